Background: an optimization exercise with open tools, aiming at small area. Do not read the settings as production practice. In this exercise RTL edits were held to simulation tests only and were not proved equivalent to the original. Runs are listed by start time; runs that overlapped did not see each other's results, and the first one shown may already differ from the original design. Some runs may be left out. An edit can pass the tests and still lose a function that they never use.

### flow/config.mk
export PLATFORM = sky130hd
export DESIGN_NAME = fir_filter_wo_axis
export DESIGN_NICKNAME = fir_filter_wo_axis
export VERILOG_FILES = /design/flow/design.v
export SDC_FILE = /design/flow/constraint.sdc
export NUM_CORES = 4
export LEC_CHECK = 0
export CAP_MARGIN = 20
export CORE_MARGIN = 2
export CORE_UTILIZATION = 40
export PLACE_DENSITY = 0.6
export SLEW_MARGIN = 20
### flow/constraint.sdc
create_clock -name core_clock -period 10.0 [get_ports {clk}]
set_input_delay 2.0000 -clock core_clock [delete_from_list [all_inputs] [get_ports {clk}]]
set_output_delay 2.0000 -clock core_clock [all_outputs]
set_load 0.01 [all_outputs]
### flow/design.v
`timescale 1ns/ 1ps
module fir_filter_wo_axis #(
  parameter DATA_WIDTH  = 16
  )(
  input                                     clk,
  input                                     reset,
  input      signed [DATA_WIDTH -1 : 0]     fir_data_in,
  input                                     enable_fir,
  output reg signed [DATA_WIDTH * 2- 1 : 0] fir_data_out  
);
  reg  signed [DATA_WIDTH - 1 : 0]   buff0, buff1, buff2, buff3, buff4, buff5, buff6, buff7, buff8, buff9, buff10, buff11, buff12, buff13, buff14;
  reg  signed [2*DATA_WIDTH - 1 : 0] acc0, acc1, acc2, acc3, acc4, acc5, acc6, acc7, acc8, acc9, acc10, acc11, acc12, acc13, acc14;
  wire signed [DATA_WIDTH - 1 : 0]   tap0, tap1, tap2, tap3, tap4, tap5, tap6, tap7, tap8, tap9, tap10, tap11, tap12, tap13, tap14;
  assign tap0  = 16'hfe64;
  assign tap1  = 16'hfc8a; 
  assign tap2  = 16'hfc04; 
  assign tap3  = 16'hff93; 
  assign tap4  = 16'h0883; 
  assign tap5  = 16'h14ef; 
  assign tap6  = 16'h1ff7; 
  assign tap7  = 16'h2463; 
  assign tap8  = 16'h1ff7; 
  assign tap9  = 16'h14ef;
  assign tap10 = 16'h0883; 
  assign tap11 = 16'hff93; 
  assign tap12 = 16'hfc04; 
  assign tap13 = 16'hfc8a; 
  assign tap14 = 16'hfe64;
  always @(posedge clk or posedge reset) begin
    if (reset == 1'b1) begin
      buff0 <= 0; buff1 <= 0; buff2 <= 0; buff3 <= 0; buff4 <= 0;
      buff5 <= 0; buff6 <= 0; buff7 <= 0; buff8 <= 0; buff9 <= 0;
      buff10 <= 0; buff11 <= 0; buff12 <= 0; buff13 <= 0; buff14 <= 0;
      acc0 <= 0; acc1 <= 0; acc2 <= 0; acc3 <= 0; acc4 <= 0;
      acc5 <= 0; acc6 <= 0; acc7 <= 0; acc8 <= 0; acc9 <= 0;
      acc10 <= 0; acc11 <= 0; acc12 <= 0; acc13 <= 0; acc14 <= 0;
    end else if (enable_fir == 1'b1) begin
      buff0         <= fir_data_in;
      acc0          <= tap0 * buff0;
      buff1         <= buff0;
      acc1          <= tap1 * buff1;
      buff2         <= buff1;
      acc2          <= tap2 * buff2;
      buff3         <= buff2;
      acc3          <= tap3 * buff3;
      buff4         <= buff3;
      acc4          <= tap4 * buff4;
      buff5         <= buff4;
      acc5          <= tap5 * buff5;
      buff6         <= buff5;
      acc6          <= tap6 * buff6;
      buff7         <= buff6;
      acc7          <= tap7 * buff7;
      buff8         <= buff7;
      acc8          <= tap8 * buff8;
      buff9         <= buff8;
      acc9          <= tap9 * buff9;
      buff10        <= buff9;
      acc10         <= tap10 * buff10;
      buff11        <= buff10;
      acc11         <= tap11 * buff11;
      buff12        <= buff11;
      acc12         <= tap12 * buff12;
      buff13        <= buff12;
      acc13         <= tap13 * buff13;
      buff14        <= buff13;
      acc14         <= tap14 * buff14;
    end
  end
  always @(posedge clk or posedge reset) begin
    if (reset == 1'b1) begin
      fir_data_out <= 0;
    end else if (enable_fir) begin
       fir_data_out <= acc0 + acc1 + acc2 + acc3 + acc4 + acc5 + acc6 + acc7 + acc8 + acc9 + acc10 + acc11 + acc12 + acc13 + acc14;
    end
  end   
endmodule
### flow/run.sh
#!/bin/bash
# synth_recipe.tcl (not shown) runs the flow's synth.tcl, then flattens the netlist and writes it again
# the make line also repeats each setting of config.mk as NAME=value (left out here)
make -C /OpenROAD-flow-scripts/flow DESIGN_CONFIG=/design/flow/config.mk WORK_HOME=/design/flow/orfs CLKGATE_MAP_FILE= SYNTH_SCRIPT=/design/flow/synth_recipe.tcl finish
==> impl_metrics.sql, run 1 <==
INSERT INTO impl_metrics (metric_group, metric, value, unit) VALUES
('synthesis', 'synth.ff_latch_count', '647', ''),
('route', 'highest-signal-layer', 'met4', ''),
('finish', 'layout-area-overhead-vs-synth', '8.123', '%'),
('route', 'average_via_count_per_standard_cell', '5.002', ''),
('timing', 'upper_clock_frequency_limit', '0.1465', 'GHz'),
('setup_path', 'timing.critical_path.arrival', '7.43', 'ns'),
('synthesis', 'synthDistinctLibCells', '94', ''),
('worst_hold_path', 'hp-start', 'acc1[21]', ''),
('finish', 'utilization', '0.4359', ''),
('die', 'floorplan.die_area', '207500', 'um2'),
('status', 'outcome', 'complete, no violations', ''),
('synthesis', 'netlist_area_before_placement', '81560', 'um2'),
('clock_network', 'cts_repair_resized_insts', '0', ''),
('placed_design', 'placement.io_buffers', '50', ''),
('timing', 'finalMaxSlewViolations', '0', ''),
('timing', 'timing.final.ws_setup', '3.172', 'ns'),
('route', 'wl_met2', '99.00', 'mm'),
('timing', 'skew', '0.03429', 'ns'),
('route', 'postRouteAntennaNets', '0', ''),
('synthesis', 'synth_most_common_cell', 'sky130_fd_sc_hd__inv_1', ''),
('die', 'core', '202300', 'um2'),
('setup_path', 'worst_reg_to_reg_path_cell_count', '20', ''),
('timing', 'setup_violations', '0', ''),
('global_route', 'first_global_vias', '58270', ''),
('clock_network', 'cts_tree', 'yes', ''),
('synthesis', 'avgSynthCellArea', '10.02', 'um2'),
('placed_design', 'global_placer_s_final_weighted_congestion', '0.9175', ''),
('synthesis', 'synth_sequential_area_ratio', '0.1985', ''),
('global_route', 'grt_use_total', '0.2082', ''),
('placed_design', 'hpwlAfterDp', '173.8', 'mm'),
('synthesis', 'synth_area_leaders', 'sky130_fd_sc_hd__fa_1, sky130_fd_sc_hd__dfrtp_1, sky130_fd_sc_hd__ha_1', ''),
('route', 'first_pass_iters', '6', ''),
('synthesis', 'synth_edf_count', '0', ''),
('setup_path', 'worst-setup-path-type', 'reg -> reg', ''),
('clock_network', 'cts_buffers', '86', ''),
('route', 'route.detailed.wl_per_inst', '19.29', 'um'),
('route', 'remaining_drc_errors', '0', ''),
('global_route', 'first_pass_grt_wire_length', '336.6', 'mm'),
('die', 'placementRows', '165', ''),
('global_route', 'grt_overflow', '0', ''),
('synthesis', 'synthesis.yosys.warnings', '1', ''),
('timing', 'fin_tns_setup', '0', 'ns'),
('global_route', 'grt_start_max_net_pins', '188', ''),
('worst_hold_path', 'min_path_type', 'reg -> reg', ''),
('setup_path', 'worst_r2r_setup_slack', '3.17', 'ns'),
('clock_network', 'clock-sinks', '647', ''),
('timing', 'fin_crit_sh', '0.6828', ''),
('synthesis', 'asyncSetResetFlopFracSynth', '1.000', ''),
('timing', 'relSlewSlack', '0.3037', ''),
('timing', 'slew_worst_pin', '1.044', 'ns'),
('die', 'initial_core_util', '0.4031', ''),
('synthesis', 'leading_post_synthesis_cells_by_instance_count', 'sky130_fd_sc_hd__inv_1, sky130_fd_sc_hd__ha_1, sky130_fd_sc_hd__fa_1, sky130_fd_sc_hd__dfrtp_1, sky130_fd_sc_hd__nand2_1', ''),
('die', 'y_dimension_of_the_die', '455.5', 'um'),
('setup_path', 'worst-endpoint-required', '10.60', 'ns'),
('timing', 'unrepaired_setup_endpoints_after_global_routing', 'false', ''),
('setup_path', 'cp-endpoint', 'fir_data_out[28]', ''),
('clock_network', 'clk-insertion-delay-late', '0.73', 'ns'),
('global_route', 'antenna_violations_before_repair', '2', ''),
('clock_network', 'clock-root-buffer', 'sky130_fd_sc_hd__clkbuf_16', ''),
('clock_network', 'clk_pin_slew', '0.06', 'ns'),
('run', 'max-cap-violations', '0', ''),
('route', 'route.final.wire_length', '210.5', 'mm'),
('setup_path', 'cp-startpoint', 'buff13[2]', ''),
('route', 'drt-met1-wl', '95.88', 'mm'),
('synthesis', 'synth.top_cell.area_share', '0.2791', ''),
('setup_path', 'critical_path.max_fanout', '5', ''),
('setup_path', 'reg2reg_to', 'fir_data_out[28]', ''),
('clock_network', 'max-clock-path-buffers', '3', ''),
('clock_network', 'h-tree-depth', '3', ''),
('clock_network', 'postCtsSetupBuffers', '0', ''),
('route', 'dr_total_vias', '54580', '');
layer usage:
| layer | vias up | track usage |
|---|---|---|
| met5 | - | 0 |
| li1 | 25890 | - |
| met4 | 0 | 0.07154 |
| met3 | 247 | 0.02112 |
| met2 | 959 | 0.3424 |
| met1 | 27490 | 0.2868 |
flip-flops by register name (all words and copies together) (netlist names), 28 cells and up:
signal / cells
acc10: 28
acc4: 28
acc5: 29
acc6: 30
acc7: 31
acc8: 30
acc9: 30
fir_data_out: 32
worst min-delay path by stage:
stage / to / slack (ns) / cells past startpoint
4_1_cts: acc1[21] / 0.48 / 2
2_1_floorplan: acc1[21] / 0.45 / 2
5_1_grt: acc4[16] / 0.51 / 2
3_3_place_gp: acc3[17] / 0.47 / 1
3_5_place_dp: acc1[21] / 0.47 / 2
6_report: acc1[21] / 0.49 / 2
through the flow:
step                      instances  instance area [um2]
after global placement        10750                85160
final                         10910                88180
after global routing          10910                88180
after floorplan                8136                81560
after detailed placement      10750                85160
after CTS                     10910                88180
critical path, stage by stage, from the launching register on:
cell	delay (ns)
sky130_fd_sc_hd__dfrtp_1	0.44
sky130_fd_sc_hd__inv_1	0.13
sky130_fd_sc_hd__fa_1	0.54
sky130_fd_sc_hd__fa_1	0.55
sky130_fd_sc_hd__inv_1	0.05
sky130_fd_sc_hd__fa_1	0.50
sky130_fd_sc_hd__fa_1	0.58
sky130_fd_sc_hd__fa_1	0.44
sky130_fd_sc_hd__fa_1	0.45
sky130_fd_sc_hd__ha_1	0.23
sky130_fd_sc_hd__fa_1	0.47
sky130_fd_sc_hd__a21o_1	0.19
sky130_fd_sc_hd__a21oi_1	0.23
sky130_fd_sc_hd__a21oi_1	0.21
sky130_fd_sc_hd__o2111ai_1	0.35
sky130_fd_sc_hd__nand3_1	0.25
sky130_fd_sc_hd__a211oi_1	0.39
sky130_fd_sc_hd__o21bai_1	0.17
sky130_fd_sc_hd__a21oi_1	0.20
sky130_fd_sc_hd__xnor2_1	0.08
sky130_fd_sc_hd__mux2_2	0.27
cell families after synthesis:
| family | count (synthesis) | share of synthesized area |
|---|---|---|
| adder cells (fa/ha/maj) | 2415 | 0.4751 |
| AND/OR/NAND/NOR | 1032 | 0.05701 |
| buffers and inverters | 2173 | 0.1003 |
| XOR/XNOR | 399 | 0.04285 |
| multiplexers | 245 | 0.03315 |
| flip-flops | 647 | 0.1985 |
| AO/OA/AOI/OAI | 1225 | 0.09298 |
cells in the final DEF, fill, tap and decap left out, types with 28 or more instances in the layout:
master	Yosys	routed
sky130_fd_sc_hd__a21o_1	104	104
sky130_fd_sc_hd__o21ai_0	463	463
sky130_fd_sc_hd__buf_4	0	28
sky130_fd_sc_hd__nand2b_1	28	28
sky130_fd_sc_hd__nand2_1	488	488
sky130_fd_sc_hd__nor3_1	63	63
sky130_fd_sc_hd__mux2i_1	44	44
sky130_fd_sc_hd__ha_1	1278	1278
sky130_fd_sc_hd__nand3_1	68	68
sky130_fd_sc_hd__fa_1	1137	1137
sky130_fd_sc_hd__mux2_2	201	201
sky130_fd_sc_hd__xnor2_1	318	318
sky130_fd_sc_hd__a31oi_1	38	38
sky130_fd_sc_hd__o21a_1	33	33
sky130_fd_sc_hd__clkbuf_16	0	89
sky130_fd_sc_hd__inv_1	2035	2033
sky130_fd_sc_hd__nor2_1	202	202
sky130_fd_sc_hd__o21bai_1	50	50
sky130_fd_sc_hd__or3_1	29	29
sky130_fd_sc_hd__a211oi_1	35	35
sky130_fd_sc_hd__xor2_1	81	81
sky130_fd_sc_hd__clkdlybuf4s50_1	0	49
sky130_fd_sc_hd__dfrtp_1	647	647
sky130_fd_sc_hd__a21oi_1	271	271
final cells by class:
class / count / area [um2]
diodes: 1 / 2.502
clock buffers: 118 / 2516
clock inverters: 39 / 503.0
fillers: 19250 / 114100
inverters: 2036 / 7649
multi-input cells: 5316 / 57180
flip-flops and latches: 647 / 16190
well taps: 2672 / 3343
repair buffers: 82 / 795.8
Power of run 1 is not shown: default switching activity piles up to over one toggle a cycle in this logic, so the estimate is an artifact.
==> run 2, diff against run 1 <==
==> flow/design.v (replaced) <==
`timescale 1ns/ 1ps
module fir_filter_wo_axis #(
  parameter DATA_WIDTH  = 16
  )(
  input                                     clk,
  input                                     reset,
  input      signed [DATA_WIDTH -1 : 0]     fir_data_in,
  input                                     enable_fir,
  output reg signed [DATA_WIDTH * 2- 1 : 0] fir_data_out
);
  reg signed [15:0] b0, b1, b2, b3, b4, b5, b6, b7, b8, b9, b10, b11, b12, b13, b14, b15;
  always @(posedge clk or posedge reset)
    if (reset) begin
      b0 <= 0; b1 <= 0; b2 <= 0; b3 <= 0; b4 <= 0; b5 <= 0; b6 <= 0; b7 <= 0; b8 <= 0; b9 <= 0; b10 <= 0; b11 <= 0; b12 <= 0; b13 <= 0; b14 <= 0; b15 <= 0;
    end else if (enable_fir) begin
      b0 <= fir_data_in;
      b1 <= b0; b2 <= b1; b3 <= b2; b4 <= b3; b5 <= b4; b6 <= b5; b7 <= b6; b8 <= b7; b9 <= b8; b10 <= b9; b11 <= b10; b12 <= b11; b13 <= b12; b14 <= b13; b15 <= b14;
    end
  wire s1, c2;
  fir_ha us1 (.a(b1[0]), .b(b15[0]), .s(s1), .co(c2));
  wire s3, c4;
  fir_fa us3 (.a(b1[1]), .b(b15[1]), .ci(c2), .s(s3), .co(c4));
  wire s5, c6;
  fir_fa us5 (.a(b1[2]), .b(b15[2]), .ci(c4), .s(s5), .co(c6));
  wire s7, c8;
  fir_fa us7 (.a(b1[3]), .b(b15[3]), .ci(c6), .s(s7), .co(c8));
  wire s9, c10;
  fir_fa us9 (.a(b1[4]), .b(b15[4]), .ci(c8), .s(s9), .co(c10));
  wire s11, c12;
  fir_fa us11 (.a(b1[5]), .b(b15[5]), .ci(c10), .s(s11), .co(c12));
  wire s13, c14;
  fir_fa us13 (.a(b1[6]), .b(b15[6]), .ci(c12), .s(s13), .co(c14));
  wire s15, c16;
  fir_fa us15 (.a(b1[7]), .b(b15[7]), .ci(c14), .s(s15), .co(c16));
  wire s17 = 1'b0 ^ 1'b0 ^ c16;
  wire s18, c19;
  fir_ha us18 (.a(b1[8]), .b(b15[8]), .s(s18), .co(c19));
  wire s20, c21;
  fir_fa us20 (.a(b1[9]), .b(b15[9]), .ci(c19), .s(s20), .co(c21));
  wire s22, c23;
  fir_fa us22 (.a(b1[10]), .b(b15[10]), .ci(c21), .s(s22), .co(c23));
  wire s24, c25;
  fir_fa us24 (.a(b1[11]), .b(b15[11]), .ci(c23), .s(s24), .co(c25));
  wire s26, c27;
  fir_fa us26 (.a(b1[12]), .b(b15[12]), .ci(c25), .s(s26), .co(c27));
  wire s28, c29;
  fir_fa us28 (.a(b1[13]), .b(b15[13]), .ci(c27), .s(s28), .co(c29));
  wire s30, c31;
  fir_fa us30 (.a(b1[14]), .b(b15[14]), .ci(c29), .s(s30), .co(c31));
  wire s32, c33;
  fir_fa us32 (.a(b1[15]), .b(b15[15]), .ci(c31), .s(s32), .co(c33));
  wire s34 = b1[15] ^ b15[15] ^ c33;
  wire s35, c36;
  fir_ha us35 (.a(b2[0]), .b(b14[0]), .s(s35), .co(c36));
  wire s37, c38;
  fir_fa us37 (.a(b2[1]), .b(b14[1]), .ci(c36), .s(s37), .co(c38));
  wire s39, c40;
  fir_fa us39 (.a(b2[2]), .b(b14[2]), .ci(c38), .s(s39), .co(c40));
  wire s41, c42;
  fir_fa us41 (.a(b2[3]), .b(b14[3]), .ci(c40), .s(s41), .co(c42));
  wire s43, c44;
  fir_fa us43 (.a(b2[4]), .b(b14[4]), .ci(c42), .s(s43), .co(c44));
  wire s45, c46;
  fir_fa us45 (.a(b2[5]), .b(b14[5]), .ci(c44), .s(s45), .co(c46));
  wire s47, c48;
  fir_fa us47 (.a(b2[6]), .b(b14[6]), .ci(c46), .s(s47), .co(c48));
  wire s49, c50;
  fir_fa us49 (.a(b2[7]), .b(b14[7]), .ci(c48), .s(s49), .co(c50));
  wire s51 = 1'b0 ^ 1'b0 ^ c50;
  wire s52, c53;
  fir_ha us52 (.a(b2[8]), .b(b14[8]), .s(s52), .co(c53));
  wire s54, c55;
  fir_fa us54 (.a(b2[9]), .b(b14[9]), .ci(c53), .s(s54), .co(c55));
  wire s56, c57;
  fir_fa us56 (.a(b2[10]), .b(b14[10]), .ci(c55), .s(s56), .co(c57));
  wire s58, c59;
  fir_fa us58 (.a(b2[11]), .b(b14[11]), .ci(c57), .s(s58), .co(c59));
  wire s60, c61;
  fir_fa us60 (.a(b2[12]), .b(b14[12]), .ci(c59), .s(s60), .co(c61));
  wire s62, c63;
  fir_fa us62 (.a(b2[13]), .b(b14[13]), .ci(c61), .s(s62), .co(c63));
  wire s64, c65;
  fir_fa us64 (.a(b2[14]), .b(b14[14]), .ci(c63), .s(s64), .co(c65));
  wire s66, c67;
  fir_fa us66 (.a(b2[15]), .b(b14[15]), .ci(c65), .s(s66), .co(c67));
  wire s68 = b2[15] ^ b14[15] ^ c67;
  wire s69, c70;
  fir_ha us69 (.a(b3[0]), .b(b13[0]), .s(s69), .co(c70));
  wire s71, c72;
  fir_fa us71 (.a(b3[1]), .b(b13[1]), .ci(c70), .s(s71), .co(c72));
  wire s73, c74;
  fir_fa us73 (.a(b3[2]), .b(b13[2]), .ci(c72), .s(s73), .co(c74));
  wire s75, c76;
  fir_fa us75 (.a(b3[3]), .b(b13[3]), .ci(c74), .s(s75), .co(c76));
  wire s77, c78;
  fir_fa us77 (.a(b3[4]), .b(b13[4]), .ci(c76), .s(s77), .co(c78));
  wire s79, c80;
  fir_fa us79 (.a(b3[5]), .b(b13[5]), .ci(c78), .s(s79), .co(c80));
  wire s81, c82;
  fir_fa us81 (.a(b3[6]), .b(b13[6]), .ci(c80), .s(s81), .co(c82));
  wire s83, c84;
  fir_fa us83 (.a(b3[7]), .b(b13[7]), .ci(c82), .s(s83), .co(c84));
  wire s85 = 1'b0 ^ 1'b0 ^ c84;
  wire s86, c87;
  fir_ha us86 (.a(b3[8]), .b(b13[8]), .s(s86), .co(c87));
  wire s88, c89;
  fir_fa us88 (.a(b3[9]), .b(b13[9]), .ci(c87), .s(s88), .co(c89));
  wire s90, c91;
  fir_fa us90 (.a(b3[10]), .b(b13[10]), .ci(c89), .s(s90), .co(c91));
  wire s92, c93;
  fir_fa us92 (.a(b3[11]), .b(b13[11]), .ci(c91), .s(s92), .co(c93));
  wire s94, c95;
  fir_fa us94 (.a(b3[12]), .b(b13[12]), .ci(c93), .s(s94), .co(c95));
  wire s96, c97;
  fir_fa us96 (.a(b3[13]), .b(b13[13]), .ci(c95), .s(s96), .co(c97));
  wire s98, c99;
  fir_fa us98 (.a(b3[14]), .b(b13[14]), .ci(c97), .s(s98), .co(c99));
  wire s100, c101;
  fir_fa us100 (.a(b3[15]), .b(b13[15]), .ci(c99), .s(s100), .co(c101));
  wire s102 = b3[15] ^ b13[15] ^ c101;
  wire s103, c104;
  fir_ha us103 (.a(b4[0]), .b(b12[0]), .s(s103), .co(c104));
  wire s105, c106;
  fir_fa us105 (.a(b4[1]), .b(b12[1]), .ci(c104), .s(s105), .co(c106));
  wire s107, c108;
  fir_fa us107 (.a(b4[2]), .b(b12[2]), .ci(c106), .s(s107), .co(c108));
  wire s109, c110;
  fir_fa us109 (.a(b4[3]), .b(b12[3]), .ci(c108), .s(s109), .co(c110));
  wire s111, c112;
  fir_fa us111 (.a(b4[4]), .b(b12[4]), .ci(c110), .s(s111), .co(c112));
  wire s113, c114;
  fir_fa us113 (.a(b4[5]), .b(b12[5]), .ci(c112), .s(s113), .co(c114));
  wire s115, c116;
  fir_fa us115 (.a(b4[6]), .b(b12[6]), .ci(c114), .s(s115), .co(c116));
  wire s117, c118;
  fir_fa us117 (.a(b4[7]), .b(b12[7]), .ci(c116), .s(s117), .co(c118));
  wire s119 = 1'b0 ^ 1'b0 ^ c118;
  wire s120, c121;
  fir_ha us120 (.a(b4[8]), .b(b12[8]), .s(s120), .co(c121));
  wire s122, c123;
  fir_fa us122 (.a(b4[9]), .b(b12[9]), .ci(c121), .s(s122), .co(c123));
  wire s124, c125;
  fir_fa us124 (.a(b4[10]), .b(b12[10]), .ci(c123), .s(s124), .co(c125));
  wire s126, c127;
  fir_fa us126 (.a(b4[11]), .b(b12[11]), .ci(c125), .s(s126), .co(c127));
  wire s128, c129;
  fir_fa us128 (.a(b4[12]), .b(b12[12]), .ci(c127), .s(s128), .co(c129));
  wire s130, c131;
  fir_fa us130 (.a(b4[13]), .b(b12[13]), .ci(c129), .s(s130), .co(c131));
  wire s132, c133;
  fir_fa us132 (.a(b4[14]), .b(b12[14]), .ci(c131), .s(s132), .co(c133));
  wire s134, c135;
  fir_fa us134 (.a(b4[15]), .b(b12[15]), .ci(c133), .s(s134), .co(c135));
  wire s136 = b4[15] ^ b12[15] ^ c135;
  wire s137, c138;
  fir_ha us137 (.a(b5[0]), .b(b11[0]), .s(s137), .co(c138));
  wire s139, c140;
  fir_fa us139 (.a(b5[1]), .b(b11[1]), .ci(c138), .s(s139), .co(c140));
  wire s141, c142;
  fir_fa us141 (.a(b5[2]), .b(b11[2]), .ci(c140), .s(s141), .co(c142));
  wire s143, c144;
  fir_fa us143 (.a(b5[3]), .b(b11[3]), .ci(c142), .s(s143), .co(c144));
  wire s145, c146;
  fir_fa us145 (.a(b5[4]), .b(b11[4]), .ci(c144), .s(s145), .co(c146));
  wire s147, c148;
  fir_fa us147 (.a(b5[5]), .b(b11[5]), .ci(c146), .s(s147), .co(c148));
  wire s149, c150;
  fir_fa us149 (.a(b5[6]), .b(b11[6]), .ci(c148), .s(s149), .co(c150));
  wire s151, c152;
  fir_fa us151 (.a(b5[7]), .b(b11[7]), .ci(c150), .s(s151), .co(c152));
  wire s153 = 1'b0 ^ 1'b0 ^ c152;
  wire s154, c155;
  fir_ha us154 (.a(b5[8]), .b(b11[8]), .s(s154), .co(c155));
  wire s156, c157;
  fir_fa us156 (.a(b5[9]), .b(b11[9]), .ci(c155), .s(s156), .co(c157));
  wire s158, c159;
  fir_fa us158 (.a(b5[10]), .b(b11[10]), .ci(c157), .s(s158), .co(c159));
  wire s160, c161;
  fir_fa us160 (.a(b5[11]), .b(b11[11]), .ci(c159), .s(s160), .co(c161));
  wire s162, c163;
  fir_fa us162 (.a(b5[12]), .b(b11[12]), .ci(c161), .s(s162), .co(c163));
  wire s164, c165;
  fir_fa us164 (.a(b5[13]), .b(b11[13]), .ci(c163), .s(s164), .co(c165));
  wire s166, c167;
  fir_fa us166 (.a(b5[14]), .b(b11[14]), .ci(c165), .s(s166), .co(c167));
  wire s168, c169;
  fir_fa us168 (.a(b5[15]), .b(b11[15]), .ci(c167), .s(s168), .co(c169));
  wire s170 = b5[15] ^ b11[15] ^ c169;
  wire s171, c172;
  fir_ha us171 (.a(b6[0]), .b(b10[0]), .s(s171), .co(c172));
  wire s173, c174;
  fir_fa us173 (.a(b6[1]), .b(b10[1]), .ci(c172), .s(s173), .co(c174));
  wire s175, c176;
  fir_fa us175 (.a(b6[2]), .b(b10[2]), .ci(c174), .s(s175), .co(c176));
  wire s177, c178;
  fir_fa us177 (.a(b6[3]), .b(b10[3]), .ci(c176), .s(s177), .co(c178));
  wire s179, c180;
  fir_fa us179 (.a(b6[4]), .b(b10[4]), .ci(c178), .s(s179), .co(c180));
  wire s181, c182;
  fir_fa us181 (.a(b6[5]), .b(b10[5]), .ci(c180), .s(s181), .co(c182));
  wire s183, c184;
  fir_fa us183 (.a(b6[6]), .b(b10[6]), .ci(c182), .s(s183), .co(c184));
  wire s185, c186;
  fir_fa us185 (.a(b6[7]), .b(b10[7]), .ci(c184), .s(s185), .co(c186));
  wire s187 = 1'b0 ^ 1'b0 ^ c186;
  wire s188, c189;
  fir_ha us188 (.a(b6[8]), .b(b10[8]), .s(s188), .co(c189));
  wire s190, c191;
  fir_fa us190 (.a(b6[9]), .b(b10[9]), .ci(c189), .s(s190), .co(c191));
  wire s192, c193;
  fir_fa us192 (.a(b6[10]), .b(b10[10]), .ci(c191), .s(s192), .co(c193));
  wire s194, c195;
  fir_fa us194 (.a(b6[11]), .b(b10[11]), .ci(c193), .s(s194), .co(c195));
  wire s196, c197;
  fir_fa us196 (.a(b6[12]), .b(b10[12]), .ci(c195), .s(s196), .co(c197));
  wire s198, c199;
  fir_fa us198 (.a(b6[13]), .b(b10[13]), .ci(c197), .s(s198), .co(c199));
  wire s200, c201;
  fir_fa us200 (.a(b6[14]), .b(b10[14]), .ci(c199), .s(s200), .co(c201));
  wire s202, c203;
  fir_fa us202 (.a(b6[15]), .b(b10[15]), .ci(c201), .s(s202), .co(c203));
  wire s204 = b6[15] ^ b10[15] ^ c203;
  wire s205, c206;
  fir_ha us205 (.a(b7[0]), .b(b9[0]), .s(s205), .co(c206));
  wire s207, c208;
  fir_fa us207 (.a(b7[1]), .b(b9[1]), .ci(c206), .s(s207), .co(c208));
  wire s209, c210;
  fir_fa us209 (.a(b7[2]), .b(b9[2]), .ci(c208), .s(s209), .co(c210));
  wire s211, c212;
  fir_fa us211 (.a(b7[3]), .b(b9[3]), .ci(c210), .s(s211), .co(c212));
  wire s213, c214;
  fir_fa us213 (.a(b7[4]), .b(b9[4]), .ci(c212), .s(s213), .co(c214));
  wire s215, c216;
  fir_fa us215 (.a(b7[5]), .b(b9[5]), .ci(c214), .s(s215), .co(c216));
  wire s217, c218;
  fir_fa us217 (.a(b7[6]), .b(b9[6]), .ci(c216), .s(s217), .co(c218));
  wire s219, c220;
  fir_fa us219 (.a(b7[7]), .b(b9[7]), .ci(c218), .s(s219), .co(c220));
  wire s221 = 1'b0 ^ 1'b0 ^ c220;
  wire s222, c223;
  fir_ha us222 (.a(b7[8]), .b(b9[8]), .s(s222), .co(c223));
  wire s224, c225;
  fir_fa us224 (.a(b7[9]), .b(b9[9]), .ci(c223), .s(s224), .co(c225));
  wire s226, c227;
  fir_fa us226 (.a(b7[10]), .b(b9[10]), .ci(c225), .s(s226), .co(c227));
  wire s228, c229;
  fir_fa us228 (.a(b7[11]), .b(b9[11]), .ci(c227), .s(s228), .co(c229));
  wire s230, c231;
  fir_fa us230 (.a(b7[12]), .b(b9[12]), .ci(c229), .s(s230), .co(c231));
  wire s232, c233;
  fir_fa us232 (.a(b7[13]), .b(b9[13]), .ci(c231), .s(s232), .co(c233));
  wire s234, c235;
  fir_fa us234 (.a(b7[14]), .b(b9[14]), .ci(c233), .s(s234), .co(c235));
  wire s236, c237;
  fir_fa us236 (.a(b7[15]), .b(b9[15]), .ci(c235), .s(s236), .co(c237));
  wire s238 = b7[15] ^ b9[15] ^ c237;
  wire s239, c240;
  fir_ha us239 (.a(b8[0]), .b(s103), .s(s239), .co(c240));
  wire s241, c242;
  fir_fa us241 (.a(s137), .b(s171), .ci(s205), .s(s241), .co(c242));
  wire n243 = ~s35;
  wire s244, c245;
  fir_fa us244 (.a(b8[1]), .b(n243), .ci(c240), .s(s244), .co(c245));
  wire s246, c247;
  fir_fa us246 (.a(s105), .b(s139), .ci(s173), .s(s246), .co(c247));
  wire s248, c249;
  fir_fa us248 (.a(s207), .b(c242), .ci(s244), .s(s248), .co(c249));
  wire n250 = ~b8[0];
  wire s251, c252;
  fir_ha us251 (.a(b8[2]), .b(n250), .s(s251), .co(c252));
  wire s253, c254;
  fir_fa us253 (.a(s1), .b(s69), .ci(s103), .s(s253), .co(c254));
  wire n255 = ~s251;
  wire s256, c257;
  fir_fa us256 (.a(s137), .b(n255), .ci(s37), .s(s256), .co(c257));
  wire s258, c259;
  fir_fa us258 (.a(c245), .b(s107), .ci(s141), .s(s258), .co(c259));
  wire s260, c261;
  fir_fa us260 (.a(s175), .b(s209), .ci(c247), .s(s260), .co(c261));
  wire n262 = ~c249;
  wire s263, c264;
  fir_fa us263 (.a(s253), .b(s256), .ci(n262), .s(s263), .co(c264));
  wire n265 = ~s263;
  wire s266, c267;
  fir_fa us266 (.a(s258), .b(s260), .ci(n265), .s(s266), .co(c267));
  wire n268 = ~b8[1];
  wire s269, c270;
  fir_ha us269 (.a(b8[3]), .b(n268), .s(s269), .co(c270));
  wire s271, c272;
  fir_fa us271 (.a(s205), .b(c252), .ci(s269), .s(s271), .co(c272));
  wire s273, c274;
  fir_fa us273 (.a(s35), .b(s3), .ci(s71), .s(s273), .co(c274));
  wire s275, c276;
  fir_fa us275 (.a(s105), .b(s139), .ci(c254), .s(s275), .co(c276));
  wire n277 = ~s271;
  wire s278, c279;
  fir_fa us278 (.a(n277), .b(s39), .ci(c257), .s(s278), .co(c279));
  wire s280, c281;
  fir_fa us280 (.a(s109), .b(s143), .ci(s177), .s(s280), .co(c281));
  wire s282, c283;
  fir_fa us282 (.a(s211), .b(c259), .ci(c261), .s(s282), .co(c283));
  wire s284, c285;
  fir_fa us284 (.a(s273), .b(s275), .ci(s278), .s(s284), .co(c285));
  wire n286 = ~c264;
  wire s287, c288;
  fir_fa us287 (.a(n286), .b(s280), .ci(s282), .s(s287), .co(c288));
  wire n289 = ~s284;
  wire s290, c291;
  fir_fa us290 (.a(n289), .b(c267), .ci(s287), .s(s290), .co(c291));
  wire n292 = ~b8[2];
  wire s293, c294;
  fir_ha us293 (.a(b8[4]), .b(n292), .s(s293), .co(c294));
  wire s295, c296;
  fir_fa us295 (.a(s171), .b(c270), .ci(s293), .s(s295), .co(c296));
  wire n297 = ~s207;
  wire s298, c299;
  fir_fa us298 (.a(s103), .b(s37), .ci(n297), .s(s298), .co(c299));
  wire s300, c301;
  fir_fa us300 (.a(s5), .b(s73), .ci(s107), .s(s300), .co(c301));
  wire s302, c303;
  fir_fa us302 (.a(s141), .b(c274), .ci(c276), .s(s302), .co(c303));
  wire n304 = ~s298;
  wire s305, c306;
  fir_fa us305 (.a(c272), .b(s295), .ci(n304), .s(s305), .co(c306));
  wire s307, c308;
  fir_fa us307 (.a(s41), .b(c279), .ci(s300), .s(s307), .co(c308));
  wire s309, c310;
  fir_fa us309 (.a(s305), .b(s111), .ci(s145), .s(s309), .co(c310));
  wire s311, c312;
  fir_fa us311 (.a(s179), .b(s213), .ci(c281), .s(s311), .co(c312));
  wire s313, c314;
  fir_fa us313 (.a(s302), .b(c285), .ci(s307), .s(s313), .co(c314));
  wire s315, c316;
  fir_fa us315 (.a(c283), .b(s309), .ci(s311), .s(s315), .co(c316));
  wire s317, c318;
  fir_fa us317 (.a(c288), .b(c291), .ci(s315), .s(s317), .co(c318));
  wire n319 = ~b8[3];
  wire s320, c321;
  fir_fa us320 (.a(b8[5]), .b(b8[0]), .ci(n319), .s(s320), .co(c321));
  wire s322, c323;
  fir_fa us322 (.a(s1), .b(c294), .ci(s320), .s(s322), .co(c323));
  wire n324 = ~s105;
  wire s325, c326;
  fir_fa us325 (.a(s173), .b(c296), .ci(n324), .s(s325), .co(c326));
  wire n327 = ~s39;
  wire s328, c329;
  fir_fa us328 (.a(s322), .b(s209), .ci(n327), .s(s328), .co(c329));
  wire s330, c331;
  fir_fa us330 (.a(c299), .b(s7), .ci(s75), .s(s330), .co(c331));
  wire s332, c333;
  fir_fa us332 (.a(s109), .b(s143), .ci(c301), .s(s332), .co(c333));
  wire s334, c335;
  fir_fa us334 (.a(s325), .b(s328), .ci(c306), .s(s334), .co(c335));
  wire s336, c337;
  fir_fa us336 (.a(c303), .b(s43), .ci(c308), .s(s336), .co(c337));
  wire s338, c339;
  fir_fa us338 (.a(s334), .b(s113), .ci(s147), .s(s338), .co(c339));
  wire s340, c341;
  fir_fa us340 (.a(s181), .b(s215), .ci(c310), .s(s340), .co(c341));
  wire n342 = ~c312;
  wire s343, c344;
  fir_fa us343 (.a(s330), .b(s332), .ci(n342), .s(s343), .co(c344));
  wire s345, c346;
  fir_fa us345 (.a(c314), .b(s336), .ci(s343), .s(s345), .co(c346));
  wire s347, c348;
  fir_fa us347 (.a(s338), .b(s340), .ci(c316), .s(s347), .co(c348));
  wire n349 = ~s345;
  wire s350, c351;
  fir_fa us350 (.a(n349), .b(s347), .ci(c318), .s(s350), .co(c351));
  wire s352, c353;
  fir_ha us352 (.a(b8[6]), .b(b8[1]), .s(s352), .co(c353));
  wire n354 = ~b8[4];
  wire s355, c356;
  fir_fa us355 (.a(n354), .b(s352), .ci(c321), .s(s355), .co(c356));
  wire s357, c358;
  fir_fa us357 (.a(s3), .b(s355), .ci(c323), .s(s357), .co(c358));
  wire n359 = ~s107;
  wire s360, c361;
  fir_fa us360 (.a(s175), .b(n359), .ci(c326), .s(s360), .co(c361));
  wire s362, c363;
  fir_fa us362 (.a(s211), .b(s357), .ci(c329), .s(s362), .co(c363));
  wire s364, c365;
  fir_fa us364 (.a(s41), .b(s9), .ci(s77), .s(s364), .co(c365));
  wire s366, c367;
  fir_fa us366 (.a(s111), .b(s145), .ci(c331), .s(s366), .co(c367));
  wire s368, c369;
  fir_fa us368 (.a(s360), .b(s362), .ci(c335), .s(s368), .co(c369));
  wire s370, c371;
  fir_fa us370 (.a(c333), .b(s45), .ci(c337), .s(s370), .co(c371));
  wire s372, c373;
  fir_fa us372 (.a(s368), .b(s115), .ci(s149), .s(s372), .co(c373));
  wire s374, c375;
  fir_fa us374 (.a(s183), .b(s217), .ci(c339), .s(s374), .co(c375));
  wire s376, c377;
  fir_fa us376 (.a(s364), .b(s366), .ci(c344), .s(s376), .co(c377));
  wire s378, c379;
  fir_fa us378 (.a(c341), .b(s372), .ci(s374), .s(s378), .co(c379));
  wire s380, c381;
  fir_fa us380 (.a(s370), .b(c346), .ci(s376), .s(s380), .co(c381));
  wire s382, c383;
  fir_fa us382 (.a(c348), .b(s378), .ci(c351), .s(s382), .co(c383));
  wire s384, c385;
  fir_ha us384 (.a(b8[7]), .b(b8[2]), .s(s384), .co(c385));
  wire s386, c387;
  fir_fa us386 (.a(b8[5]), .b(b8[0]), .ci(s1), .s(s386), .co(c387));
  wire s388, c389;
  fir_fa us388 (.a(c353), .b(s103), .ci(s384), .s(s388), .co(c389));
  wire s390, c391;
  fir_fa us390 (.a(s35), .b(s137), .ci(s386), .s(s390), .co(c391));
  wire s392, c393;
  fir_fa us392 (.a(c356), .b(s388), .ci(s5), .s(s392), .co(c393));
  wire s394, c395;
  fir_fa us394 (.a(c358), .b(s177), .ci(s392), .s(s394), .co(c395));
  wire n396 = ~c361;
  wire s397, c398;
  fir_fa us397 (.a(s390), .b(s109), .ci(n396), .s(s397), .co(c398));
  wire n399 = ~s43;
  wire s400, c401;
  fir_fa us400 (.a(s213), .b(c363), .ci(n399), .s(s400), .co(c401));
  wire s402, c403;
  fir_fa us402 (.a(s397), .b(s11), .ci(s79), .s(s402), .co(c403));
  wire s404, c405;
  fir_fa us404 (.a(s113), .b(s147), .ci(c365), .s(s404), .co(c405));
  wire s406, c407;
  fir_fa us406 (.a(s394), .b(c369), .ci(s400), .s(s406), .co(c407));
  wire s408, c409;
  fir_fa us408 (.a(c367), .b(s47), .ci(c371), .s(s408), .co(c409));
  wire s410, c411;
  fir_fa us410 (.a(s117), .b(s151), .ci(s185), .s(s410), .co(c411));
  wire s412, c413;
  fir_fa us412 (.a(s219), .b(c373), .ci(c375), .s(s412), .co(c413));
  wire s414, c415;
  fir_fa us414 (.a(s402), .b(s404), .ci(c377), .s(s414), .co(c415));
  wire s416, c417;
  fir_fa us416 (.a(s406), .b(s410), .ci(c379), .s(s416), .co(c417));
  wire s418, c419;
  fir_fa us418 (.a(s408), .b(s414), .ci(c381), .s(s418), .co(c419));
  wire s420, c421;
  fir_fa us420 (.a(s412), .b(s416), .ci(c383), .s(s420), .co(c421));
  wire n422 = ~b8[6];
  wire s423, c424;
  fir_fa us423 (.a(b8[8]), .b(b8[3]), .ci(n422), .s(s423), .co(c424));
  wire s425, c426;
  fir_fa us425 (.a(c385), .b(s120), .ci(s154), .s(s425), .co(c426));
  wire n427 = ~s188;
  wire s428, c429;
  fir_fa us428 (.a(b8[1]), .b(s171), .ci(n427), .s(s428), .co(c429));
  wire s430, c431;
  fir_fa us430 (.a(s222), .b(s423), .ci(s105), .s(s430), .co(c431));
  wire s432, c433;
  fir_fa us432 (.a(c387), .b(s3), .ci(s37), .s(s432), .co(c433));
  wire n434 = ~s139;
  wire s435, c436;
  fir_fa us435 (.a(c389), .b(n434), .ci(s425), .s(s435), .co(c436));
  wire n437 = ~s430;
  wire s438, c439;
  fir_fa us438 (.a(s428), .b(c391), .ci(n437), .s(s438), .co(c439));
  wire s440, c441;
  fir_fa us440 (.a(s435), .b(c393), .ci(s7), .s(s440), .co(c441));
  wire s442, c443;
  fir_fa us442 (.a(s432), .b(s438), .ci(s111), .s(s442), .co(c443));
  wire s444, c445;
  fir_fa us444 (.a(s179), .b(c395), .ci(s440), .s(s444), .co(c445));
  wire s446, c447;
  fir_fa us446 (.a(c398), .b(s45), .ci(s442), .s(s446), .co(c447));
  wire s448, c449;
  fir_fa us448 (.a(s215), .b(c401), .ci(s444), .s(s448), .co(c449));
  wire s450, c451;
  fir_fa us450 (.a(s13), .b(s81), .ci(s115), .s(s450), .co(c451));
  wire s452, c453;
  fir_fa us452 (.a(s149), .b(c403), .ci(c405), .s(s452), .co(c453));
  wire n454 = ~s446;
  wire s455, c456;
  fir_fa us455 (.a(n454), .b(c407), .ci(s448), .s(s455), .co(c456));
  wire s457, c458;
  fir_fa us457 (.a(s49), .b(c409), .ci(s450), .s(s457), .co(c458));
  wire s459, c460;
  fir_fa us459 (.a(c411), .b(c413), .ci(s455), .s(s459), .co(c460));
  wire s461, c462;
  fir_fa us461 (.a(s119), .b(s153), .ci(s187), .s(s461), .co(c462));
  wire n463 = ~s221;
  wire s464, c465;
  fir_fa us464 (.a(s452), .b(c415), .ci(n463), .s(s464), .co(c465));
  wire s466, c467;
  fir_fa us466 (.a(c417), .b(s459), .ci(s461), .s(s466), .co(c467));
  wire s468, c469;
  fir_fa us468 (.a(s457), .b(c419), .ci(s464), .s(s468), .co(c469));
  wire n470 = ~s468;
  wire s471, c472;
  fir_fa us471 (.a(c421), .b(s466), .ci(n470), .s(s471), .co(c472));
  wire s473, c474;
  fir_ha us473 (.a(b8[9]), .b(b8[4]), .s(s473), .co(c474));
  wire s475, c476;
  fir_fa us475 (.a(b8[7]), .b(b8[2]), .ci(s52), .s(s475), .co(c476));
  wire s477, c478;
  fir_fa us477 (.a(s1), .b(s473), .ci(c424), .s(s477), .co(c478));
  wire s479, c480;
  fir_fa us479 (.a(s122), .b(s156), .ci(s190), .s(s479), .co(c480));
  wire s481, c482;
  fir_fa us481 (.a(s173), .b(s475), .ci(c429), .s(s481), .co(c482));
  wire s483, c484;
  fir_fa us483 (.a(s224), .b(c426), .ci(s477), .s(s483), .co(c484));
  wire s485, c486;
  fir_fa us485 (.a(s5), .b(s39), .ci(s141), .s(s485), .co(c486));
  wire n487 = ~c433;
  wire s488, c489;
  fir_fa us488 (.a(s107), .b(c431), .ci(n487), .s(s488), .co(c489));
  wire s490, c491;
  fir_fa us490 (.a(c436), .b(s479), .ci(s483), .s(s490), .co(c491));
  wire s492, c493;
  fir_fa us492 (.a(s481), .b(c439), .ci(s485), .s(s492), .co(c493));
  wire s494, c495;
  fir_fa us494 (.a(s488), .b(s490), .ci(s9), .s(s494), .co(c495));
  wire s496, c497;
  fir_fa us496 (.a(s492), .b(s113), .ci(c443), .s(s496), .co(c497));
  wire s498, c499;
  fir_fa us498 (.a(c441), .b(s181), .ci(s494), .s(s498), .co(c499));
  wire n500 = ~s47;
  wire s501, c502;
  fir_fa us501 (.a(c445), .b(s217), .ci(n500), .s(s501), .co(c502));
  wire n503 = ~s498;
  wire s504, c505;
  fir_fa us504 (.a(c447), .b(s496), .ci(n503), .s(s504), .co(c505));
  wire s506, c507;
  fir_fa us506 (.a(s15), .b(s83), .ci(s117), .s(s506), .co(c507));
  wire s508, c509;
  fir_fa us508 (.a(s151), .b(c451), .ci(c453), .s(s508), .co(c509));
  wire s510, c511;
  fir_fa us510 (.a(c449), .b(s501), .ci(c456), .s(s510), .co(c511));
  wire s512, c513;
  fir_fa us512 (.a(s504), .b(s51), .ci(s506), .s(s512), .co(c513));
  wire n514 = ~s510;
  wire s515, c516;
  fir_fa us515 (.a(c458), .b(s508), .ci(n514), .s(s515), .co(c516));
  wire n517 = ~c465;
  wire s518, c519;
  fir_fa us518 (.a(c460), .b(c462), .ci(n517), .s(s518), .co(c519));
  wire s520, c521;
  fir_fa us520 (.a(s512), .b(s515), .ci(c469), .s(s520), .co(c521));
  wire n522 = ~s520;
  wire s523, c524;
  fir_fa us523 (.a(c467), .b(s518), .ci(n522), .s(s523), .co(c524));
  wire s525, c526;
  fir_ha us525 (.a(b8[10]), .b(b8[5]), .s(s525), .co(c526));
  wire s527, c528;
  fir_fa us527 (.a(b8[8]), .b(b8[3]), .ci(b8[0]), .s(s527), .co(c528));
  wire s529, c530;
  fir_fa us529 (.a(c474), .b(s35), .ci(s69), .s(s529), .co(c530));
  wire s531, c532;
  fir_fa us531 (.a(s18), .b(s86), .ci(s120), .s(s531), .co(c532));
  wire n533 = ~s525;
  wire s534, c535;
  fir_fa us534 (.a(s154), .b(s171), .ci(n533), .s(s534), .co(c535));
  wire s536, c537;
  fir_fa us536 (.a(s527), .b(c476), .ci(s54), .s(s536), .co(c537));
  wire s538, c539;
  fir_fa us538 (.a(s3), .b(c478), .ci(s529), .s(s538), .co(c539));
  wire s540, c541;
  fir_fa us540 (.a(s531), .b(s534), .ci(s175), .s(s540), .co(c541));
  wire s542, c543;
  fir_fa us542 (.a(s124), .b(s158), .ci(s192), .s(s542), .co(c543));
  wire n544 = ~c482;
  wire s545, c546;
  fir_fa us545 (.a(s226), .b(c480), .ci(n544), .s(s545), .co(c546));
  wire s547, c548;
  fir_fa us547 (.a(s536), .b(s7), .ci(s41), .s(s547), .co(c548));
  wire s549, c550;
  fir_fa us549 (.a(c484), .b(s538), .ci(s109), .s(s549), .co(c550));
  wire s551, c552;
  fir_fa us551 (.a(s143), .b(c486), .ci(s540), .s(s551), .co(c552));
  wire s553, c554;
  fir_fa us553 (.a(c489), .b(s542), .ci(s545), .s(s553), .co(c554));
  wire s555, c556;
  fir_fa us555 (.a(c493), .b(s547), .ci(s551), .s(s555), .co(c556));
  wire s557, c558;
  fir_fa us557 (.a(c491), .b(s549), .ci(s553), .s(s557), .co(c558));
  wire s559, c560;
  fir_fa us559 (.a(s11), .b(c495), .ci(s183), .s(s559), .co(c560));
  wire s561, c562;
  fir_fa us561 (.a(s555), .b(s115), .ci(c497), .s(s561), .co(c562));
  wire s563, c564;
  fir_fa us563 (.a(s557), .b(c499), .ci(s219), .s(s563), .co(c564));
  wire n565 = ~s49;
  wire s566, c567;
  fir_fa us566 (.a(s559), .b(n565), .ci(c502), .s(s566), .co(c567));
  wire s568, c569;
  fir_fa us568 (.a(s561), .b(c505), .ci(c507), .s(s568), .co(c569));
  wire s570, c571;
  fir_fa us570 (.a(c509), .b(s17), .ci(s85), .s(s570), .co(c571));
  wire n572 = ~s563;
  wire s573, c574;
  fir_fa us573 (.a(s119), .b(s153), .ci(n572), .s(s573), .co(c574));
  wire n575 = ~s568;
  wire s576, c577;
  fir_fa us576 (.a(s566), .b(c511), .ci(n575), .s(s576), .co(c577));
  wire s578, c579;
  fir_fa us578 (.a(c513), .b(s570), .ci(s573), .s(s578), .co(c579));
  wire n580 = ~c516;
  wire s581, c582;
  fir_fa us581 (.a(n580), .b(s576), .ci(c519), .s(s581), .co(c582));
  wire n583 = ~s581;
  wire s584, c585;
  fir_fa us584 (.a(s578), .b(c521), .ci(n583), .s(s584), .co(c585));
  wire s586, c587;
  fir_ha us586 (.a(b8[11]), .b(b8[6]), .s(s586), .co(c587));
  wire s588, c589;
  fir_fa us588 (.a(b8[9]), .b(b8[4]), .ci(b8[1]), .s(s588), .co(c589));
  wire s590, c591;
  fir_fa us590 (.a(c526), .b(s222), .ci(s586), .s(s590), .co(c591));
  wire s592, c593;
  fir_fa us592 (.a(s52), .b(s137), .ci(c528), .s(s592), .co(c593));
  wire s594, c595;
  fir_fa us594 (.a(s588), .b(s20), .ci(s88), .s(s594), .co(c595));
  wire s596, c597;
  fir_fa us596 (.a(s37), .b(s71), .ci(c530), .s(s596), .co(c597));
  wire s598, c599;
  fir_fa us598 (.a(s122), .b(s156), .ci(s173), .s(s598), .co(c599));
  wire s600, c601;
  fir_fa us600 (.a(c532), .b(c535), .ci(s592), .s(s600), .co(c601));
  wire n602 = ~s56;
  wire s603, c604;
  fir_fa us603 (.a(s590), .b(s5), .ci(n602), .s(s603), .co(c604));
  wire s605, c606;
  fir_fa us605 (.a(c537), .b(s594), .ci(s598), .s(s605), .co(c606));
  wire n607 = ~s600;
  wire s608, c609;
  fir_fa us608 (.a(c539), .b(s596), .ci(n607), .s(s608), .co(c609));
  wire s610, c611;
  fir_fa us610 (.a(s126), .b(s160), .ci(s194), .s(s610), .co(c611));
  wire n612 = ~s228;
  wire s613, c614;
  fir_fa us613 (.a(c541), .b(s177), .ci(n612), .s(s613), .co(c614));
  wire s615, c616;
  fir_fa us615 (.a(c543), .b(c546), .ci(s603), .s(s615), .co(c616));
  wire s617, c618;
  fir_fa us617 (.a(s605), .b(s9), .ci(s43), .s(s617), .co(c618));
  wire s619, c620;
  fir_fa us619 (.a(s111), .b(c550), .ci(s608), .s(s619), .co(c620));
  wire s621, c622;
  fir_fa us621 (.a(s145), .b(c548), .ci(c552), .s(s621), .co(c622));
  wire n623 = ~s613;
  wire s624, c625;
  fir_fa us624 (.a(s610), .b(c554), .ci(n623), .s(s624), .co(c625));
  wire s626, c627;
  fir_fa us626 (.a(s617), .b(c556), .ci(s621), .s(s626), .co(c627));
  wire s628, c629;
  fir_fa us628 (.a(s615), .b(s619), .ci(c558), .s(s628), .co(c629));
  wire s630, c631;
  fir_fa us630 (.a(s13), .b(s624), .ci(s185), .s(s630), .co(c631));
  wire s632, c633;
  fir_fa us632 (.a(s626), .b(s117), .ci(c562), .s(s632), .co(c633));
  wire s634, c635;
  fir_fa us634 (.a(c560), .b(s628), .ci(c564), .s(s634), .co(c635));
  wire s636, c637;
  fir_fa us636 (.a(s630), .b(s221), .ci(c567), .s(s636), .co(c637));
  wire s638, c639;
  fir_fa us638 (.a(s51), .b(s632), .ci(c569), .s(s638), .co(c639));
  wire n640 = ~s634;
  wire s641, c642;
  fir_fa us641 (.a(c571), .b(n640), .ci(c574), .s(s641), .co(c642));
  wire n643 = ~s638;
  wire s644, c645;
  fir_fa us644 (.a(s636), .b(c577), .ci(n643), .s(s644), .co(c645));
  wire n646 = ~c582;
  wire s647, c648;
  fir_fa us647 (.a(c579), .b(s641), .ci(n646), .s(s647), .co(c648));
  wire n649 = ~s644;
  wire s650, c651;
  fir_fa us650 (.a(n649), .b(s647), .ci(c585), .s(s650), .co(c651));
  wire s652, c653;
  fir_fa us652 (.a(b8[10]), .b(b8[5]), .ci(b8[2]), .s(s652), .co(c653));
  wire s654, c655;
  fir_fa us654 (.a(b8[12]), .b(b8[7]), .ci(c587), .s(s654), .co(c655));
  wire s656, c657;
  fir_fa us656 (.a(s120), .b(s171), .ci(n427), .s(s656), .co(c657));
  wire s658, c659;
  fir_fa us658 (.a(c589), .b(s652), .ci(s54), .s(s658), .co(c659));
  wire s660, c661;
  fir_fa us660 (.a(s224), .b(c591), .ci(s654), .s(s660), .co(c661));
  wire s662, c663;
  fir_fa us662 (.a(s139), .b(c593), .ci(s656), .s(s662), .co(c663));
  wire s664, c665;
  fir_fa us664 (.a(s22), .b(s90), .ci(s124), .s(s664), .co(c665));
  wire s666, c667;
  fir_fa us666 (.a(s39), .b(s73), .ci(c597), .s(s666), .co(c667));
  wire s668, c669;
  fir_fa us668 (.a(s158), .b(s175), .ci(c595), .s(s668), .co(c669));
  wire s670, c671;
  fir_fa us670 (.a(c599), .b(s658), .ci(c601), .s(s670), .co(c671));
  wire s672, c673;
  fir_fa us672 (.a(s660), .b(s7), .ci(c604), .s(s672), .co(c673));
  wire s674, c675;
  fir_fa us674 (.a(s662), .b(s58), .ci(s664), .s(s674), .co(c675));
  wire s676, c677;
  fir_fa us676 (.a(s668), .b(c606), .ci(s670), .s(s676), .co(c677));
  wire s678, c679;
  fir_fa us678 (.a(s666), .b(c609), .ci(s128), .s(s678), .co(c679));
  wire s680, c681;
  fir_fa us680 (.a(s162), .b(s196), .ci(s230), .s(s680), .co(c681));
  wire n682 = ~c611;
  wire s683, c684;
  fir_fa us683 (.a(s179), .b(c614), .ci(n682), .s(s683), .co(c684));
  wire n685 = ~s674;
  wire s686, c687;
  fir_fa us686 (.a(c616), .b(s672), .ci(n685), .s(s686), .co(c687));
  wire s688, c689;
  fir_fa us688 (.a(s676), .b(s11), .ci(s45), .s(s688), .co(c689));
  wire s690, c691;
  fir_fa us690 (.a(s147), .b(c618), .ci(c622), .s(s690), .co(c691));
  wire s692, c693;
  fir_fa us692 (.a(s113), .b(c620), .ci(s678), .s(s692), .co(c693));
  wire n694 = ~s683;
  wire s695, c696;
  fir_fa us695 (.a(s680), .b(c625), .ci(n694), .s(s695), .co(c696));
  wire s697, c698;
  fir_fa us697 (.a(s688), .b(s690), .ci(c627), .s(s697), .co(c698));
  wire s699, c700;
  fir_fa us699 (.a(s686), .b(s692), .ci(c629), .s(s699), .co(c700));
  wire s701, c702;
  fir_fa us701 (.a(s15), .b(s695), .ci(c631), .s(s701), .co(c702));
  wire s703, c704;
  fir_fa us703 (.a(s697), .b(c633), .ci(s119), .s(s703), .co(c704));
  wire s705, c706;
  fir_fa us705 (.a(s699), .b(s187), .ci(c635), .s(s705), .co(c706));
  wire n707 = ~s703;
  wire s708, c709;
  fir_fa us708 (.a(s701), .b(c637), .ci(n707), .s(s708), .co(c709));
  wire n710 = ~s705;
  wire s711, c712;
  fir_fa us711 (.a(c639), .b(n710), .ci(c642), .s(s711), .co(c712));
  wire n713 = ~s711;
  wire s714, c715;
  fir_fa us714 (.a(s708), .b(c645), .ci(n713), .s(s714), .co(c715));
  wire n716 = ~s714;
  wire s717, c718;
  fir_fa us717 (.a(c648), .b(n716), .ci(c651), .s(s717), .co(c718));
  wire s719, c720;
  fir_fa us719 (.a(b8[11]), .b(b8[6]), .ci(b8[3]), .s(s719), .co(c720));
  wire s721, c722;
  fir_fa us721 (.a(b8[13]), .b(b8[8]), .ci(n250), .s(s721), .co(c722));
  wire n723 = ~s18;
  wire s724, c725;
  fir_fa us724 (.a(s205), .b(n723), .ci(c653), .s(s724), .co(c725));
  wire s726, c727;
  fir_fa us726 (.a(s719), .b(s122), .ci(s173), .s(s726), .co(c727));
  wire s728, c729;
  fir_fa us728 (.a(s721), .b(c655), .ci(s190), .s(s728), .co(c729));
  wire s730, c731;
  fir_fa us730 (.a(c657), .b(s724), .ci(s56), .s(s730), .co(c731));
  wire n732 = ~s226;
  wire s733, c734;
  fir_fa us733 (.a(s141), .b(c659), .ci(n732), .s(s733), .co(c734));
  wire n735 = ~c663;
  wire s736, c737;
  fir_fa us736 (.a(c661), .b(s728), .ci(n735), .s(s736), .co(c737));
  wire s738, c739;
  fir_fa us738 (.a(s726), .b(s24), .ci(s92), .s(s738), .co(c739));
  wire s740, c741;
  fir_fa us740 (.a(s126), .b(s160), .ci(s177), .s(s740), .co(c741));
  wire s742, c743;
  fir_fa us742 (.a(s41), .b(s75), .ci(c667), .s(s742), .co(c743));
  wire s744, c745;
  fir_fa us744 (.a(c665), .b(c669), .ci(s730), .s(s744), .co(c745));
  wire s746, c747;
  fir_fa us746 (.a(c671), .b(s733), .ci(s60), .s(s746), .co(c747));
  wire s748, c749;
  fir_fa us748 (.a(s736), .b(s9), .ci(c673), .s(s748), .co(c749));
  wire s750, c751;
  fir_fa us750 (.a(c675), .b(s738), .ci(s740), .s(s750), .co(c751));
  wire n752 = ~s742;
  wire s753, c754;
  fir_fa us753 (.a(s744), .b(c677), .ci(n752), .s(s753), .co(c754));
  wire s755, c756;
  fir_fa us755 (.a(s130), .b(s164), .ci(s198), .s(s755), .co(c756));
  wire s757, c758;
  fir_fa us757 (.a(s232), .b(c679), .ci(c681), .s(s757), .co(c758));
  wire s759, c760;
  fir_fa us759 (.a(s181), .b(s746), .ci(c684), .s(s759), .co(c760));
  wire s761, c762;
  fir_fa us761 (.a(s748), .b(c687), .ci(s115), .s(s761), .co(c762));
  wire s763, c764;
  fir_fa us763 (.a(s750), .b(s13), .ci(s47), .s(s763), .co(c764));
  wire s765, c766;
  fir_fa us765 (.a(s149), .b(c689), .ci(s753), .s(s765), .co(c766));
  wire s767, c768;
  fir_fa us767 (.a(c693), .b(s755), .ci(s757), .s(s767), .co(c768));
  wire n769 = ~c696;
  wire s770, c771;
  fir_fa us770 (.a(c691), .b(s759), .ci(n769), .s(s770), .co(c771));
  wire s772, c773;
  fir_fa us772 (.a(s763), .b(s765), .ci(c698), .s(s772), .co(c773));
  wire s774, c775;
  fir_fa us774 (.a(s761), .b(c700), .ci(s767), .s(s774), .co(c775));
  wire n776 = ~s17;
  wire s777, c778;
  fir_fa us777 (.a(s770), .b(n776), .ci(s772), .s(s777), .co(c778));
  wire n779 = ~c704;
  wire s780, c781;
  fir_fa us780 (.a(c702), .b(s774), .ci(n779), .s(s780), .co(c781));
  wire s782, c783;
  fir_fa us782 (.a(c706), .b(c709), .ci(s780), .s(s782), .co(c783));
  wire n784 = ~s782;
  wire s785, c786;
  fir_fa us785 (.a(s777), .b(c712), .ci(n784), .s(s785), .co(c786));
  wire n787 = ~c715;
  wire s788, c789;
  fir_fa us788 (.a(n787), .b(s785), .ci(c718), .s(s788), .co(c789));
  wire s790, c791;
  fir_ha us790 (.a(b8[14]), .b(b8[9]), .s(s790), .co(c791));
  wire s792, c793;
  fir_fa us792 (.a(b8[12]), .b(b8[7]), .ci(b8[4]), .s(s792), .co(c793));
  wire n794 = ~s790;
  wire s795, c796;
  fir_fa us795 (.a(b8[1]), .b(n794), .ci(c720), .s(s795), .co(c796));
  wire s797, c798;
  fir_fa us797 (.a(s792), .b(s207), .ci(c725), .s(s797), .co(c798));
  wire n799 = ~s795;
  wire s800, c801;
  fir_fa us800 (.a(c722), .b(s20), .ci(n799), .s(s800), .co(c801));
  wire s802, c803;
  fir_fa us802 (.a(s124), .b(s175), .ci(c727), .s(s802), .co(c803));
  wire n804 = ~s797;
  wire s805, c806;
  fir_fa us805 (.a(s192), .b(c729), .ci(n804), .s(s805), .co(c806));
  wire s807, c808;
  fir_fa us807 (.a(c731), .b(s58), .ci(s143), .s(s807), .co(c808));
  wire n809 = ~c734;
  wire s810, c811;
  fir_fa us810 (.a(s228), .b(s800), .ci(n809), .s(s810), .co(c811));
  wire s812, c813;
  fir_fa us812 (.a(s802), .b(s26), .ci(s94), .s(s812), .co(c813));
  wire s814, c815;
  fir_fa us814 (.a(c737), .b(s805), .ci(s43), .s(s814), .co(c815));
  wire s816, c817;
  fir_fa us816 (.a(s128), .b(s162), .ci(s179), .s(s816), .co(c817));
  wire s818, c819;
  fir_fa us818 (.a(c739), .b(c741), .ci(c745), .s(s818), .co(c819));
  wire s820, c821;
  fir_fa us820 (.a(s77), .b(c743), .ci(s810), .s(s820), .co(c821));
  wire s822, c823;
  fir_fa us822 (.a(s807), .b(s62), .ci(c747), .s(s822), .co(c823));
  wire s824, c825;
  fir_fa us824 (.a(s11), .b(c749), .ci(s814), .s(s824), .co(c825));
  wire s826, c827;
  fir_fa us826 (.a(s812), .b(s816), .ci(c751), .s(s826), .co(c827));
  wire s828, c829;
  fir_fa us828 (.a(s820), .b(s132), .ci(s166), .s(s828), .co(c829));
  wire s830, c831;
  fir_fa us830 (.a(s818), .b(c754), .ci(s183), .s(s830), .co(c831));
  wire s832, c833;
  fir_fa us832 (.a(s200), .b(s234), .ci(c756), .s(s832), .co(c833));
  wire n834 = ~c758;
  wire s835, c836;
  fir_fa us835 (.a(n834), .b(c760), .ci(s822), .s(s835), .co(c836));
  wire s837, c838;
  fir_fa us837 (.a(s826), .b(s15), .ci(s49), .s(s837), .co(c838));
  wire s839, c840;
  fir_fa us839 (.a(s824), .b(s117), .ci(c762), .s(s839), .co(c840));
  wire s841, c842;
  fir_fa us841 (.a(s151), .b(c764), .ci(c766), .s(s841), .co(c842));
  wire s843, c844;
  fir_fa us843 (.a(s828), .b(s832), .ci(c768), .s(s843), .co(c844));
  wire s845, c846;
  fir_fa us845 (.a(s830), .b(s835), .ci(c771), .s(s845), .co(c846));
  wire s847, c848;
  fir_fa us847 (.a(s837), .b(s841), .ci(c773), .s(s847), .co(c848));
  wire s849, c850;
  fir_fa us849 (.a(s839), .b(s843), .ci(c775), .s(s849), .co(c850));
  wire s851, c852;
  fir_fa us851 (.a(s845), .b(c778), .ci(s847), .s(s851), .co(c852));
  wire n853 = ~s851;
  wire s854, c855;
  fir_fa us854 (.a(s849), .b(c781), .ci(n853), .s(s854), .co(c855));
  wire n856 = ~c786;
  wire s857, c858;
  fir_fa us857 (.a(c783), .b(s854), .ci(n856), .s(s857), .co(c858));
  wire s859, c860;
  fir_fa us859 (.a(b8[15]), .b(b8[13]), .ci(b8[8]), .s(s859), .co(c860));
  wire n861 = ~b8[5];
  wire s862, c863;
  fir_ha us862 (.a(b8[10]), .b(n861), .s(s862), .co(c863));
  wire s864, c865;
  fir_fa us864 (.a(b8[2]), .b(s18), .ci(s52), .s(s864), .co(c865));
  wire n866 = ~s154;
  wire s867, c868;
  fir_fa us867 (.a(c791), .b(s120), .ci(n866), .s(s867), .co(c868));
  wire n869 = ~s862;
  wire s870, c871;
  fir_fa us870 (.a(c793), .b(n869), .ci(s859), .s(s870), .co(c871));
  wire n872 = ~s867;
  wire s873, c874;
  fir_fa us873 (.a(c796), .b(s864), .ci(n872), .s(s873), .co(c874));
  wire s875, c876;
  fir_fa us875 (.a(s870), .b(s209), .ci(c798), .s(s875), .co(c876));
  wire s877, c878;
  fir_fa us877 (.a(s22), .b(c801), .ci(s194), .s(s877), .co(c878));
  wire s879, c880;
  fir_fa us879 (.a(s873), .b(s126), .ci(s177), .s(s879), .co(c880));
  wire n881 = ~c806;
  wire s882, c883;
  fir_fa us882 (.a(c803), .b(s875), .ci(n881), .s(s882), .co(c883));
  wire s884, c885;
  fir_fa us884 (.a(s60), .b(s145), .ci(c808), .s(s884), .co(c885));
  wire s886, c887;
  fir_fa us886 (.a(s230), .b(s877), .ci(c811), .s(s886), .co(c887));
  wire s888, c889;
  fir_fa us888 (.a(s879), .b(s28), .ci(s96), .s(s888), .co(c889));
  wire s890, c891;
  fir_fa us890 (.a(s45), .b(s79), .ci(c815), .s(s890), .co(c891));
  wire s892, c893;
  fir_fa us892 (.a(s130), .b(s164), .ci(s181), .s(s892), .co(c893));
  wire s894, c895;
  fir_fa us894 (.a(c813), .b(c817), .ci(s882), .s(s894), .co(c895));
  wire n896 = ~c821;
  wire s897, c898;
  fir_fa us897 (.a(c819), .b(s884), .ci(n896), .s(s897), .co(c898));
  wire n899 = ~s64;
  wire s900, c901;
  fir_fa us900 (.a(s886), .b(s13), .ci(n899), .s(s900), .co(c901));
  wire s902, c903;
  fir_fa us902 (.a(c823), .b(s888), .ci(s892), .s(s902), .co(c903));
  wire n904 = ~c827;
  wire s905, c906;
  fir_fa us905 (.a(c825), .b(s890), .ci(n904), .s(s905), .co(c906));
  wire s907, c908;
  fir_fa us907 (.a(s134), .b(s168), .ci(s202), .s(s907), .co(c908));
  wire s909, c910;
  fir_fa us909 (.a(s894), .b(s185), .ci(c831), .s(s909), .co(c910));
  wire s911, c912;
  fir_fa us911 (.a(s236), .b(c829), .ci(c833), .s(s911), .co(c912));
  wire n913 = ~s900;
  wire s914, c915;
  fir_fa us914 (.a(s897), .b(c836), .ci(n913), .s(s914), .co(c915));
  wire s916, c917;
  fir_fa us916 (.a(s902), .b(c838), .ci(c842), .s(s916), .co(c917));
  wire s918, c919;
  fir_fa us918 (.a(s905), .b(c840), .ci(s119), .s(s918), .co(c919));
  wire s920, c921;
  fir_fa us920 (.a(s17), .b(s51), .ci(s153), .s(s920), .co(c921));
  wire s922, c923;
  fir_fa us922 (.a(s907), .b(c844), .ci(s911), .s(s922), .co(c923));
  wire s924, c925;
  fir_fa us924 (.a(s909), .b(s914), .ci(c846), .s(s924), .co(c925));
  wire s926, c927;
  fir_fa us926 (.a(s916), .b(c848), .ci(s920), .s(s926), .co(c927));
  wire s928, c929;
  fir_fa us928 (.a(s918), .b(c850), .ci(s922), .s(s928), .co(c929));
  wire s930, c931;
  fir_fa us930 (.a(s924), .b(c852), .ci(s926), .s(s930), .co(c931));
  wire n932 = ~s930;
  wire s933, c934;
  fir_fa us933 (.a(s928), .b(c855), .ci(n932), .s(s933), .co(c934));
  wire s935, c936;
  fir_fa us935 (.a(b8[14]), .b(b8[9]), .ci(b8[6]), .s(s935), .co(c936));
  wire n937 = ~b8[11];
  wire s938, c939;
  fir_fa us938 (.a(b8[3]), .b(n937), .ci(s188), .s(s938), .co(c939));
  wire n940 = ~c863;
  wire s941, c942;
  fir_fa us941 (.a(c860), .b(n940), .ci(s935), .s(s941), .co(c942));
  wire s943, c944;
  fir_fa us943 (.a(s20), .b(s54), .ci(s156), .s(s943), .co(c944));
  wire n945 = ~s122;
  wire s946, c947;
  fir_fa us946 (.a(c865), .b(s938), .ci(n945), .s(s946), .co(c947));
  wire n948 = ~c868;
  wire s949, c950;
  fir_fa us949 (.a(n948), .b(c871), .ci(s941), .s(s949), .co(c950));
  wire s951, c952;
  fir_fa us951 (.a(s943), .b(s946), .ci(c874), .s(s951), .co(c952));
  wire s953, c954;
  fir_fa us953 (.a(s211), .b(s949), .ci(c876), .s(s953), .co(c954));
  wire s955, c956;
  fir_fa us955 (.a(s24), .b(s196), .ci(c878), .s(s955), .co(c956));
  wire s957, c958;
  fir_fa us957 (.a(s128), .b(s179), .ci(s951), .s(s957), .co(c958));
  wire s959, c960;
  fir_fa us959 (.a(c880), .b(s953), .ci(c883), .s(s959), .co(c960));
  wire s961, c962;
  fir_fa us961 (.a(s62), .b(s147), .ci(c885), .s(s961), .co(c962));
  wire s963, c964;
  fir_fa us963 (.a(s232), .b(c887), .ci(s955), .s(s963), .co(c964));
  wire s965, c966;
  fir_fa us965 (.a(s957), .b(s30), .ci(s98), .s(s965), .co(c966));
  wire s967, c968;
  fir_fa us967 (.a(s132), .b(s166), .ci(s183), .s(s967), .co(c968));
  wire s969, c970;
  fir_fa us969 (.a(s47), .b(s81), .ci(c891), .s(s969), .co(c970));
  wire s971, c972;
  fir_fa us971 (.a(c889), .b(c893), .ci(s959), .s(s971), .co(c972));
  wire s973, c974;
  fir_fa us973 (.a(c895), .b(s961), .ci(c898), .s(s973), .co(c974));
  wire s975, c976;
  fir_fa us975 (.a(s963), .b(s15), .ci(c901), .s(s975), .co(c976));
  wire s977, c978;
  fir_fa us977 (.a(s66), .b(s965), .ci(s967), .s(s977), .co(c978));
  wire n979 = ~s969;
  wire s980, c981;
  fir_fa us980 (.a(c903), .b(s971), .ci(n979), .s(s980), .co(c981));
  wire s982, c983;
  fir_fa us982 (.a(c906), .b(c908), .ci(c912), .s(s982), .co(c983));
  wire s984, c985;
  fir_fa us984 (.a(s973), .b(c910), .ci(s136), .s(s984), .co(c985));
  wire s986, c987;
  fir_fa us986 (.a(s170), .b(s204), .ci(s187), .s(s986), .co(c987));
  wire n988 = ~s975;
  wire s989, c990;
  fir_fa us989 (.a(s238), .b(n988), .ci(c915), .s(s989), .co(c990));
  wire s991, c992;
  fir_fa us991 (.a(s977), .b(s980), .ci(c917), .s(s991), .co(c992));
  wire s993, c994;
  fir_fa us993 (.a(c919), .b(s982), .ci(c923), .s(s993), .co(c994));
  wire s995, c996;
  fir_fa us995 (.a(c921), .b(s984), .ci(s986), .s(s995), .co(c996));
  wire s997, c998;
  fir_fa us997 (.a(c925), .b(s989), .ci(s991), .s(s997), .co(c998));
  wire n999 = ~s993;
  wire s1000, c1001;
  fir_fa us1000 (.a(c927), .b(s995), .ci(n999), .s(s1000), .co(c1001));
  wire n1002 = ~c929;
  wire s1003, c1004;
  fir_fa us1003 (.a(n1002), .b(s997), .ci(c931), .s(s1003), .co(c1004));
  wire n1005 = ~c934;
  wire s1006, c1007;
  fir_fa us1006 (.a(s1000), .b(s1003), .ci(n1005), .s(s1006), .co(c1007));
  wire s1008, c1009;
  fir_fa us1008 (.a(b8[10]), .b(b8[7]), .ci(b8[4]), .s(s1008), .co(c1009));
  wire s1010, c1011;
  fir_fa us1010 (.a(b8[15]), .b(b8[12]), .ci(s18), .s(s1010), .co(c1011));
  wire s1012, c1013;
  fir_fa us1012 (.a(c936), .b(s1008), .ci(c939), .s(s1012), .co(c1013));
  wire n1014 = ~s1010;
  wire s1015, c1016;
  fir_fa us1015 (.a(s190), .b(n1014), .ci(c942), .s(s1015), .co(c1016));
  wire s1017, c1018;
  fir_fa us1017 (.a(s22), .b(s56), .ci(s158), .s(s1017), .co(c1018));
  wire s1019, c1020;
  fir_fa us1019 (.a(c944), .b(s1012), .ci(c947), .s(s1019), .co(c1020));
  wire n1021 = ~s124;
  wire s1022, c1023;
  fir_fa us1022 (.a(n1021), .b(s1015), .ci(c950), .s(s1022), .co(c1023));
  wire s1024, c1025;
  fir_fa us1024 (.a(s1017), .b(s1019), .ci(c952), .s(s1024), .co(c1025));
  wire s1026, c1027;
  fir_fa us1026 (.a(s213), .b(c954), .ci(s1022), .s(s1026), .co(c1027));
  wire s1028, c1029;
  fir_fa us1028 (.a(s130), .b(s181), .ci(s1024), .s(s1028), .co(c1029));
  wire s1030, c1031;
  fir_fa us1030 (.a(s26), .b(s198), .ci(c956), .s(s1030), .co(c1031));
  wire s1032, c1033;
  fir_fa us1032 (.a(c958), .b(s1026), .ci(c960), .s(s1032), .co(c1033));
  wire s1034, c1035;
  fir_fa us1034 (.a(s64), .b(s149), .ci(c962), .s(s1034), .co(c1035));
  wire s1036, c1037;
  fir_fa us1036 (.a(s234), .b(s1030), .ci(c964), .s(s1036), .co(c1037));
  wire s1038, c1039;
  fir_fa us1038 (.a(s1028), .b(s32), .ci(s100), .s(s1038), .co(c1039));
  wire s1040, c1041;
  fir_fa us1040 (.a(s134), .b(s168), .ci(s185), .s(s1040), .co(c1041));
  wire s1042, c1043;
  fir_fa us1042 (.a(s49), .b(s83), .ci(c970), .s(s1042), .co(c1043));
  wire s1044, c1045;
  fir_fa us1044 (.a(c966), .b(c968), .ci(c972), .s(s1044), .co(c1045));
  wire s1046, c1047;
  fir_fa us1046 (.a(s1032), .b(s1034), .ci(c974), .s(s1046), .co(c1047));
  wire s1048, c1049;
  fir_fa us1048 (.a(s1036), .b(c976), .ci(s17), .s(s1048), .co(c1049));
  wire s1050, c1051;
  fir_fa us1050 (.a(s1038), .b(s1040), .ci(c978), .s(s1050), .co(c1051));
  wire n1052 = ~s1044;
  wire s1053, c1054;
  fir_fa us1053 (.a(s68), .b(s1042), .ci(n1052), .s(s1053), .co(c1054));
  wire s1055, c1056;
  fir_fa us1055 (.a(c981), .b(s1046), .ci(c985), .s(s1055), .co(c1056));
  wire n1057 = ~c987;
  wire s1058, c1059;
  fir_fa us1058 (.a(c983), .b(n1057), .ci(s1048), .s(s1058), .co(c1059));
  wire s1060, c1061;
  fir_fa us1060 (.a(c990), .b(s1050), .ci(c992), .s(s1060), .co(c1061));
  wire n1062 = ~s1055;
  wire s1063, c1064;
  fir_fa us1063 (.a(s1053), .b(c994), .ci(n1062), .s(s1063), .co(c1064));
  wire s1065, c1066;
  fir_fa us1065 (.a(c996), .b(s1060), .ci(c998), .s(s1065), .co(c1066));
  wire n1067 = ~c1001;
  wire s1068, c1069;
  fir_fa us1068 (.a(s1058), .b(s1063), .ci(n1067), .s(s1068), .co(c1069));
  wire n1070 = ~s1068;
  wire s1071, c1072;
  fir_fa us1071 (.a(s1065), .b(c1004), .ci(n1070), .s(s1071), .co(c1072));
  wire s1073, c1074;
  fir_fa us1073 (.a(b8[11]), .b(b8[8]), .ci(b8[5]), .s(s1073), .co(c1074));
  wire s1075, c1076;
  fir_ha us1075 (.a(b8[13]), .b(s52), .s(s1075), .co(c1076));
  wire n1077 = ~s86;
  wire s1078, c1079;
  fir_fa us1078 (.a(s188), .b(n1077), .ci(c1009), .s(s1078), .co(c1079));
  wire s1080, c1081;
  fir_fa us1080 (.a(s1075), .b(c1011), .ci(s20), .s(s1080), .co(c1081));
  wire s1082, c1083;
  fir_fa us1082 (.a(s1073), .b(s1078), .ci(c1013), .s(s1082), .co(c1083));
  wire n1084 = ~s1080;
  wire s1085, c1086;
  fir_fa us1085 (.a(s192), .b(c1016), .ci(n1084), .s(s1085), .co(c1086));
  wire s1087, c1088;
  fir_fa us1087 (.a(s24), .b(s58), .ci(s160), .s(s1087), .co(c1088));
  wire s1089, c1090;
  fir_fa us1089 (.a(c1018), .b(s1082), .ci(c1020), .s(s1089), .co(c1090));
  wire n1091 = ~s126;
  wire s1092, c1093;
  fir_fa us1092 (.a(n1091), .b(c1023), .ci(s1085), .s(s1092), .co(c1093));
  wire s1094, c1095;
  fir_fa us1094 (.a(s1087), .b(s1089), .ci(c1025), .s(s1094), .co(c1095));
  wire s1096, c1097;
  fir_fa us1096 (.a(s215), .b(c1027), .ci(s1092), .s(s1096), .co(c1097));
  wire s1098, c1099;
  fir_fa us1098 (.a(s132), .b(s183), .ci(s1094), .s(s1098), .co(c1099));
  wire s1100, c1101;
  fir_fa us1100 (.a(s28), .b(s200), .ci(c1031), .s(s1100), .co(c1101));
  wire s1102, c1103;
  fir_fa us1102 (.a(c1029), .b(s1096), .ci(c1033), .s(s1102), .co(c1103));
  wire s1104, c1105;
  fir_fa us1104 (.a(s66), .b(s151), .ci(c1035), .s(s1104), .co(c1105));
  wire s1106, c1107;
  fir_fa us1106 (.a(s236), .b(s1100), .ci(c1037), .s(s1106), .co(c1107));
  wire s1108, c1109;
  fir_fa us1108 (.a(s1098), .b(c1039), .ci(c1041), .s(s1108), .co(c1109));
  wire s1110, c1111;
  fir_fa us1110 (.a(c1043), .b(s34), .ci(s51), .s(s1110), .co(c1111));
  wire s1112, c1113;
  fir_fa us1112 (.a(s102), .b(s85), .ci(s136), .s(s1112), .co(c1113));
  wire s1114, c1115;
  fir_fa us1114 (.a(c1045), .b(s1102), .ci(s187), .s(s1114), .co(c1115));
  wire n1116 = ~s170;
  wire s1117, c1118;
  fir_fa us1117 (.a(s1104), .b(n1116), .ci(c1047), .s(s1117), .co(c1118));
  wire s1119, c1120;
  fir_fa us1119 (.a(c1051), .b(s1108), .ci(s1114), .s(s1119), .co(c1120));
  wire s1121, c1122;
  fir_fa us1121 (.a(s1106), .b(c1049), .ci(s1110), .s(s1121), .co(c1122));
  wire n1123 = ~s1117;
  wire s1124, c1125;
  fir_fa us1124 (.a(s1112), .b(c1054), .ci(n1123), .s(s1124), .co(c1125));
  wire s1126, c1127;
  fir_fa us1126 (.a(c1056), .b(s1119), .ci(c1061), .s(s1126), .co(c1127));
  wire s1128, c1129;
  fir_fa us1128 (.a(c1059), .b(s1121), .ci(s1124), .s(s1128), .co(c1129));
  wire n1130 = ~c1064;
  wire s1131, c1132;
  fir_fa us1131 (.a(n1130), .b(c1066), .ci(s1126), .s(s1131), .co(c1132));
  wire n1133 = ~s1131;
  wire s1134, c1135;
  fir_fa us1134 (.a(s1128), .b(c1069), .ci(n1133), .s(s1134), .co(c1135));
  wire s1136, c1137;
  fir_fa us1136 (.a(b8[12]), .b(b8[9]), .ci(b8[6]), .s(s1136), .co(c1137));
  wire s1138, c1139;
  fir_ha us1138 (.a(b8[14]), .b(n866), .s(s1138), .co(c1139));
  wire n1140 = ~c1076;
  wire s1141, c1142;
  fir_fa us1141 (.a(c1074), .b(s1136), .ci(n1140), .s(s1141), .co(c1142));
  wire s1143, c1144;
  fir_fa us1143 (.a(s1138), .b(s54), .ci(s88), .s(s1143), .co(c1144));
  wire s1145, c1146;
  fir_fa us1145 (.a(s190), .b(c1079), .ci(s1141), .s(s1145), .co(c1146));
  wire s1147, c1148;
  fir_fa us1147 (.a(s22), .b(c1081), .ci(s1143), .s(s1147), .co(c1148));
  wire s1149, c1150;
  fir_fa us1149 (.a(c1083), .b(s194), .ci(s1145), .s(s1149), .co(c1150));
  wire s1151, c1152;
  fir_fa us1151 (.a(c1086), .b(s26), .ci(s60), .s(s1151), .co(c1152));
  wire s1153, c1154;
  fir_fa us1153 (.a(s162), .b(c1088), .ci(c1090), .s(s1153), .co(c1154));
  wire n1155 = ~s1149;
  wire s1156, c1157;
  fir_fa us1156 (.a(s1147), .b(s128), .ci(n1155), .s(s1156), .co(c1157));
  wire s1158, c1159;
  fir_fa us1158 (.a(c1093), .b(s1151), .ci(s1153), .s(s1158), .co(c1159));
  wire n1160 = ~c1095;
  wire s1161, c1162;
  fir_fa us1161 (.a(n1160), .b(s1156), .ci(s30), .s(s1161), .co(c1162));
  wire s1163, c1164;
  fir_fa us1163 (.a(s217), .b(c1097), .ci(s1158), .s(s1163), .co(c1164));
  wire s1165, c1166;
  fir_fa us1165 (.a(s134), .b(s185), .ci(c1099), .s(s1165), .co(c1166));
  wire s1167, c1168;
  fir_fa us1167 (.a(s202), .b(c1101), .ci(s1161), .s(s1167), .co(c1168));
  wire s1169, c1170;
  fir_fa us1169 (.a(c1103), .b(c1105), .ci(s1163), .s(s1169), .co(c1170));
  wire s1171, c1172;
  fir_fa us1171 (.a(s153), .b(s238), .ci(s1165), .s(s1171), .co(c1172));
  wire s1173, c1174;
  fir_fa us1173 (.a(s68), .b(c1107), .ci(s1167), .s(s1173), .co(c1174));
  wire s1175, c1176;
  fir_fa us1175 (.a(c1109), .b(c1115), .ci(s1169), .s(s1175), .co(c1176));
  wire n1177 = ~s1171;
  wire s1178, c1179;
  fir_fa us1178 (.a(c1111), .b(c1113), .ci(n1177), .s(s1178), .co(c1179));
  wire s1180, c1181;
  fir_fa us1180 (.a(c1118), .b(c1120), .ci(s1175), .s(s1180), .co(c1181));
  wire s1182, c1183;
  fir_fa us1182 (.a(s1173), .b(c1122), .ci(s1178), .s(s1182), .co(c1183));
  wire n1184 = ~c1125;
  wire s1185, c1186;
  fir_fa us1185 (.a(n1184), .b(s1180), .ci(c1127), .s(s1185), .co(c1186));
  wire n1187 = ~c1132;
  wire s1188, c1189;
  fir_fa us1188 (.a(s1182), .b(c1129), .ci(n1187), .s(s1188), .co(c1189));
  wire n1190 = ~s1185;
  wire s1191, c1192;
  fir_fa us1191 (.a(n1190), .b(s1188), .ci(c1135), .s(s1191), .co(c1192));
  wire s1193, c1194;
  fir_fa us1193 (.a(b8[15]), .b(b8[13]), .ci(b8[10]), .s(s1193), .co(c1194));
  wire s1195, c1196;
  fir_fa us1195 (.a(1'b1), .b(b8[7]), .ci(s188), .s(s1195), .co(c1196));
  wire s1197, c1198;
  fir_fa us1197 (.a(c1137), .b(s1193), .ci(s156), .s(s1197), .co(c1198));
  wire s1199, c1200;
  fir_fa us1199 (.a(c1139), .b(s56), .ci(s90), .s(s1199), .co(c1200));
  wire s1201, c1202;
  fir_fa us1201 (.a(s1195), .b(c1142), .ci(s192), .s(s1201), .co(c1202));
  wire n1203 = ~s1197;
  wire s1204, c1205;
  fir_fa us1204 (.a(c1144), .b(n1203), .ci(s24), .s(s1204), .co(c1205));
  wire n1206 = ~c1148;
  wire s1207, c1208;
  fir_fa us1207 (.a(c1146), .b(s1201), .ci(n1206), .s(s1207), .co(c1208));
  wire n1209 = ~s196;
  wire s1210, c1211;
  fir_fa us1210 (.a(s1199), .b(s1204), .ci(n1209), .s(s1210), .co(c1211));
  wire s1212, c1213;
  fir_fa us1212 (.a(c1150), .b(s1207), .ci(s28), .s(s1212), .co(c1213));
  wire s1214, c1215;
  fir_fa us1214 (.a(s62), .b(s164), .ci(c1152), .s(s1214), .co(c1215));
  wire s1216, c1217;
  fir_fa us1216 (.a(s130), .b(s1210), .ci(c1157), .s(s1216), .co(c1217));
  wire s1218, c1219;
  fir_fa us1218 (.a(c1154), .b(s1212), .ci(s1214), .s(s1218), .co(c1219));
  wire s1220, c1221;
  fir_fa us1220 (.a(s32), .b(c1162), .ci(s1216), .s(s1220), .co(c1221));
  wire s1222, c1223;
  fir_fa us1222 (.a(c1159), .b(s219), .ci(s1218), .s(s1222), .co(c1223));
  wire s1224, c1225;
  fir_fa us1224 (.a(c1164), .b(c1166), .ci(s204), .s(s1224), .co(c1225));
  wire s1226, c1227;
  fir_fa us1226 (.a(s136), .b(c1168), .ci(s1220), .s(s1226), .co(c1227));
  wire s1228, c1229;
  fir_fa us1228 (.a(s187), .b(s1222), .ci(c1170), .s(s1228), .co(c1229));
  wire n1230 = ~c1174;
  wire s1231, c1232;
  fir_fa us1231 (.a(c1172), .b(s1224), .ci(n1230), .s(s1231), .co(c1232));
  wire n1233 = ~s1226;
  wire s1234, c1235;
  fir_fa us1234 (.a(n1233), .b(s1228), .ci(c1176), .s(s1234), .co(c1235));
  wire s1236, c1237;
  fir_fa us1236 (.a(s1231), .b(c1181), .ci(s1234), .s(s1236), .co(c1237));
  wire n1238 = ~c1186;
  wire s1239, c1240;
  fir_fa us1239 (.a(c1179), .b(c1183), .ci(n1238), .s(s1239), .co(c1240));
  wire n1241 = ~s1236;
  wire s1242, c1243;
  fir_fa us1242 (.a(n1241), .b(s1239), .ci(c1189), .s(s1242), .co(c1243));
  wire s1244, c1245;
  fir_fa us1244 (.a(b8[14]), .b(b8[11]), .ci(b8[8]), .s(s1244), .co(c1245));
  wire s1246, c1247;
  fir_fa us1246 (.a(1'b1), .b(s222), .ci(c1194), .s(s1246), .co(c1247));
  wire s1248, c1249;
  fir_fa us1248 (.a(s1244), .b(c1196), .ci(s190), .s(s1248), .co(c1249));
  wire s1250, c1251;
  fir_fa us1250 (.a(s1246), .b(s158), .ci(c1198), .s(s1250), .co(c1251));
  wire s1252, c1253;
  fir_fa us1252 (.a(s1248), .b(c1202), .ci(s194), .s(s1252), .co(c1253));
  wire s1254, c1255;
  fir_fa us1254 (.a(s58), .b(s92), .ci(c1200), .s(s1254), .co(c1255));
  wire n1256 = ~s1250;
  wire s1257, c1258;
  fir_fa us1257 (.a(n1256), .b(s26), .ci(c1205), .s(s1257), .co(c1258));
  wire n1259 = ~s1254;
  wire s1260, c1261;
  fir_fa us1260 (.a(s1252), .b(n1259), .ci(c1208), .s(s1260), .co(c1261));
  wire n1262 = ~s198;
  wire s1263, c1264;
  fir_fa us1263 (.a(n1262), .b(c1211), .ci(s1257), .s(s1263), .co(c1264));
  wire s1265, c1266;
  fir_fa us1265 (.a(s30), .b(s64), .ci(s166), .s(s1265), .co(c1266));
  wire s1267, c1268;
  fir_fa us1267 (.a(c1213), .b(c1215), .ci(s1260), .s(s1267), .co(c1268));
  wire s1269, c1270;
  fir_fa us1269 (.a(s132), .b(s1263), .ci(c1217), .s(s1269), .co(c1270));
  wire s1271, c1272;
  fir_fa us1271 (.a(c1219), .b(s1265), .ci(s1267), .s(s1271), .co(c1272));
  wire n1273 = ~s34;
  wire s1274, c1275;
  fir_fa us1274 (.a(c1221), .b(s1269), .ci(n1273), .s(s1274), .co(c1275));
  wire s1276, c1277;
  fir_fa us1276 (.a(s221), .b(c1223), .ci(s1271), .s(s1276), .co(c1277));
  wire n1278 = ~c1225;
  wire s1279, c1280;
  fir_fa us1279 (.a(c1227), .b(n1278), .ci(s1274), .s(s1279), .co(c1280));
  wire s1281, c1282;
  fir_fa us1281 (.a(c1229), .b(s1276), .ci(c1232), .s(s1281), .co(c1282));
  wire n1283 = ~s1279;
  wire s1284, c1285;
  fir_fa us1284 (.a(n1283), .b(c1235), .ci(s1281), .s(s1284), .co(c1285));
  wire n1286 = ~c1240;
  wire s1287, c1288;
  fir_fa us1287 (.a(c1237), .b(s1284), .ci(n1286), .s(s1287), .co(c1288));
  wire n1289 = ~b8[15];
  wire s1290, c1291;
  fir_fa us1290 (.a(b8[12]), .b(b8[9]), .ci(n1289), .s(s1290), .co(c1291));
  wire s1292, c1293;
  fir_fa us1292 (.a(c1245), .b(s1290), .ci(s224), .s(s1292), .co(c1293));
  wire s1294, c1295;
  fir_fa us1294 (.a(c1247), .b(s192), .ci(c1249), .s(s1294), .co(c1295));
  wire s1296, c1297;
  fir_fa us1296 (.a(s1292), .b(s160), .ci(c1251), .s(s1296), .co(c1297));
  wire s1298, c1299;
  fir_fa us1298 (.a(s1294), .b(s196), .ci(c1253), .s(s1298), .co(c1299));
  wire s1300, c1301;
  fir_fa us1300 (.a(s60), .b(s94), .ci(c1255), .s(s1300), .co(c1301));
  wire n1302 = ~s1296;
  wire s1303, c1304;
  fir_fa us1303 (.a(n1302), .b(s28), .ci(c1258), .s(s1303), .co(c1304));
  wire n1305 = ~s1300;
  wire s1306, c1307;
  fir_fa us1306 (.a(s1298), .b(n1305), .ci(c1261), .s(s1306), .co(c1307));
  wire n1308 = ~s200;
  wire s1309, c1310;
  fir_fa us1309 (.a(n1308), .b(c1264), .ci(s1303), .s(s1309), .co(c1310));
  wire s1311, c1312;
  fir_fa us1311 (.a(s32), .b(s66), .ci(s168), .s(s1311), .co(c1312));
  wire s1313, c1314;
  fir_fa us1313 (.a(c1266), .b(c1268), .ci(s1306), .s(s1313), .co(c1314));
  wire s1315, c1316;
  fir_fa us1315 (.a(s134), .b(c1270), .ci(s1309), .s(s1315), .co(c1316));
  wire s1317, c1318;
  fir_fa us1317 (.a(s1311), .b(c1272), .ci(s1313), .s(s1317), .co(c1318));
  wire n1319 = ~c1277;
  wire s1320, c1321;
  fir_fa us1320 (.a(s1315), .b(c1275), .ci(n1319), .s(s1320), .co(c1321));
  wire n1322 = ~s1317;
  wire s1323, c1324;
  fir_fa us1323 (.a(n1322), .b(c1280), .ci(s1320), .s(s1323), .co(c1324));
  wire n1325 = ~s1323;
  wire s1326, c1327;
  fir_fa us1326 (.a(c1282), .b(n1325), .ci(c1285), .s(s1326), .co(c1327));
  wire s1328, c1329;
  fir_fa us1328 (.a(b8[13]), .b(b8[10]), .ci(c1291), .s(s1328), .co(c1329));
  wire s1330, c1331;
  fir_fa us1330 (.a(s1328), .b(s226), .ci(c1293), .s(s1330), .co(c1331));
  wire s1332, c1333;
  fir_fa us1332 (.a(s194), .b(c1295), .ci(s1330), .s(s1332), .co(c1333));
  wire s1334, c1335;
  fir_fa us1334 (.a(s162), .b(c1297), .ci(s1332), .s(s1334), .co(c1335));
  wire s1336, c1337;
  fir_fa us1336 (.a(s62), .b(s96), .ci(c1301), .s(s1336), .co(c1337));
  wire s1338, c1339;
  fir_fa us1338 (.a(s198), .b(c1299), .ci(s1334), .s(s1338), .co(c1339));
  wire s1340, c1341;
  fir_fa us1340 (.a(s30), .b(c1304), .ci(s1336), .s(s1340), .co(c1341));
  wire s1342, c1343;
  fir_fa us1342 (.a(c1307), .b(s202), .ci(s1338), .s(s1342), .co(c1343));
  wire s1344, c1345;
  fir_fa us1344 (.a(c1310), .b(s1340), .ci(s34), .s(s1344), .co(c1345));
  wire s1346, c1347;
  fir_fa us1346 (.a(c1312), .b(c1314), .ci(s136), .s(s1346), .co(c1347));
  wire n1348 = ~s1342;
  wire s1349, c1350;
  fir_fa us1349 (.a(s68), .b(s170), .ci(n1348), .s(s1349), .co(c1350));
  wire n1351 = ~c1318;
  wire s1352, c1353;
  fir_fa us1352 (.a(c1316), .b(s1344), .ci(n1351), .s(s1352), .co(c1353));
  wire s1354, c1355;
  fir_fa us1354 (.a(s1349), .b(s1352), .ci(c1321), .s(s1354), .co(c1355));
  wire n1356 = ~s1346;
  wire s1357, c1358;
  fir_fa us1357 (.a(n1356), .b(c1324), .ci(s1354), .s(s1357), .co(c1358));
  wire s1359, c1360;
  fir_fa us1359 (.a(b8[14]), .b(b8[11]), .ci(c1329), .s(s1359), .co(c1360));
  wire s1361, c1362;
  fir_fa us1361 (.a(s1359), .b(s228), .ci(c1331), .s(s1361), .co(c1362));
  wire s1363, c1364;
  fir_fa us1363 (.a(s196), .b(c1333), .ci(s1361), .s(s1363), .co(c1364));
  wire s1365, c1366;
  fir_fa us1365 (.a(s164), .b(c1335), .ci(s1363), .s(s1365), .co(c1366));
  wire s1367, c1368;
  fir_fa us1367 (.a(s64), .b(s98), .ci(c1337), .s(s1367), .co(c1368));
  wire s1369, c1370;
  fir_fa us1369 (.a(s200), .b(c1339), .ci(s1365), .s(s1369), .co(c1370));
  wire s1371, c1372;
  fir_fa us1371 (.a(s32), .b(c1341), .ci(s1367), .s(s1371), .co(c1372));
  wire n1373 = ~s204;
  wire s1374, c1375;
  fir_fa us1374 (.a(c1343), .b(s1369), .ci(n1373), .s(s1374), .co(c1375));
  wire n1376 = ~c1347;
  wire s1377, c1378;
  fir_fa us1377 (.a(s1371), .b(c1345), .ci(n1376), .s(s1377), .co(c1378));
  wire s1379, c1380;
  fir_fa us1379 (.a(c1350), .b(s1377), .ci(c1353), .s(s1379), .co(c1380));
  wire n1381 = ~s1374;
  wire s1382, c1383;
  fir_fa us1382 (.a(n1381), .b(c1355), .ci(s1379), .s(s1382), .co(c1383));
  wire s1384, c1385;
  fir_fa us1384 (.a(b8[12]), .b(n1289), .ci(c1360), .s(s1384), .co(c1385));
  wire s1386, c1387;
  fir_fa us1386 (.a(s1384), .b(s230), .ci(c1362), .s(s1386), .co(c1387));
  wire s1388, c1389;
  fir_fa us1388 (.a(s198), .b(s1386), .ci(c1364), .s(s1388), .co(c1389));
  wire s1390, c1391;
  fir_fa us1390 (.a(s166), .b(c1366), .ci(s1388), .s(s1390), .co(c1391));
  wire s1392, c1393;
  fir_fa us1392 (.a(s66), .b(s100), .ci(c1368), .s(s1392), .co(c1393));
  wire s1394, c1395;
  fir_fa us1394 (.a(s202), .b(c1370), .ci(s34), .s(s1394), .co(c1395));
  wire n1396 = ~s1390;
  wire s1397, c1398;
  fir_fa us1397 (.a(s1392), .b(c1372), .ci(n1396), .s(s1397), .co(c1398));
  wire n1399 = ~s1397;
  wire s1400, c1401;
  fir_fa us1400 (.a(c1375), .b(s1394), .ci(n1399), .s(s1400), .co(c1401));
  wire n1402 = ~s1400;
  wire s1403, c1404;
  fir_fa us1403 (.a(c1378), .b(n1402), .ci(c1380), .s(s1403), .co(c1404));
  wire s1405, c1406;
  fir_fa us1405 (.a(1'b1), .b(b8[13]), .ci(c1385), .s(s1405), .co(c1406));
  wire s1407, c1408;
  fir_fa us1407 (.a(s1405), .b(s232), .ci(c1387), .s(s1407), .co(c1408));
  wire s1409, c1410;
  fir_fa us1409 (.a(s200), .b(s1407), .ci(c1389), .s(s1409), .co(c1410));
  wire s1411, c1412;
  fir_fa us1411 (.a(s168), .b(s1409), .ci(c1391), .s(s1411), .co(c1412));
  wire n1413 = ~c1393;
  wire s1414, c1415;
  fir_fa us1414 (.a(s68), .b(s102), .ci(n1413), .s(s1414), .co(c1415));
  wire s1416, c1417;
  fir_fa us1416 (.a(n1373), .b(c1395), .ci(s1411), .s(s1416), .co(c1417));
  wire n1418 = ~c1398;
  wire s1419, c1420;
  fir_fa us1419 (.a(s1414), .b(n1418), .ci(s1416), .s(s1419), .co(c1420));
  wire n1421 = ~c1404;
  wire s1422, c1423;
  fir_fa us1422 (.a(c1401), .b(s1419), .ci(n1421), .s(s1422), .co(c1423));
  wire s1424, c1425;
  fir_fa us1424 (.a(b8[14]), .b(c1406), .ci(s234), .s(s1424), .co(c1425));
  wire s1426, c1427;
  fir_fa us1426 (.a(c1408), .b(s202), .ci(s1424), .s(s1426), .co(c1427));
  wire s1428, c1429;
  fir_fa us1428 (.a(c1410), .b(s1426), .ci(n1116), .s(s1428), .co(c1429));
  wire s1430, c1431;
  fir_fa us1430 (.a(c1412), .b(c1415), .ci(s1428), .s(s1430), .co(c1431));
  wire s1432, c1433;
  fir_fa us1432 (.a(c1417), .b(s1430), .ci(c1420), .s(s1432), .co(c1433));
  wire s1434, c1435;
  fir_fa us1434 (.a(n1289), .b(s236), .ci(c1425), .s(s1434), .co(c1435));
  wire s1436, c1437;
  fir_fa us1436 (.a(c1427), .b(s1434), .ci(n1373), .s(s1436), .co(c1437));
  wire s1438, c1439;
  fir_fa us1438 (.a(c1429), .b(s1436), .ci(c1431), .s(s1438), .co(c1439));
  wire n1440 = ~c1435;
  wire s1441, c1442;
  fir_ha us1441 (.a(n1440), .b(s238), .s(s1441), .co(c1442));
  wire n1443 = ~s1441;
  wire s1444, c1445;
  fir_fa us1444 (.a(n1443), .b(c1437), .ci(c1439), .s(s1444), .co(c1445));
  wire n1446 = ~s239;
  wire n1447 = ~s241;
  wire n1448 = ~s246;
  wire n1449 = ~s248;
  wire n1450 = ~s266;
  wire n1451 = ~s290;
  wire n1452 = ~s317;
  wire n1453 = ~s350;
  wire n1454 = ~s382;
  wire n1455 = ~s420;
  wire n1456 = ~s471;
  wire n1457 = ~c472;
  wire n1458 = ~s523;
  wire n1459 = ~c524;
  wire n1460 = ~s857;
  wire n1461 = ~c858;
  wire n1462 = ~s933;
  wire n1463 = ~s1134;
  wire n1464 = ~s1191;
  wire n1465 = ~c1192;
  wire n1466 = ~s1242;
  wire n1467 = ~c1243;
  wire n1468 = ~s1357;
  wire n1469 = ~c1358;
  wire n1470 = ~s1382;
  wire n1471 = ~c1383;
  wire n1472 = ~s1403;
  wire n1473 = ~c1442;
  wire [31:0] ra = {1'b1, n1473, s1444, c1433, c1423, s1422, n1471, n1469, c1327, c1288, n1467, n1465, n1464, c1072, c1007, s1006, n1461, c789, s788, s717, s650, n1459, n1457, n1456, s418, s380, n1453, s313, n1451, n1450, n1448, n1446};
  wire [31:0] rb = {1'b0, c1445, 1'b0, s1438, s1432, 1'b0, n1472, n1470, n1468, s1326, s1287, n1466, 1'b0, n1463, s1071, 1'b0, n1462, n1460, 1'b0, 1'b0, 1'b0, s584, n1458, 1'b0, n1455, n1454, 1'b0, n1452, 1'b0, 1'b0, n1449, n1447};
  wire [31:0] y = ra + rb;
  always @(posedge clk or posedge reset)
    if (reset) fir_data_out <= 0;
    else if (enable_fir) fir_data_out <= y;
endmodule
module fir_fa (input a, input b, input ci, output s, output co);
  assign s  = a ^ b ^ ci;
  assign co = (a & b) | (a & ci) | (b & ci);
endmodule
module fir_ha (input a, input b, output s, output co);
  assign s  = a ^ b;
  assign co = a & b;
endmodule
--- a/flow/config.mk
+++ b/flow/config.mk
@@ -5,8 +5,11 @@
 export SDC_FILE = /design/flow/constraint.sdc
 export NUM_CORES = 4
 export LEC_CHECK = 0
+export ABC_AREA = 1
 export CAP_MARGIN = 20
 export CORE_MARGIN = 2
-export CORE_UTILIZATION = 40
+export CORE_UTILIZATION = 50
 export PLACE_DENSITY = 0.6
 export SLEW_MARGIN = 20
+export SYNTH_HIERARCHICAL = 1
+export SYNTH_MINIMUM_KEEP_SIZE = 0
==> run 2 against run 1 <==
  * Sequential cell count down 359
  * Critical path depth up 8
  * Cell count down 72%
  * Worst setup slack worse by 2.0 ns
  * Non-clock buffer count down 24
  * Routed wire length down 68%
  * Design area down 68%
  * Synthesized cell count down 72%
  * Highest routed layer unchanged
  * Die area down 74%
  * Register-to-register slack worse by 2.0 ns
  * Count of clock-buffer cells in the layout down 65
  * Fmax down 23%
==> impl_metrics.sql, run 2 <==
INSERT INTO impl_metrics (metric_group, metric, value, unit) VALUES
('clock_network', 'clock-sinks', '288', ''),
('clock_network', 'clock-root-buffer', 'sky130_fd_sc_hd__clkbuf_16', ''),
('setup_path', 'worstPathBufferInverterCount', '2', ''),
('setup_path', 'worst_setup_path_start_kind', 'flip-flop', ''),
('timing', 'fin_tns_setup', '0', 'ns'),
('clock_network', 'clk-insertion-delay-late', '0.57', 'ns'),
('timing', 'relSlewSlack', '0.3009', ''),
('synthesis', 'netlist_area_before_placement', '25880', 'um2'),
('finish', 'biggest_register', 'fir_data_out', ''),
('synthesis', 'asyncSetResetFlopFracSynth', '1.000', ''),
('clock_network', 'cts_tree', 'yes', ''),
('run', 'max-cap-violations', '0', ''),
('setup_path', 'critical_path.slowest_cell', 'sky130_fd_sc_hd__fa_1', ''),
('clock_network', 'clk_pin_slew', '0.06', 'ns'),
('die', 'die_w', '231.5', 'um'),
('synthesis', 'synth.ff_latch_count', '288', ''),
('finish', 'mostFrequentLayoutCell', 'sky130_fd_sc_hd__fa_1', ''),
('worst_hold_path', 'hp-start', 'b0[15]', ''),
('timing', 'final_period_minus_worst_setup_slack', '8.815', 'ns'),
('route', 'highest-signal-layer', 'met4', ''),
('synthesis', 'synth.top_cell.area_share', '0.4757', ''),
('timing', 'unrepaired_setup_endpoints_after_global_routing', 'false', ''),
('setup_path', 'timing.critical_path.arrival', '9.25', 'ns'),
('route', 'drt-met1-wl', '29.25', 'mm'),
('clock_network', 'postCtsSetupBuffers', '0', ''),
('placed_design', 'dp_cells', '2968', ''),
('clock_network', 'max-clock-path-buffers', '3', ''),
('setup_path', 'critical_path.max_fanout', '4', ''),
('placed_design', 'placement.io_buffers', '50', ''),
('route', 'route.detailed.wl_per_inst', '22.36', 'um'),
('setup_path', 'cp-startpoint', 'b13[0]', ''),
('placed_design', 'hpwlAfterDp', '56.87', 'mm'),
('global_route', 'grt_overflow', '0', ''),
('finish', 'post_layout_nonfiller_instances', '3035', ''),
('synthesis', 'yosys.area.top_type', 'sky130_fd_sc_hd__fa_1', ''),
('global_route', 'grt_start_max_net_pins', '131', ''),
('die', 'initial_core_util', '0.5055', ''),
('route', 'drt_first_iter_violations', '1180', ''),
('finish', 'layout-area-overhead-vs-synth', '9.170', '%'),
('die', 'y_dimension_of_the_die', '231.5', 'um'),
('timing', 'upper_clock_frequency_limit', '0.1134', 'GHz'),
('finish', 'nNetsFinal', '3009', ''),
('timing', 'fin_crit_sh', '0.8815', ''),
('synthesis', 'synth_sequential_area_ratio', '0.2784', ''),
('synthesis', 'synth_area_leaders', 'sky130_fd_sc_hd__fa_1, sky130_fd_sc_hd__dfrtp_1, sky130_fd_sc_hd__nand2_1', ''),
('clock_network', 'h-tree-depth', '2', ''),
('global_route', 'grt_use_total', '0.2705', ''),
('die', 'floorplan.die_area', '53600', 'um2'),
('timing', 'finalMaxSlewViolations', '0', ''),
('finish', 'most_used_cells_in_the_layout_excluding_fill_and_tap_cells', 'sky130_fd_sc_hd__fa_1, sky130_fd_sc_hd__nand2_1, sky130_fd_sc_hd__inv_1, sky130_fd_sc_hd__dfrtp_1, sky130_fd_sc_hd__o21ai_0', ''),
('timing', 'final_hold_viol_count', '0', ''),
('die', 'core', '51200', 'um2'),
('synthesis', 'netlist_instances', '2291', ''),
('clock_network', 'cts_buffers', '37', ''),
('route', 'postRouteAntennaNets', '0', ''),
('finish', 'drive_gt1_frac', '0.03949', ''),
('timing', 'skew', '0.03197', 'ns'),
('setup_path', 'crit_path_max_incr_delay', '0.58', 'ns'),
('clock_network', 'hold_buffers', '0', ''),
('worst_hold_path', 'min_path_type', 'reg -> reg', ''),
('status', 'outcome', 'complete, no violations', ''),
('die', 'placementRows', '83', ''),
('synthesis', 'synth_most_common_cell', 'sky130_fd_sc_hd__fa_1', ''),
('route', 'met3RoutedLength', '4.375', 'mm'),
('synthesis', 'leading_post_synthesis_cells_by_instance_count', 'sky130_fd_sc_hd__fa_1, sky130_fd_sc_hd__nand2_1, sky130_fd_sc_hd__inv_1, sky130_fd_sc_hd__dfrtp_1, sky130_fd_sc_hd__o21ai_0', ''),
('timing', 'setup_violations', '0', ''),
('setup_path', 'worst-setup-path-type', 'reg -> reg', ''),
('route', 'dr_total_vias', '15870', ''),
('route', 'first_pass_iters', '5', ''),
('setup_path', 'worst_r2r_startpoint', 'b13[0]', ''),
('synthesis', 'synthesis.yosys.warnings', '7', ''),
('route', 'wl_met2', '32.08', 'mm'),
('setup_path', 'timing.critical_path.mode_cell', 'sky130_fd_sc_hd__fa_1', ''),
('placed_design', 'global_placer_s_final_weighted_congestion', '0.9321', ''),
('route', 'remaining_drc_errors', '0', ''),
('clock_network', 'cts_repair_resized_insts', '0', ''),
('global_route', 'antenna_violations_before_repair', '0', ''),
('timing', 'slew_worst_pin', '1.049', 'ns'),
('die', 'ioPinCount', '51', ''),
('setup_path', 'top_family_by_delay_on_critical_path', 'adder cells', ''),
('global_route', 'first_global_vias', '17740', ''),
('setup_path', 'cp_capture_type', 'flip-flop', ''),
('global_route', 'first_pass_grt_wire_length', '106.2', 'mm'),
('finish', 'diodes', '0', ''),
('finish', 'largest_register_ff_count', '32', ''),
('synthesis', 'synth_top_flop_cell', 'sky130_fd_sc_hd__dfrtp_1', ''),
('finish', 'final_design_area_no_fill', '28260', 'um2'),
('synthesis', 'avgSynthCellArea', '11.30', 'um2'),
('route', 'route.final.wire_length', '67.85', 'mm'),
('placed_design', 'placed_area', '27000', 'um2'),
('synthesis', 'synthDistinctLibCells', '36', ''),
('route', 'average_via_count_per_standard_cell', '5.230', ''),
('setup_path', 'worst-endpoint-required', '10.44', 'ns'),
('timing', 'timing.hold.ws', '0.4715', 'ns'),
('synthesis', 'synth_edf_count', '0', '');
[run 2: cell count changes after synthesis, moves of 103 or more]
cell and change:
sky130_fd_sc_hd__ha_1 -1230, sky130_fd_sc_hd__dfrtp_1 -359, sky130_fd_sc_hd__o21ai_0 -231, sky130_fd_sc_hd__fa_1 -522, sky130_fd_sc_hd__mux2_2 -201, sky130_fd_sc_hd__xnor2_1 -307, sky130_fd_sc_hd__a21oi_1 -262, sky130_fd_sc_hd__a21o_1 -103
sky130_fd_sc_hd__inv_1 -1696, sky130_fd_sc_hd__nor2_1 -163
[run 2: per-layer routing]
| metal | global-route usage | vias to the layer above |
|---|---|---|
| met3 | 0.06779 | 114 |
| li1 | - | 6992 |
| met4 | 0.07923 | 0 |
| met2 | 0.4253 | 445 |
| met1 | 0.3761 | 8321 |
| met5 | 0 | - |
[run 2: cell families after synthesis]
| kind of cell | share of synthesized area |
|---|---|
| fa+ha+maj | 0.4989 |
| xor+xnor | 0.007444 |
| other cells | 0.0001449 |
| simple gates | 0.1021 |
| buf+inv | 0.06212 |
| flops | 0.2784 |
| compound gates | 0.05081 |
[run 2: metrics by stage]
stage	setup WS, ns	utilization
final	1.185	0.5519
after global placement	1.256	0.5274
after floorplan	0.05100	-
after CTS	1.203	0.5519
after detailed placement	1.252	0.5274
after global routing	0.8167	0.5519
[run 2: path summary, 6_finish.rpt]
path | end | slack, ns | cells past startpoint
hold / removal | b0[15] | 0.47 | 2
setup / recovery | fir_data_out[25] | 1.19 | 28
min in group asynchronous | b3[13] | 2.04 | 2
hold reg to reg | b0[15] | 0.47 | 2
max in group asynchronous | b4[6] | 6.50 | 3
setup reg to reg | fir_data_out[25] | 1.19 | 28
[run 2: cell type report]
type | count | area (um2)
Tap cell | 680 | 850.8
Multi-Input combinational cell | 1598 | 17080
Clock inverter | 14 | 195.2
Fill cell | 4462 | 22940
Sequential cell | 288 | 7207
Inverter | 344 | 1306
Timing Repair Buffer | 58 | 564.3
Clock buffer | 53 | 1057
[run 2: worst min-delay path: cells and delay by family (launching register included)]
family / cells / cell delay (ns)
simple gates: 2 / 0.11
flops: 1 / 0.33
[run 2: Yosys stat by module, one instance, submodules excluded]
module	cells	times used	area, um2	flip-flops and latches
fir_fa	1	614	20.02	0
fir_ha	1	28	12.51	0
fir_filter_wo_axis	1649	1	13240	288
Power of run 2 is left out for the same reason.

==> port drivers added, routing unchanged <==
No port has a modelled driver above. Below, the same layouts with a new extraction and two added sets of constraints.
Step 1 (the two cells are an assumption about what drives the block):
set clk [get_ports {clk}]
set_driving_cell -lib_cell sky130_fd_sc_hd__clkbuf_16 $clk
set_driving_cell -lib_cell sky130_fd_sc_hd__buf_2 [delete_from_list [all_inputs] $clk]
Step 2 also shifts input and output timing later by t, the mid clock arrival at the registers, as if the neighbouring blocks saw the same clock.
Slacks: no drivers / after step 1 / after step 2; pairs: no drivers / after step 1.
| run | shift t [ns] | slack for setup (ns) | worst hold slack (ns) | worst setup path after step 2 | slew at the worst register clock pin (ns) |
|---|---|---|---|---|---|
| run 1 | 0.797 | 3.172 / 3.172 / 3.172 | 0.488 / 0.488 / 0.488 | register to register | 0.07 / 0.07 |
| run 2 | 0.612 | 1.185 / 1.185 / 1.185 | 0.472 / 0.472 / 0.472 | register to register | 0.07 / 0.07 |
After both steps setup and hold are still met in every run listed.
